This design comes from an exercise in tuning for small area on the open sky130 flow, not from production work. At most, simulation tests tie the RTL to the original design; equivalence was not proved. Runs are listed by start time; runs that overlapped did not see each other's results, and the first one shown may already differ from the original design. Not every run is shown, and edits may drop behaviour that the tests do not exercise. Function not checked in run 1: the RTL went through the layout flow alone. Power is estimated from default activity; no workload was simulated.

File: run.sh
#!/bin/bash
# synth_recipe.tcl (not shown) runs the flow's synth.tcl, then flattens the netlist and writes it again
# the make line also repeats each setting of config.mk as NAME=value (left out here)
make -C /OpenROAD-flow-scripts/flow DESIGN_CONFIG=/design/flow/config.mk WORK_HOME=/design/flow/orfs CLKGATE_MAP_FILE= SYNTH_SCRIPT=/design/flow/synth_recipe.tcl finish
File: config.mk
export PLATFORM = sky130hd
export DESIGN_NAME = riscV
export DESIGN_NICKNAME = riscV
export VERILOG_FILES = /design/flow/design.v
export SDC_FILE = /design/flow/constraint.sdc
export NUM_CORES = 4
export LEC_CHECK = 0
export CAP_MARGIN = 20
export CORE_MARGIN = 2
export CORE_UTILIZATION = 40
export PLACE_DENSITY = 0.6
export SLEW_MARGIN = 20
File: constraint.sdc
create_clock -name core_clock -period 10.0 [get_ports {clk}]
set_input_delay 2.0000 -clock core_clock [delete_from_list [all_inputs] [get_ports {clk}]]
set_output_delay 2.0000 -clock core_clock [all_outputs]
set_load 0.01 [all_outputs]
File: design.v
module alu(
    input wire signed [31:0] A1,
    input wire signed [31:0] A2,
    input wire[3:0] aluCont,
    output reg[31:0] aluOut
);
wire [31:0] X;
wire [31:0] Y;
assign X = A1;
assign Y = A2;
always@(*) begin
    case(aluCont)
    4'b0000: aluOut = A1 + A2;       
    4'b1000: aluOut = A1 - A2;       
    4'b0100: aluOut = A1 ^ A2;       
    4'b0110: aluOut = A1 | A2;       
    4'b0111: aluOut = A1 & A2;       
    4'b0001: aluOut = A1 << A2[4:0];      
    4'b0101: aluOut = X >> A2[4:0];       
    4'b1101: aluOut = A1 >>> A2[4:0];     
    4'b0010: aluOut = A1 < A2 ? 32'd1 : 32'd0;   
    4'b0011: aluOut = X < Y ? 32'd1 : 32'd0;       
    default: aluOut = 32'd0;
    endcase
end
endmodule
module branch (
    input branch_comm,               
    input prediction,                
    input jump,                      
    input [31:0] PC,                 
    input [31:0] imm,                
    input prev_mispredicted,         
    input ex_pred_taken,             
    input [31:0] ex_PC,
    input [31:0] ex_imm,
    input ex_jalr,                   
    input [31:0] ex_jalr_target,
    output id_takebranch,
    output ex_takebranch,
    output reg [31:0] next_add
);
assign id_takebranch = (branch_comm && prediction) || jump;
assign ex_takebranch = prev_mispredicted || ex_jalr;
always @(*) begin
    if (ex_jalr)
        next_add = {ex_jalr_target[31:1], 1'b0};
    else if (prev_mispredicted)
        next_add = ex_pred_taken ? ex_PC + 4 : ex_PC + ex_imm;
    else
        next_add = PC + imm;
end
endmodule
module branchpredictor (
    input wire clk,
    input wire rst,
    input wire mispredicted,       
    input wire update_en,          
    output wire prediction         
);
    parameter STRONGLY_NOT_TAKEN = 2'b00;
    parameter WEAKLY_NOT_TAKEN   = 2'b01;
    parameter WEAKLY_TAKEN       = 2'b10;
    parameter STRONGLY_TAKEN     = 2'b11;
    reg [1:0] state;
    assign prediction = state[1];
    always @(posedge clk) begin
        if (rst) begin
            state <= WEAKLY_NOT_TAKEN;   
        end
        else if (update_en) begin
            case (state)
                STRONGLY_NOT_TAKEN: 
                    state <= mispredicted ? WEAKLY_NOT_TAKEN : STRONGLY_NOT_TAKEN;
                WEAKLY_NOT_TAKEN:   
                    state <= mispredicted ? WEAKLY_TAKEN : STRONGLY_NOT_TAKEN;
                WEAKLY_TAKEN:       
                    state <= mispredicted ? WEAKLY_NOT_TAKEN : STRONGLY_TAKEN;
                STRONGLY_TAKEN:     
                    state <= mispredicted ? WEAKLY_TAKEN : STRONGLY_TAKEN;
            endcase
        end
    end
endmodule
module branchresolve(
    input wire [2:0] func3,
    input wire signed [31:0] A,
    input wire signed [31:0] B,
    input wire branch_taken,     
    input wire branch_comm,      
    output reg brnchOut,         
    output reg misprediction);
wire [31:0] X;   
wire [31:0] Y;  
assign X = A;
assign Y = B;
always @(*) begin
    case(func3)
        3'b000: brnchOut = A == B ? 1:0;
        3'b001: brnchOut = A != B ? 1:0;
        3'b100: brnchOut = A <  B ? 1:0;
        3'b101: brnchOut = A >= B ? 1:0;
        3'b110: brnchOut = X <  Y ? 1:0;
        3'b111: brnchOut = X >= Y ? 1:0;
        default: brnchOut = 0;
    endcase
end
always @(*) begin
    if (branch_comm && branch_taken && brnchOut) misprediction = 0;
    else if (branch_comm && !branch_taken && !brnchOut) misprediction = 0;
    else if (branch_comm) misprediction = 1;
    else misprediction = 0;
end
endmodule
module controlUnit(
    input wire[6:0]opcode,
    input wire[2:0]func3,
    input wire func7,
    output reg[3:0] aluCont,
    output reg rdEn,
    output reg rs1_read,
    output reg rs2_read,
    output reg DMwriteEn,
    output reg DMread,
    output reg rdmuxSel,
    output reg alumux1sel,
    output reg alumux2sel,
    output reg[2:0]imm,
    output reg branch,
    output reg jump   
    );
always@(*) begin
    case(opcode)
    7'b0110011: begin          
        aluCont = {func7, func3};
        rdEn = 1;
        rs1_read = 1;
        rs2_read = 1;
        DMwriteEn = 0;
        DMread = 0;
        imm = 3'b000; 
        rdmuxSel = 0;  
        alumux1sel  = 0;
        alumux2sel = 0;
        branch = 0;
        jump = 0;
    end
    7'b0010011: begin     
        aluCont = {func7 & (func3 == 3'b101), func3};
        rdEn = 1;
        rs1_read = 1;
        rs2_read = 0;
        DMwriteEn = 0;
        DMread = 0;
        if(func3==3'b101)
            imm = 3'b101; 
        else imm = 3'b000;
        rdmuxSel = 0;  
        alumux1sel  = 0;
        alumux2sel = 1;
        branch = 0;
        jump = 0;
    end
    7'b0000011: begin     
        aluCont = 4'b0000;
        rdEn = 1;
        rs1_read = 1;
        rs2_read = 0;
        DMwriteEn = 0;
        DMread = 1;
        imm = 3'b000;
        rdmuxSel = 1;   
        alumux1sel  = 0;
        alumux2sel = 1;
        branch = 0;
        jump = 0;
    end
    7'b0100011: begin     
        aluCont = 4'b0000;
        rdEn = 0;
        rs1_read = 1;
        rs2_read = 1;
        DMwriteEn = 1;
        DMread = 0;
        imm = 3'b001;
        rdmuxSel = 0;   
        alumux1sel  = 0;
        alumux2sel = 1;
        branch = 0;
        jump = 0;
    end
    7'b1100011: begin     
        aluCont = 4'b0000;
        rdEn = 0;
        rs1_read = 1;
        rs2_read = 1;
        DMwriteEn = 0;
        DMread = 0;
        imm = 3'b010;
        rdmuxSel = 0;   
        alumux1sel  = 1;
        alumux2sel = 1;
        branch = 1;
        jump = 0;
    end
    7'b1101111: begin     
        aluCont = 4'b0000;
        rdEn = 1;
        rs1_read = 0;
        rs2_read = 0;
        DMwriteEn = 0;
        DMread = 0;
        imm = 3'b011; 
        rdmuxSel = 0;   
        alumux1sel  = 1;
        alumux2sel = 1;
        branch = 0;
        jump = 1;
    end
    7'b1100111: begin     
        aluCont = 4'b0000;
        rdEn = 1;
        rs1_read = 1;
        rs2_read = 0;
        DMwriteEn = 0;
        DMread = 0;
        imm = 3'b000; 
        rdmuxSel = 0;   
        alumux1sel  = 0;
        alumux2sel = 1;
        branch = 0;
        jump = 1;
    end
    7'b0110111: begin     
        aluCont = 4'b0000;
        rdEn = 1;
        rs1_read = 0;
        rs2_read = 0;
        DMwriteEn = 0;
        DMread = 0;
        imm = 3'b100; 
        rdmuxSel = 0;   
        alumux1sel  = 0;
        alumux2sel = 0;
        branch = 0;
        jump = 0;
    end
    7'b0010111: begin     
        aluCont = 4'b0000;
        rdEn = 1;
        rs1_read = 0;
        rs2_read = 0;
        DMwriteEn = 0;
        DMread = 0;
        imm = 3'b100; 
        rdmuxSel = 0;   
        alumux1sel  = 1;
        alumux2sel = 1;
        branch = 0;
        jump = 0;
    end
    default: begin     
        aluCont = 4'b0000;
        rdEn = 0;
        rs1_read = 0;
        rs2_read = 0;
        DMwriteEn = 0;
        DMread = 0;
        imm = 3'b0; 
        rdmuxSel = 0;
        alumux1sel  = 0;
        alumux2sel = 0;
        branch = 0;
        jump = 0;
    end
    endcase
end
endmodule
module datamem(
    input wire[2:0]func3,
    input wire[31:0] rdata,
    output reg[31:0] loadVal
);
always @(*) begin
    case(func3)
    3'b000: loadVal = {{24{rdata[7]}}, rdata[7:0]};     
    3'b001: loadVal = {{16{rdata[15]}}, rdata[15:0]};     
    3'b010: loadVal = rdata;    
    3'b100: loadVal = {24'd0, rdata[7:0]};     
    3'b101: loadVal = {16'd0, rdata[15:0]};     
    default: loadVal = 32'd0;
    endcase   
end
endmodule
module forwardingUnit (
    input wire [4:0] dec_ex_rs1_ad,
    input wire [4:0] dec_ex_rs2_ad,
    input wire [4:0] ex_mem_rd_ad,
    input wire [4:0] mem_wb_rd_ad,
    input wire ex_mem_rdEn,
    input wire mem_wb_rdEn,
    output reg [1:0] ForwardA,
    output reg [1:0] ForwardB
);
always @(*) begin
    if (ex_mem_rdEn && (ex_mem_rd_ad != 5'b00000) && (ex_mem_rd_ad == dec_ex_rs1_ad))
        ForwardA = 2'b10;
    else if (mem_wb_rdEn && (mem_wb_rd_ad != 5'b00000) && (mem_wb_rd_ad == dec_ex_rs1_ad))
        ForwardA = 2'b01;
    else
        ForwardA = 2'b00;
end
always @(*) begin
    if (ex_mem_rdEn && (ex_mem_rd_ad != 5'b00000) && (ex_mem_rd_ad == dec_ex_rs2_ad))
        ForwardB = 2'b10;
    else if (mem_wb_rdEn && (mem_wb_rd_ad != 5'b00000) && (mem_wb_rd_ad == dec_ex_rs2_ad))
        ForwardB = 2'b01;
    else
        ForwardB = 2'b00;
end
endmodule
module imm(
    input wire[31:0] ins,
    input wire[2:0] cont,
    output reg [31:0] imm
);
always@(*) begin
    case(cont)
    3'b000: imm = {{20{ins[31]}}, ins[31:20]};  
    3'b001: imm = {{20{ins[31]}}, ins[31:25], ins[11:7]};    
    3'b010: imm = {{20{ins[31]}}, ins[7], ins[30:25], ins[11:8], 1'b0};  
    3'b011: imm = {{11{ins[31]}}, ins[31], ins[19:12], ins[20], ins[30:21], 1'b0};      
    3'b100: imm = {ins[31:12], 12'd0};   
    3'b101: imm = {27'd0, ins[24:20]};  
    default: imm = 32'd0;
    endcase
end
endmodule
module mux2to1 (
    input wire sel,
    input wire[31:0] A,
    input wire[31:0] B,
    output reg[31:0] Out
);
always @(*) begin
    case(sel)
        1'b0: Out = A;
        1'b1: Out = B;
    endcase
end
endmodule
module mux4to1 (
    input [1:0] sel,
    input [31:0] A,
    input [31:0] B,
    input [31:0] C,
    input [31:0] D,
    output reg [31:0] out
);
always @(*)begin
    case (sel)
        0: out = A;
        1: out = B;
        2: out = C;
        3: out = D;
        default: out = A;
    endcase
end
endmodule
module pc(
    input clk,
    input reset,
    input stall,
    input enl,
    input wire[31:0] load,     
    output reg[31:0] count
);
always @(posedge clk ) begin
    if(reset) count <= 0;
    else if(enl) count <= load;
    else if(!stall) count <= count + 4;
end
endmodule
module pipeline_control (
    input wire reset,
    input wire branch_taken,         
    input wire branch_mispredicted,  
    input wire load_use_hazard,
    output reg stall_fetch_dec,
    output reg flush_fetch_dec,
    output reg flush_dec_ex
);
always @(*) begin
    flush_fetch_dec = 1'b0;
    flush_dec_ex = 1'b0;
    stall_fetch_dec = 1'b0;
    if (reset) begin
        flush_fetch_dec = 1'b1;
        flush_dec_ex = 1'b1;
    end else if (branch_mispredicted) begin
        flush_fetch_dec = 1'b1;
        flush_dec_ex = 1'b1;
    end else if (load_use_hazard) begin
        stall_fetch_dec = 1'b1;
        flush_dec_ex = 1'b1;
    end else if (branch_taken) begin
        flush_fetch_dec = 1'b1;
    end
end
endmodule
module pip_dec_ex (
    input clk,
    input discard,
    input [4:0] rs1_ad,
    input [4:0] rs2_ad,
    input [4:0] rd_ad,
    input [31:0] rs1,
    input [31:0] rs2,
    input [31:0] imm,
    input [31:0] pc,
    input [3:0] aluCont,
    input rdmuxSel,
    input alumux1sel,
    input alumux2sel,  
    input DMwriteEn,
    input DMread,
    input [2:0] DM_ctrl,
    input rdEn,
    input branch_comm,
    input branch_taken,
    input jump,
    input jalr,
    output reg [4:0] rs1_ad_p,
    output reg [4:0] rs2_ad_p,
    output reg [4:0] rd_ad_p,
    output reg [31:0] rs1_p,
    output reg [31:0] rs2_p,
    output reg [31:0] imm_p,
    output reg [31:0] pc_p,
    output reg [3:0] aluCont_p,
    output reg rdmuxSel_p,
    output reg alumux1sel_p,
    output reg alumux2sel_p,  
    output reg DMwriteEn_p,
    output reg DMread_p,
    output reg [2:0] DM_ctrl_p,
    output reg rdEn_p,
    output reg branch_comm_p,
    output reg branch_taken_p,
    output reg jump_p,
    output reg jalr_p
);
always @(posedge clk) begin
    if (discard) begin
        rs1_ad_p <= 0;
        rs2_ad_p <= 0;
        rd_ad_p <= 0;
        rs1_p <= 0;
        rs2_p <= 0;
        imm_p <= 0;
        pc_p <= 0;
        aluCont_p <= 0;
        rdmuxSel_p <= 0;
        alumux1sel_p <= 0;
        alumux2sel_p <= 0;
        DMwriteEn_p <= 0;
        DMread_p <= 0;
        DM_ctrl_p <= 0; 
        rdEn_p <= 0;
        branch_taken_p <= 0;
        branch_comm_p <= 0;
        jump_p <= 0;
        jalr_p <= 0;
    end
    else begin
        rs1_ad_p <= rs1_ad;
        rs2_ad_p <= rs2_ad;
        rd_ad_p <= rd_ad;
        rs1_p <= rs1;
        rs2_p <= rs2;
        imm_p <= imm;
        pc_p <= pc;
        aluCont_p <= aluCont;
        rdmuxSel_p <= rdmuxSel;
        alumux1sel_p <= alumux1sel;
        alumux2sel_p <= alumux2sel;
        DMwriteEn_p <= DMwriteEn;
        DMread_p <= DMread;
        DM_ctrl_p <= DM_ctrl; 
        rdEn_p <= rdEn;
        branch_taken_p <= branch_taken;
        branch_comm_p <= branch_comm;
        jump_p <= jump;
        jalr_p <= jalr;
    end
end
endmodule
module pip_ex_mem (
    input clk,
    input discard,
    input [31:0] alu_out,
    input [31:0] rs2,
    input [4:0] rd_ad,
    input DMwriteEn,
    input DMread,
    input [2:0] DM_ctrl,
    input rdEn,
    input rdmuxSel,
    output reg [31:0] alu_out_p,
    output reg [31:0] rs2_p,
    output reg [4:0] rd_ad_p,
    output reg DMwriteEn_p,
    output reg DMread_p,
    output reg [2:0] DM_ctrl_p,
    output reg rdEn_p,
    output reg rdmuxSel_p
);
always @(posedge clk ) begin
    if(discard) begin
        rd_ad_p <= 0;
        DMwriteEn_p <= 0;
        DMread_p <= 0;
        rdEn_p <= 0;
        alu_out_p <= 0;
        rs2_p <= 0;
        DM_ctrl_p <= 0;
        rdmuxSel_p <= 0;
    end
    else begin
        rd_ad_p <= rd_ad;
        DMwriteEn_p <= DMwriteEn;
        DMread_p <= DMread;
        rdEn_p <= rdEn;
        alu_out_p <= alu_out;
        rs2_p <= rs2;
        DM_ctrl_p <= DM_ctrl;
        rdmuxSel_p <= rdmuxSel;
    end
end
endmodule
module pip_fetch_dec (
    input clk,
    input pip_en,
    input discard,
    input [31:0] instr,
    input [31:0] pc,
    output reg [31:0] instr_p,
    output reg [31:0] pc_p
);
always @(posedge clk) begin
    if(discard)
        instr_p <= 0;
    else if(pip_en) begin
        instr_p <= instr;
        pc_p <= pc;
    end
end
endmodule
module pip_mem_wb (
    input clk,
    input discard,
    input [31:0] rd,
    input [4:0] rd_ad,
    input rdEn,
    output reg [31:0] rd_p,
    output reg [4:0] rd_ad_p,
    output reg rdEn_p
);
always @(posedge clk) begin
    if(discard) begin
        rd_p <= 0;
        rd_ad_p <= 0;
        rdEn_p <= 0;
    end
    else begin
        rd_p <= rd;
        rd_ad_p <= rd_ad;
        rdEn_p <= rdEn;
    end
end
endmodule
module regFile(
    input clk,
    input enrd,
    input reset,
    input wire [4:0] rdsel,
    input wire [31:0] rd,
    input wire [4:0] rs1sel,
    input wire [4:0] rs2sel,
    output wire[31:0] rs1,
    output wire[31:0] rs2,
    output wire[31:0] out
);
integer i;
reg [31:0] registers[0:31];
always @(posedge clk) begin
    if(reset) begin
        for (i = 0; i < 32; i = i + 1) begin
            registers[i] <= 0;
        end
    end
    else if(enrd && (rdsel != 5'd0)) begin 
        registers[rdsel] <= rd;
    end
end
assign rs1 = (enrd && (rdsel != 5'd0) && (rdsel == rs1sel)) ? rd : registers[rs1sel];
assign rs2 = (enrd && (rdsel != 5'd0) && (rdsel == rs2sel)) ? rd : registers[rs2sel];
assign out = registers[31];
endmodule
module riscV(
    input wire clk,
    input wire reset,
    output wire [31:0] imem_addr,
    input wire [31:0] imem_rdata,
    output wire [31:0] dmem_addr,
    output wire [31:0] dmem_wdata,
    output wire [2:0] dmem_size,
    output wire dmem_we,
    output wire dmem_re,
    input wire [31:0] dmem_rdata,
    output wire [18:0] out
);
wire[31:0] instr;
wire[31:0] rd, rs1, rs2, imm;
wire[31:0] aluOut, count, dmLoad;
wire[31:0] A1, A2, A1s;
wire [31:0] pcload;
wire[2:0] immsel;
wire[3:0] alucont;
wire aluMux1Sel;
wire aluMux2sel;
wire rdmuxSel;
wire rdEn, DMwriteEn, DMread, branch, rs1_read, rs2_read, jump;
wire[31:0] t6;
wire stall;
wire [31:0] instr_p, pc_p;
wire[31:0] rs1_p, rs2_p, imm_p, rs2_p2, pc_p2;
wire [4:0] rs1_ad, rs2_ad;
wire [4:0] rs1_ad_p, rs2_ad_p, rd_ad_p;
wire [4:0] rd_ad_p2;
wire [4:0] rd_ad_p3;
wire rdEn_p, rdEn_p2, rdEn_p3;
wire DMwriteEn_p, DMwriteEn_p2;
wire DMread_p, DMread_p2;
wire [3:0] aluCont_p;
wire [2:0] DM_ctrl_p, DM_ctrl_p2;
wire aluMux1Sel_p, aluMux2sel_p;
wire jump_p, jalr_p;
wire rdmuxSel_p, rdmuxSel_p2;
wire [31:0] alu_out_p;
wire [31:0] rd_p;
wire [31:0] ex_result;
wire branch_comm_p;
wire branch_taken_p;
wire brnchOut;
wire p1flush, p2flush;
wire id_redirect, ex_redirect, id_take;
wire load_use;
wire [1:0] ForwardA, ForwardB;
wire [31:0] A2F;
wire prediction;
wire mispredicted;
assign imem_addr = count;
assign instr = imem_rdata;
pc counter(
    .clk(clk),
    .reset(reset),
    .stall(stall),
    .enl(ex_redirect | id_redirect),
    .load(pcload),
    .count(count)
);
pip_fetch_dec p1(
    .clk(clk),
    .pip_en(!stall),
    .discard(p1flush),
    .instr(instr),
    .pc(count),
    .instr_p(instr_p),
    .pc_p(pc_p)
);
controlUnit CU1(
    .opcode(instr_p[6:0]),
    .func3(instr_p[14:12]),
    .func7(instr_p[30]),
    .branch(branch),
    .jump(jump),
    .aluCont(alucont),
    .rdEn(rdEn),
    .rs1_read(rs1_read),
    .rs2_read(rs2_read),
    .DMwriteEn(DMwriteEn),
    .DMread(DMread),
    .rdmuxSel(rdmuxSel),
    .alumux1sel(aluMux1Sel),
    .alumux2sel(aluMux2sel),
    .imm(immsel)
);
imm imm1(
    .ins(instr_p),
    .cont(immsel),
    .imm(imm)
);
assign rs1_ad = rs1_read ? instr_p[19:15] : 5'd0;
assign rs2_ad = rs2_read ? instr_p[24:20] : 5'd0;
regFile regfile(
    .clk(clk),
    .enrd(rdEn_p3),
    .reset(reset),
    .rdsel(rd_ad_p3),
    .rs1sel(rs1_ad),
    .rs2sel(rs2_ad),
    .rd(rd_p),
    .rs1(rs1),
    .rs2(rs2),
    .out(t6)
);
branchpredictor bp(      
    .clk(clk),
    .rst(reset),
    .mispredicted(mispredicted),     
    .update_en(branch_comm_p),        
    .prediction(prediction)          
);
assign load_use = DMread_p && (rd_ad_p != 5'd0) &&
                  ((rs1_ad == rd_ad_p) || (rs2_ad == rd_ad_p));
branch b1(
    .branch_comm(branch),
    .prediction(prediction),
    .jump(jump & !rs1_read),         
    .PC(pc_p),
    .imm(imm),
    .prev_mispredicted(mispredicted),
    .ex_pred_taken(branch_taken_p),
    .ex_PC(pc_p2),
    .ex_imm(imm_p),
    .ex_jalr(jalr_p),
    .ex_jalr_target(aluOut),
    .id_takebranch(id_take),
    .ex_takebranch(ex_redirect),
    .next_add(pcload)
);
assign id_redirect = id_take & !stall;
pipeline_control pctrl(
    .reset(reset),
    .branch_taken(id_take),
    .branch_mispredicted(ex_redirect),
    .load_use_hazard(load_use),
    .stall_fetch_dec(stall),
    .flush_fetch_dec(p1flush),
    .flush_dec_ex(p2flush)
);
pip_dec_ex p2 (
    .clk(clk),                 
    .discard(p2flush),
    .rs1_ad(rs1_ad), 
    .rs2_ad(rs2_ad),  
    .rd_ad(instr_p[11:7]), 
    .rs1(rs1), 
    .rs2(rs2), 
    .imm(imm),
    .pc(pc_p),
    .aluCont(alucont),     
    .rdmuxSel(rdmuxSel),
    .alumux1sel(aluMux1Sel),
    .alumux2sel(aluMux2sel),
    .DMwriteEn(DMwriteEn),
    .DMread(DMread),
    .DM_ctrl(instr_p[14:12]),
    .rdEn(rdEn),
    .branch_comm(branch),
    .branch_taken(prediction),
    .jump(jump),
    .jalr(jump & rs1_read),
    .rs1_ad_p(rs1_ad_p),
    .rs2_ad_p(rs2_ad_p),
    .rd_ad_p(rd_ad_p),
    .rs1_p(rs1_p),
    .rs2_p(rs2_p), 
    .imm_p(imm_p),
    .pc_p(pc_p2),
    .aluCont_p(aluCont_p),
    .rdmuxSel_p(rdmuxSel_p),
    .alumux1sel_p(aluMux1Sel_p),
    .alumux2sel_p(aluMux2sel_p),
    .DMwriteEn_p(DMwriteEn_p),
    .DMread_p(DMread_p),
    .DM_ctrl_p(DM_ctrl_p),
    .rdEn_p(rdEn_p),
    .branch_comm_p(branch_comm_p),
    .branch_taken_p(branch_taken_p),
    .jump_p(jump_p),
    .jalr_p(jalr_p)
);
forwardingUnit fu1(
    .dec_ex_rs1_ad(rs1_ad_p),
    .dec_ex_rs2_ad(rs2_ad_p),
    .ex_mem_rd_ad(rd_ad_p2),
    .mem_wb_rd_ad(rd_ad_p3),
    .ex_mem_rdEn(rdEn_p2),
    .mem_wb_rdEn(rdEn_p3),
    .ForwardA(ForwardA),
    .ForwardB(ForwardB)
);
mux4to1 f1(
    .sel(ForwardA),
    .A(rs1_p),
    .B(rd_p),
    .C(alu_out_p),
    .D(rs1_p),
    .out(A1)
);
mux4to1 f2(
    .sel(ForwardB),
    .A(rs2_p),
    .B(rd_p),
    .C(alu_out_p),
    .D(rs2_p),
    .out(A2F)
);
mux2to1 Alumux1(     
    .sel(aluMux1Sel_p),
    .A(A1),
    .B(pc_p2),
    .Out(A1s)
);
mux2to1 Alumux2(
    .sel(aluMux2sel_p),
    .A(A2F),
    .B(imm_p),
    .Out(A2)
);
alu Alu(
    .A1(A1s),
    .A2(A2),
    .aluCont(aluCont_p),
    .aluOut(aluOut)
);
branchresolve brnch1(    
    .func3(DM_ctrl_p), 
    .A(A1),
    .B(A2F),
    .branch_taken(branch_taken_p),
    .branch_comm(branch_comm_p),    
    .brnchOut(brnchOut),
    .misprediction(mispredicted)         
);
assign ex_result = jump_p ? pc_p2 + 32'd4 : aluOut;
pip_ex_mem p3(
    .clk(clk),         
    .discard(reset),
    .alu_out(ex_result),
    .rs2(A2F),
    .DM_ctrl(DM_ctrl_p),
    .rd_ad(rd_ad_p),  
    .DMwriteEn(DMwriteEn_p), 
    .DMread(DMread_p),  
    .rdEn(rdEn_p),
    .rdmuxSel(rdmuxSel_p), 
    .alu_out_p(alu_out_p), 
    .rs2_p(rs2_p2), 
    .DM_ctrl_p(DM_ctrl_p2), 
    .rd_ad_p(rd_ad_p2),        
    .DMwriteEn_p(DMwriteEn_p2), 
    .DMread_p(DMread_p2),   
    .rdEn_p(rdEn_p2),
    .rdmuxSel_p(rdmuxSel_p2)   
);
assign dmem_addr = alu_out_p;
assign dmem_wdata = rs2_p2;
assign dmem_size = DM_ctrl_p2;
assign dmem_we = DMwriteEn_p2;
assign dmem_re = DMread_p2;
datamem DataMem(
    .func3(DM_ctrl_p2),
    .rdata(dmem_rdata),
    .loadVal(dmLoad)
);
mux2to1 rdMux(
    .sel(rdmuxSel_p2),
    .A(alu_out_p),
    .B(dmLoad),
    .Out(rd)
);
pip_mem_wb p4 (
    .clk(clk),
    .discard(reset),
    .rd(rd),
    .rd_ad(rd_ad_p2),
    .rdEn(rdEn_p2),
    .rd_p(rd_p),
    .rd_ad_p(rd_ad_p3),
    .rdEn_p(rdEn_p3)
);
assign out = t6[18:0];
endmodule
==> results.py, run 1 <==
metrics = {
    "critical_path": {
        "cp_slowest_stage_delay_ns": 0.94,
        "critPathArrivalTime_ns": 8.70,
        "critPathBufInv": 4,
        "r2r_cells": 20,
        "cp_top_family": "simple AND/OR/NAND/NOR gates",
        "crit_start": "p4.rd_ad_p[3]$_SDFF_PP0_",
        "criticalPathCategory": "reg2reg",
        "cp_max_fo": 31,
        "path_cells": "or3_1 > o31ai_4 > or4_4 > nor2_2 > buf_4 > a222oi_1 > ha_1 > nand4_1 > nor4_1 > nand3_1 > nand2_1 > xnor2_1 > nor3_1 > a21oi_1 > o221ai_4 > buf_4 > nor3_2 > buf_4 > and3_1 > buf_4",
        "crit_end": "p1.pc_p[0]$_DFFE_PP_",
        "cp.depth": 20,
        "cpMostUsedCell": "buf_4",
        "reg2reg_to": "p1.pc_p[0]$_DFFE_PP_",
        "slowest_stage": "nor4_1",
        "r2r_slack_ns": 1.80,
        "crit_path_end_kind": "flop",
        "reg2reg_from": "p4.rd_ad_p[3]$_SDFF_PP0_",
        "cp-start-kind": "flop",
        "critPathRequiredTime_ns": 10.50,
    },
    "logic_synthesis": {
        "yosysUniqueCellTypes": 98,
        "synth_edf_count": 1056,
        "synth_area_um2": 85600,
        "yosysSeqAreaShare": 0.450,
        "synth_area_per_cell_um2": 9.04,
        "synth.yosys.warnings": 17,
        "synth-seq-cells": 1394,
        "synthTopCellsByArea": "edfxtp_1 37%, dfxtp_1 7.9%, and2_1 7.9%, nand2_1 6.8%, nand3_1 3.2%",
        "ys.flop_type": "edfxtp_1",
        "yosysTopAreaCellShare": 0.371,
        "yosysTopAreaCell": "edfxtp_1",
        "synth_async_sr_flop_share": 0,
        "synthCells": 9468,
    },
    "clock_network": {
        "cts.path.max_buffers": 3,
        "numCtsBuffers": 164,
        "cts_tree": "built",
        "clk_latency_ns": 0.86,
        "clock-sinks": 1394,
        "cts.hold.buffers_added": 0,
        "root_buffer": "clkbuf_16",
        "cts_resized": 0,
        "htreeDepth": 4,
        "cts_setup_buffers": 0,
        "path_clk_slew_ns": 0.06,
    },
    "grt": {
        "grt_overflow": 0,
        "grt_pass1_vias": 74305,
        "gr-usage-all-layers": 0.400,
        "grt_first_pass_wirelength_um": 612000,
        "antenna_found_initial": 63,
        "grt_start_max_net_pins": 142,
    },
    "die": {
        "start_util": 0.403,
        "die_area_um2": 218000,
        "rows": 169,
        "io_pins": 186,
        "die_y_um": 466,
        "coreArea_um2": 212000,
        "dieWidth_um": 466,
    },
    "layout": {
        "areaGrowthSynthToFinish_pct": 12.5,
        "layout_common_cells": "1,535 x nand2_1, 1,079 x and2_1, 1,056 x edfxtp_1",
        "nNetsFinal": 9541,
        "final_common_cell": "nand2_1",
        "final_layout_size_suffix_gt1_frac": 0.0898,
    },
    "timing": {
        "setup_tns_ns": 0,
        "hold_viol": 0,
        "rsz0062_at_grt": "false",
        "slew_viol_final": 0,
        "period_share": 0.820,
        "skew_ns": 0.0618,
        "setup-violations-final": 0,
        "worstMarginPinSlew_ns": 1.39,
        "slew_headroom": 0.0650,
        "period_needed_ns": 8.20,
        "fmax_mhz": 122,
    },
    "routing": {
        "wl_met2_um": 183000,
        "antenna_left": 0,
        "dr.pass1.iters": 9,
        "drtIter0Drc": 13672,
        "post_drt_via_cell_ratio": 6.57,
        "routed_wl_um": 450000,
        "met3_length_um": 63700,
        "drc": 0,
        "wl_per_cell_um": 36.7,
        "top_layer": "met5",
        "wl_met1_um": 175000,
        "vias": 80516,
    },
    "pwr": {
        "netSwitchingFraction": 0.301,
        "clockPowerShare": 0.404,
        "p_comb_frac": 0.147,
        "ir_worst_vdd_mv": 0.187,
        "p_leak_nw": 36.2,
        "internal_power_mw": 10.4,
        "switchingPower_mw": 4.49,
        "seqPwrFrac": 0.448,
        "fin_total_pwr_mw": 14.9,
        "power_density_nw_per_um2": 155,
    },
    "placed_design": {
        "dp_hpwl_um": 310000,
        "portBuffers": 185,
        "routabilityCongestion": 1.08,
    },
    "min_path": {
        "hold_path.class": "reg2reg",
        "min_path_cells": 1,
    },
    "run": {
        "maxCapViolCount": 0,
    },
    "outcome": {
        "status": "no timing/DRC/antenna violations",
    },
}
## worst min-delay path by stage
stage                     slack (ns)                         to                      start
after global routing            0.46       p3.rdEn_p$_SDFF_PP0_       p2.rdEn_p$_SDFF_PP0_
after floorplan                 0.41  p3.DMwriteEn_p$_SDFF_PP0_  p2.DMwriteEn_p$_SDFF_PP0_
after CTS                       0.46       p3.rdEn_p$_SDFF_PP0_       p2.rdEn_p$_SDFF_PP0_
after global placement          0.43       p3.rdEn_p$_SDFF_PP0_       p2.rdEn_p$_SDFF_PP0_
final                           0.46       p3.rdEn_p$_SDFF_PP0_       p2.rdEn_p$_SDFF_PP0_
after detailed placement        0.44       p3.rdEn_p$_SDFF_PP0_       p2.rdEn_p$_SDFF_PP0_
## metrics by stage
step | cells | utilization | hold WS, ns | area [um2] | setup WS [ns]
6_report | 12263 | 0.453 | 0.460 | 96200 | 1.80
2_1_floorplan | 9499 | - | 0.414 | 85700 | 4.07
5_1_grt | 12244 | 0.453 | 0.461 | 96200 | 1.45
3_3_place_gp | 11925 | 0.427 | 0.426 | 90700 | 2.17
3_5_place_dp | 11929 | 0.428 | 0.441 | 90800 | 2.00
4_1_cts | 12234 | 0.453 | 0.455 | 96100 | 1.98
## power groups by stage
stage	Clock (mW)	Combinational, mW	Sequential [mW]
global route	6.27	2.26	6.69
global placement	0	2.10	6.79
detailed placement	0	2.09	6.79
CTS	6.04	2.10	6.67
finish	6.04	2.20	6.69
floorplan	0	1.14	6.65
## layout make-up
class,count,area (um2)
clock inverter,75,747
sequential,1394,38500
multi-input combinational,7103,44000
fill,20279,116000
timing repair buffer,483,4270
antenna,25,62.6
clock buffer,230,4560
inverter,132,502
tap,2821,3530
## sequential cells by signal, summed over array words and instances, names as in the netlist, 4 cells and up, named ones only
name	flops
counter.count	32
p1.instr_p	32
p1.pc_p	32
p2.aluCont_p	4
p2.imm_p	32
p2.pc_p	32
p2.rd_ad_p	5
p2.rs1_ad_p	5
p2.rs1_p	32
p2.rs2_ad_p	5
p2.rs2_p	32
p3.alu_out_p	32
p3.rd_ad_p	5
p3.rs2_p	32
p4.rd_ad_p	5
p4.rd_p	32
regfile.registers	1024
## layer usage
metal  vias up  track usage
met5         -            0
met4        38        0.219
met3      1024        0.144
met2      5968        0.560
met1     39746        0.533
li1      33740            -
## synthesized netlist by cell type, drive strengths merged (122+ instances only)
library cell / number
a31oi: 134
a22oi: 277
inv: 129
buf: 166
nor2: 562
o211ai: 195
a311oi: 122
dfxtp: 338
and3: 142
nand3: 546
and2: 1084
edfxtp: 1056
nor3: 185
mux2i: 272
ha: 193
a21oi: 498
clkbuf: 704
nand2: 1545
o21ai: 303
## kinds of logic (layout without fill, tap and decap cells)
| group | count (synthesis) | after routing | share of synthesized area |
|---|---|---|---|
| AOI/OAI and AO/OA | 2109 | 2109 | 0.174 |
| xor gates and xnor gates | 149 | 149 | 0.0153 |
| adders and majority gates | 197 | 197 | 0.0292 |
| buffers and inverters | 1002 | 920 | 0.0463 |
| DFF | 1394 | 1394 | 0.450 |
| muxes | 375 | 375 | 0.0469 |
| other | 1 | 57 | 0.0000438 |
| and+or+nand+nor | 4241 | 4241 | 0.239 |
==> inputs of run 2 (changes only) <==
==> design.v (replaced) <==
module riscV(
    input wire clk,
    input wire reset,
    output wire [31:0] imem_addr,
    input wire [31:0] imem_rdata,
    output wire [31:0] dmem_addr,
    output wire [31:0] dmem_wdata,
    output wire [2:0] dmem_size,
    output wire dmem_we,
    output wire dmem_re,
    input wire [31:0] dmem_rdata,
    output wire [18:0] out
);
localparam [3:0] C_NOP   = 4'd0,
                 C_LUI   = 4'd1,
                 C_AUIPC = 4'd2,
                 C_JAL   = 4'd3,
                 C_IA    = 4'd4,
                 C_LD    = 4'd5,
                 C_JALR  = 4'd6,
                 C_R     = 4'd12,
                 C_ST    = 4'd13,
                 C_BR    = 4'd14;
reg [31:1] pc;                   
assign imem_addr = {pc, 1'b0};
reg [3:0] f_cls;
always @(*) begin
    case (imem_rdata[6:0])
    7'b0110011: f_cls = C_R;
    7'b0010011: f_cls = C_IA;
    7'b0000011: f_cls = C_LD;
    7'b0100011: f_cls = C_ST;
    7'b1100011: f_cls = C_BR;
    7'b1101111: f_cls = C_JAL;
    7'b1100111: f_cls = C_JALR;
    7'b0110111: f_cls = C_LUI;
    7'b0010111: f_cls = C_AUIPC;
    default:    f_cls = C_NOP;
    endcase
end
reg [3:0]  d_cls;
reg [31:7] d_ins;
reg [31:1] d_pc;
wire d_r    = d_cls == C_R;
wire d_ia   = d_cls == C_IA;
wire d_ld   = d_cls == C_LD;
wire d_st   = d_cls == C_ST;
wire d_br   = d_cls == C_BR;
wire d_jal  = d_cls == C_JAL;
wire d_jalr = d_cls == C_JALR;
wire d_lui  = d_cls == C_LUI;
wire d_aui  = d_cls == C_AUIPC;
wire d_rs1r = d_r | d_ia | d_ld | d_st | d_br | d_jalr;
wire d_rs2r = d_r | d_st | d_br;
wire d_rdEn = d_r | d_ia | d_ld | d_jal | d_jalr | d_lui | d_aui;
reg        e_wen, e_ld, e_st, e_br, e_jalr;
reg        e_rs1r, e_rs2r, e_pxsel, e_immsel, e_arith, e_pred;
reg [31:7] e_ins;
reg [31:1] e_px;
wire       e_redirect;
wire [31:1] e_target;
reg [1:0] bp;                    
wire pred = bp[1];
wire lu = e_ld & e_wen &
          ((d_rs1r & (d_ins[19:15] == e_ins[11:7])) |
           (d_rs2r & (d_ins[24:20] == e_ins[11:7])));
wire d_take = (d_br & pred) | d_jal;
reg [31:1] d_imm;
always @(*) begin
    if (d_jal)
        d_imm = {{12{d_ins[31]}}, d_ins[19:12], d_ins[20], d_ins[30:21]};
    else if (d_aui)
        d_imm = {d_ins[31:12], 11'd0};
    else
        d_imm = {{20{d_ins[31]}}, d_ins[7], d_ins[30:25], d_ins[11:8]};
end
wire [31:1] d_tgt = d_pc + d_imm;
wire [31:1] d_px = (d_aui | (d_br & ~pred)) ? d_tgt : pc;
wire stall   = lu & ~e_redirect;
wire f_flush = reset | e_redirect | (d_take & ~lu);
wire d_flush = reset | e_redirect | lu;
always @(posedge clk) begin
    if (reset)
        pc <= 31'd0;
    else if (e_redirect)
        pc <= e_target;
    else if (!lu) begin
        if (d_take) pc <= d_tgt;
        else        pc <= pc + 31'd2;
    end
end
always @(posedge clk) begin
    if (f_flush)
        d_cls <= C_NOP;
    else if (!stall)
        d_cls <= f_cls;
    if (!stall) begin
        d_ins <= imem_rdata[31:7];
        d_pc  <= pc;
    end
end
always @(posedge clk) begin
    if (d_flush) begin
        e_wen  <= 1'b0;
        e_ld   <= 1'b0;
        e_st   <= 1'b0;
        e_br   <= 1'b0;
        e_jalr <= 1'b0;
    end else begin
        e_wen  <= d_rdEn & (d_ins[11:7] != 5'd0);
        e_ld   <= d_ld;
        e_st   <= d_st;
        e_br   <= d_br;
        e_jalr <= d_jalr;
    end
    e_rs1r   <= d_rs1r;
    e_rs2r   <= d_rs2r;
    e_pxsel  <= d_aui | d_jal | d_jalr;
    e_immsel <= d_ia | d_ld | d_st | d_jalr;
    e_arith  <= d_r | d_ia;
    e_pred   <= pred;
    e_ins    <= d_ins;
    e_px     <= d_px;
end
reg  [31:0] m_res;
reg  [4:0]  m_rd;
reg         m_wen;
wire [4:0] e_rs1 = e_ins[19:15];
wire [4:0] e_rs2 = e_ins[24:20];
wire [2:0] e_f3  = e_ins[14:12];
wire [31:0] m_wd;
wire [31:0] rfq [0:31];
assign rfq[0] = 32'd0;
wire [31:0] m_wd_r = m_wd & {32{~reset}};
genvar gi;
generate
    for (gi = 1; gi < 32; gi = gi + 1) begin : rf
        reg [31:0] q;
        always @(posedge clk)
            if (reset | (m_wen & (m_rd == gi)))
                q <= m_wd_r;
        assign rfq[gi] = q;
    end
endgenerate
wire [4:0] ra1 = e_rs1r ? e_rs1 : 5'd0;
wire [4:0] ra2 = e_rs2r ? e_rs2 : 5'd0;
wire [31:0] rv1 = rfq[ra1];
wire [31:0] rv2 = rfq[ra2];
wire fwd1 = m_wen & e_rs1r & (m_rd == e_rs1);
wire fwd2 = m_wen & e_rs2r & (m_rd == e_rs2);
wire [31:0] opa = fwd1 ? m_res : rv1;
wire [31:0] opb = fwd2 ? m_res : rv2;
wire [31:0] e_imm = {{20{e_ins[31]}}, e_ins[31:25], e_st ? e_ins[11:7] : e_ins[24:20]};
wire [31:0] opb2 = e_immsel ? e_imm : opb;
wire [3:0] fn = e_arith ? {e_ins[30] & (e_rs2r | (e_f3 == 3'b101)), e_f3} : 4'b0000;
wire sub = e_br | (fn == 4'b1000) | (fn == 4'b0010) | (fn == 4'b0011);
wire [32:0] sum = {1'b0, opa} + {1'b0, opb2 ^ {32{sub}}} + {32'd0, sub};
wire ltu = ~sum[32];
wire lt  = (opa[31] ^ opb2[31]) ? opa[31] : sum[31];
wire eq  = sum[31:0] == 32'd0;
function [31:0] rev32(input [31:0] x);
    integer k;
    for (k = 0; k < 32; k = k + 1) rev32[k] = x[31 - k];
endfunction
wire shl = fn[2:0] == 3'b001;
wire [31:0] sh_in = shl ? rev32(opa) : opa;
wire sh_fill = fn[3] & opa[31];
wire [31:0] sh_1 = opb2[0] ? {{1{sh_fill}},  sh_in[31:1]}  : sh_in;
wire [31:0] sh_2 = opb2[1] ? {{2{sh_fill}},  sh_1[31:2]}   : sh_1;
wire [31:0] sh_4 = opb2[2] ? {{4{sh_fill}},  sh_2[31:4]}   : sh_2;
wire [31:0] sh_8 = opb2[3] ? {{8{sh_fill}},  sh_4[31:8]}   : sh_4;
wire [31:0] sh_r = opb2[4] ? {{16{sh_fill}}, sh_8[31:16]}  : sh_8;
reg [31:0] alu;
always @(*) begin
    case (fn)
    4'b0000, 4'b1000: alu = sum[31:0];
    4'b0100: alu = opa ^ opb2;
    4'b0110: alu = opa | opb2;
    4'b0111: alu = opa & opb2;
    4'b0001: alu = rev32(sh_r);
    4'b0101, 4'b1101: alu = sh_r;
    4'b0010: alu = {31'd0, lt};
    4'b0011: alu = {31'd0, ltu};
    default: alu = 32'd0;
    endcase
end
wire [31:0] e_res = e_pxsel ? {e_px, 1'b0} : alu;
reg taken;
always @(*) begin
    case (e_f3)
    3'b000: taken = eq;
    3'b001: taken = ~eq;
    3'b100: taken = lt;
    3'b101: taken = ~lt;
    3'b110: taken = ltu;
    3'b111: taken = ~ltu;
    default: taken = 1'b0;
    endcase
end
wire mispred = e_br & (taken != e_pred);
assign e_redirect = mispred | e_jalr;
assign e_target = e_jalr ? sum[31:1] : e_px;
always @(posedge clk) begin
    if (reset)
        bp <= 2'b01;
    else if (e_br)
        case (bp)
        2'b00: bp <= mispred ? 2'b01 : 2'b00;
        2'b01: bp <= mispred ? 2'b10 : 2'b00;
        2'b10: bp <= mispred ? 2'b01 : 2'b11;
        2'b11: bp <= mispred ? 2'b10 : 2'b11;
        endcase
end
reg [31:0] m_wdata;
reg [2:0]  m_f3;
reg        m_we, m_re;
always @(posedge clk) begin
    if (reset) begin
        m_wen <= 1'b0;
        m_we  <= 1'b0;
        m_re  <= 1'b0;
    end else begin
        m_wen <= e_wen;
        m_we  <= e_st;
        m_re  <= e_ld;
    end
    m_res   <= e_res;
    m_wdata <= opb;
    m_f3    <= e_f3;
    m_rd    <= e_ins[11:7];
end
assign dmem_addr  = m_res;
assign dmem_wdata = m_wdata;
assign dmem_size  = m_f3;
assign dmem_we    = m_we;
assign dmem_re    = m_re;
reg [31:0] ld;
always @(*) begin
    case (m_f3)
    3'b000: ld = {{24{dmem_rdata[7]}}, dmem_rdata[7:0]};
    3'b001: ld = {{16{dmem_rdata[15]}}, dmem_rdata[15:0]};
    3'b010: ld = dmem_rdata;
    3'b100: ld = {24'd0, dmem_rdata[7:0]};
    3'b101: ld = {16'd0, dmem_rdata[15:0]};
    default: ld = 32'd0;
    endcase
end
assign m_wd = m_re ? ld : m_res;
reg [18:0] out_q;
always @(posedge clk) begin
    if (reset) out_q <= 19'd0;
    else       out_q <= rfq[31][18:0];
end
assign out = out_q;
endmodule
==> run 2 against run 1 <==
Hold slack lost 0.083 ns. Via count fell by 32%. Combinational power fell by 77%. Setup slack got worse by 1.3 ns. Critical endpoint is now pc[24]$_SDFFE_PP0P_. Synthesized area decreased by 30%. Non-clock buffer count is 17 lower. Critical path type unchanged. Clock power fell by 12%. Critical path depth is 10 higher. Largest cell class is now flip-flops and latches. Register-to-register slack got worse by 1.3 ns. Clock-buffer cell count is 65 lower.
==> results.py, run 2 <==
metrics = {
    "die": {
        "io_pins": 186,
        "die_area_um2": 153000,
        "rows": 142,
        "die_y_um": 392,
        "dieWidth_um": 392,
        "start_util": 0.402,
        "coreArea_um2": 149000,
    },
    "clock_network": {
        "cts_tree": "built",
        "clk_latency_ns": 0.83,
        "cts.hold.buffers_added": 0,
        "clock-sinks": 1246,
        "htreeDepth": 4,
        "numCtsBuffers": 139,
        "path_clk_slew_ns": 0.06,
        "cts.path.max_buffers": 3,
        "root_buffer": "clkbuf_16",
        "cts_resized": 0,
        "cts_setup_buffers": 0,
    },
    "critical_path": {
        "cpMostUsedCell": "buf_4",
        "cp-start-kind": "flop",
        "critPathArrivalTime_ns": 10.19,
        "critPathBufInv": 3,
        "slowest_stage": "nor4_1",
        "cp_slowest_stage_delay_ns": 1.01,
        "cp_top_family": "simple AND/OR/NAND/NOR gates",
        "crit_path_end_kind": "flop",
        "cp_max_fo": 31,
        "critPathRequiredTime_ns": 10.71,
        "criticalPathCategory": "reg2reg",
    },
    "timing": {
        "period_share": 0.948,
        "fmax_mhz": 105,
        "hold-worst-slack_ns": 0.377,
        "setup-violations-final": 0,
        "rsz0062_at_grt": "false",
        "skew_ns": 0.0365,
        "setup_tns_ns": 0,
        "worstMarginPinSlew_ns": 1.33,
        "hold_viol": 0,
        "slew_headroom": 0.106,
        "slew_viol_final": 0,
        "period_needed_ns": 9.48,
        "fin_ws_ns": 0.517,
    },
    "logic_synthesis": {
        "synth.most_common_cell": "edfxtp_1",
        "synth.yosys.warnings": 1,
        "synth_edf_count": 1048,
        "synth_area_um2": 60100,
        "yosysUniqueCellTypes": 94,
        "yosysTopAreaCell": "edfxtp_1",
        "synth-seq-cells": 1246,
        "yosysTopAreaCellShare": 0.524,
        "ys.flop_type": "edfxtp_1",
        "synthCells": 5233,
        "synth_area_per_cell_um2": 11.5,
        "yosysSeqAreaShare": 0.590,
        "synthTopCellsByArea": "edfxtp_1 52%, a22oi_1 11%, dfxtp_1 6.6%, nand2_1 3.9%, ha_1 2.6%",
        "synth_async_sr_flop_share": 0,
        "synth_common_cells": "1,048 x edfxtp_1, 897 x a22oi_1, 631 x nand2_1",
    },
    "placed_design": {
        "dp_slack_ns": 0.932,
        "dp_hpwl_um": 199000,
        "portBuffers": 184,
        "routabilityCongestion": 1.06,
        "placed_cells": 7337,
    },
    "routing": {
        "dr.pass1.iters": 17,
        "wl_per_cell_um": 41.4,
        "routed_wl_um": 315000,
        "vias": 54868,
        "post_drt_via_cell_ratio": 7.21,
        "antenna_left": 0,
        "drc": 0,
        "drtIter0Drc": 12279,
    },
    "layout": {
        "final_layout_size_suffix_gt1_frac": 0.119,
        "top_regs": "rf.q (992), m_res (32), m_wdata (32)",
        "fillers": 13380,
        "regMostFlops": "rf.q",
        "largest_reg_flops": 992,
        "layout_common_cells": "1,048 x edfxtp_1, 897 x a22oi_1, 616 x nand2_1",
        "final_common_cell": "edfxtp_1",
        "stdcell_count": 7608,
        "areaGrowthSynthToFinish_pct": 17.8,
        "nNetsFinal": 5660,
    },
    "min_path": {
        "hold_path.class": "reg2reg",
    },
    "run": {
        "maxCapViolCount": 0,
    },
    "grt": {
        "antenna_found_initial": 17,
        "grt_first_pass_wirelength_um": 419000,
        "grtUsageMet3": 0.195,
        "gr-usage-all-layers": 0.399,
        "grtUsageMet2": 0.565,
        "grt_pass1_vias": 50920,
        "grt_overflow": 0,
        "grt_start_max_net_pins": 62,
        "use_met1": 0.476,
        "gr-max-usage-layer": "met2",
    },
    "pwr": {
        "power_density_nw_per_um2": 167,
        "ir_worst_vdd_mv": 0.182,
        "p_leak_nw": 27.0,
    },
    "outcome": {
        "status": "no timing/DRC/antenna violations",
    },
}
run 2: kinds of logic (layout without fill, tap and decap cells):
logic type	after synthesis	in the layout	synth area share
xor+xnor	108	108	0.0157
simple gates	1445	1445	0.113
fa+ha+maj	128	128	0.0269
flops	1246	1246	0.590
mux	136	136	0.0231
compound gates	1690	1690	0.201
other cells	1	16	0.0000624
buf+inv	479	823	0.0306
run 2: area by class of cell:
class / instances / area (um2) / area share
clock inverters: 87 / 967 / 0.0137
inverters: 105 / 394 / 0.00557
repair buffers: 466 / 4120 / 0.0583
clock buffers: 165 / 3660 / 0.0517
flip-flops and latches: 1246 / 35400 / 0.501
diodes: 15 / 37.5 / 0.000530
multi-input cells: 3508 / 23600 / 0.334
well taps: 2016 / 2520 / 0.0356
run 2: per-stage QoR:
step                total power, mW   util  cell area (um2)
floorplan                      6.22      -            60100
global placement               6.58  0.442            66000
detailed placement             6.58  0.442            66000
CTS                            11.8  0.473            70700
global route                   12.0  0.473            70700
finish                         11.8  0.474            70800
run 2: worst paths after layout:
check                                         start                   to  slack, ns  depth (start not counted)
worst max-delay path              e_ins[23]$_DFF_P_  pc[24]$_SDFFE_PP0P_       0.52                         30
worst min-delay path            d_ins[12]$_DFFE_PN_    e_ins[12]$_DFF_P_       0.38                          0
worst min register to register  d_ins[12]$_DFFE_PN_    e_ins[12]$_DFF_P_       0.38                          0
worst max register to register    e_ins[23]$_DFF_P_  pc[24]$_SDFFE_PP0P_       0.52                         30
run 2: metal layers:
layer / up-vias / share of wire
met5: - / 0.0017
met4: 26 / 0.085
met3: 1533 / 0.17
met2: 5698 / 0.41
met1: 26597 / 0.34
li1: 21014 / -
run 2: where the power goes:
part           internal, mW  switching, mW  total [mW]  leakage (nW)
combinational         0.121          0.377       0.498          12.2
clock                  3.05           2.26        5.31          2.26
sequential             5.83          0.193        6.02          12.5
==> inputs of run 3 (changes only) <==
--- a/design.v
+++ b/design.v
@@ -1,3 +1,94 @@
+module bk_add #(parameter N = 32) (
+    input  wire [N-1:0] a,
+    input  wire [N-1:0] b,
+    input  wire         ci,
+    output reg  [N-1:0] s,
+    output reg          co,
+    output reg          pa
+);
+localparam integer H = (N - 1) / 2;
+localparam integer DS = (H >= 64) ? 64 : (H >= 32) ? 32 : (H >= 16) ? 16 : (H >= 8) ? 8 : (H >= 4) ? 4 : (H >= 2) ? 2 : 1;
+reg [N-1:0] p, G, P;
+integer i, d;
+always @(*) begin
+    p = a ^ b;
+    G = a & b;
+    P = p;
+    G[0] = G[0] | (p[0] & ci);
+    for (d = 1; d < N; d = d * 2)
+        for (i = 2 * d - 1; i < N; i = i + 2 * d) begin
+            G[i] = G[i] | (P[i] & G[i - d]);
+            P[i] = P[i] & P[i - d];
+        end
+    for (d = DS; d >= 1; d = d / 2)
+        for (i = 3 * d - 1; i < N; i = i + 2 * d) begin
+            G[i] = G[i] | (P[i] & G[i - d]);
+            P[i] = P[i] & P[i - d];
+        end
+    s[0] = p[0] ^ ci;
+    for (i = 1; i < N; i = i + 1)
+        s[i] = p[i] ^ G[i - 1];
+    co = G[N - 1];
+    pa = P[N - 1];
+end
+endmodule
+module rf_aoi222(input a0, input b0, input a1, input b1, input a2, input b2, output y);
+assign y = ~((a0 & b0) | (a1 & b1) | (a2 & b2));
+endmodule
+module rf_nand2(input a, input b, output y);
+assign y = ~(a & b);
+endmodule
+module rf_nand4(input a, input b, input c, input d, output y);
+assign y = ~(a & b & c & d);
+endmodule
+module rf_nand3(input a, input b, input c, output y);
+assign y = ~(a & b & c);
+endmodule
+module rf_ao2111(input a1, input a2, input b, input c, input d, output y);
+assign y = (a1 & a2) | b | c | d;
+endmodule
+module rf_rdbit(input [31:1] d, input [31:1] s, input f, input fs, output y);
+wire [10:0] l;
+genvar k;
+generate
+    for (k = 0; k < 10; k = k + 1) begin : g
+        rf_aoi222 u(.a0(d[3*k+1]), .b0(s[3*k+1]), .a1(d[3*k+2]), .b1(s[3*k+2]),
+                    .a2(d[3*k+3]), .b2(s[3*k+3]), .y(l[k]));
+    end
+endgenerate
+rf_nand2 u10(.a(d[31]), .b(s[31]), .y(l[10]));
+wire n0, n1, n2;
+rf_nand4 v0(.a(l[0]), .b(l[1]), .c(l[2]), .d(l[3]), .y(n0));
+rf_nand4 v1(.a(l[4]), .b(l[5]), .c(l[6]), .d(l[7]), .y(n1));
+rf_nand3 v2(.a(l[8]), .b(l[9]), .c(l[10]), .y(n2));
+rf_ao2111 w(.a1(f), .a2(fs), .b(n0), .c(n1), .d(n2), .y(y));
+endmodule
+module sh_mux2i(input a, input b, input s, output y);
+assign y = ~(s ? b : a);
+endmodule
+module shifter(input [31:0] x, input rev, input fill, input [4:0] n, output [31:0] y);
+wire [31:0] l0, l1, l2, l3, l4, l5;
+wire [63:0] e0 = {{32{~fill}}, l0};
+wire [63:0] e1 = {{32{ fill}}, l1};
+wire [63:0] e2 = {{32{~fill}}, l2};
+wire [63:0] e3 = {{32{ fill}}, l3};
+wire [63:0] e4 = {{32{~fill}}, l4};
+genvar i;
+generate
+    for (i = 0; i < 32; i = i + 1) begin : b
+        sh_mux2i m0(.a(x[i]),  .b(x[31 - i]),  .s(rev),  .y(l0[i]));
+        sh_mux2i m1(.a(e0[i]), .b(e0[i + 1]),  .s(n[0]), .y(l1[i]));
+        sh_mux2i m2(.a(e1[i]), .b(e1[i + 2]),  .s(n[1]), .y(l2[i]));
+        sh_mux2i m3(.a(e2[i]), .b(e2[i + 4]),  .s(n[2]), .y(l3[i]));
+        sh_mux2i m4(.a(e3[i]), .b(e3[i + 8]),  .s(n[3]), .y(l4[i]));
+        sh_mux2i m5(.a(e4[i]), .b(e4[i + 16]), .s(n[4]), .y(l5[i]));
+    end
+endgenerate
+assign y = l5;
+endmodule
+module rf_hold(input en, input d, input nen, input q, output y);
+assign y = (en & d) | (nen & q);
+endmodule
 module riscV(
     input wire clk,
     input wire reset,
@@ -40,7 +131,6 @@
 end
 reg [3:0]  d_cls;
 reg [31:7] d_ins;
-reg [31:1] d_pc;
 wire d_r    = d_cls == C_R;
 wire d_ia   = d_cls == C_IA;
 wire d_ld   = d_cls == C_LD;
@@ -74,9 +164,21 @@
     else
         d_imm = {{20{d_ins[31]}}, d_ins[7], d_ins[30:25], d_ins[11:8]};
 end
-wire [31:1] d_tgt = d_pc + d_imm;
+reg [31:1] d_immm;
+reg        d_bw;
+integer bi;
+always @(*) begin
+    d_bw = 1'b1;
+    d_immm[1] = d_imm[1];
+    for (bi = 2; bi < 32; bi = bi + 1) begin
+        d_immm[bi] = d_imm[bi] ^ d_bw;
+        d_bw = d_bw & ~d_imm[bi];
+    end
+end
+wire [31:1] d_tgt;
+wire        d_tgt_co, d_tgt_pa;
+bk_add #(31) tgt_add(.a(pc), .b(d_immm), .ci(1'b0), .s(d_tgt), .co(d_tgt_co), .pa(d_tgt_pa));
 wire [31:1] d_px = (d_aui | (d_br & ~pred)) ? d_tgt : pc;
-wire stall   = lu & ~e_redirect;
 wire f_flush = reset | e_redirect | (d_take & ~lu);
 wire d_flush = reset | e_redirect | lu;
 always @(posedge clk) begin
@@ -92,12 +194,10 @@
 always @(posedge clk) begin
     if (f_flush)
         d_cls <= C_NOP;
-    else if (!stall)
+    else if (!lu)
         d_cls <= f_cls;
-    if (!stall) begin
+    if (!lu)
         d_ins <= imem_rdata[31:7];
-        d_pc  <= pc;
-    end
 end
 always @(posedge clk) begin
     if (d_flush) begin
@@ -128,48 +228,64 @@
 wire [4:0] e_rs1 = e_ins[19:15];
 wire [4:0] e_rs2 = e_ins[24:20];
 wire [2:0] e_f3  = e_ins[14:12];
-wire [31:0] m_wd;
 wire [31:0] rfq [0:31];
 assign rfq[0] = 32'd0;
-wire [31:0] m_wd_r = m_wd & {32{~reset}};
+wire [31:0] m_wd_r;
 genvar gi;
 generate
     for (gi = 1; gi < 32; gi = gi + 1) begin : rf
         reg [31:0] q;
+        wire en = reset | (m_wen & (m_rd == gi));
+        wire nen = ~en;
+        wire [31:0] nx;
+        genvar gj;
+        for (gj = 0; gj < 32; gj = gj + 1) begin : b
+            rf_hold h(.en(en), .d(m_wd_r[gj]), .nen(nen), .q(q[gj]), .y(nx[gj]));
+        end
         always @(posedge clk)
-            if (reset | (m_wen & (m_rd == gi)))
-                q <= m_wd_r;
+            q <= nx;
         assign rfq[gi] = q;
     end
 endgenerate
-wire [4:0] ra1 = e_rs1r ? e_rs1 : 5'd0;
-wire [4:0] ra2 = e_rs2r ? e_rs2 : 5'd0;
-wire [31:0] rv1 = rfq[ra1];
-wire [31:0] rv2 = rfq[ra2];
 wire fwd1 = m_wen & e_rs1r & (m_rd == e_rs1);
 wire fwd2 = m_wen & e_rs2r & (m_rd == e_rs2);
-wire [31:0] opa = fwd1 ? m_res : rv1;
-wire [31:0] opb = fwd2 ? m_res : rv2;
+wire [31:1] sel1, sel2;
+generate
+    for (gi = 1; gi < 32; gi = gi + 1) begin : rs
+        assign sel1[gi] = e_rs1r & ~fwd1 & (e_rs1 == gi);
+        assign sel2[gi] = e_rs2r & ~fwd2 & (e_rs2 == gi);
+    end
+endgenerate
+wire [31:0] opa, opb;
+generate
+    for (gi = 0; gi < 32; gi = gi + 1) begin : rp
+        wire [31:1] col;
+        genvar gj;
+        for (gj = 1; gj < 32; gj = gj + 1) begin : c
+            assign col[gj] = rfq[gj][gi];
+        end
+        rf_rdbit p1(.d(col), .s(sel1), .f(m_res[gi]), .fs(fwd1), .y(opa[gi]));
+        rf_rdbit p2(.d(col), .s(sel2), .f(m_res[gi]), .fs(fwd2), .y(opb[gi]));
+    end
+endgenerate
 wire [31:0] e_imm = {{20{e_ins[31]}}, e_ins[31:25], e_st ? e_ins[11:7] : e_ins[24:20]};
 wire [31:0] opb2 = e_immsel ? e_imm : opb;
 wire [3:0] fn = e_arith ? {e_ins[30] & (e_rs2r | (e_f3 == 3'b101)), e_f3} : 4'b0000;
 wire sub = e_br | (fn == 4'b1000) | (fn == 4'b0010) | (fn == 4'b0011);
-wire [32:0] sum = {1'b0, opa} + {1'b0, opb2 ^ {32{sub}}} + {32'd0, sub};
+wire [32:0] sum;
+wire        all_p;
+bk_add #(32) alu_add(.a(opa), .b(opb2 ^ {32{sub}}), .ci(sub), .s(sum[31:0]), .co(sum[32]), .pa(all_p));
 wire ltu = ~sum[32];
-wire lt  = (opa[31] ^ opb2[31]) ? opa[31] : sum[31];
-wire eq  = sum[31:0] == 32'd0;
+wire lt  = (opa[31] ^ opb2[31]) ? opa[31] : ltu;
+wire eq  = all_p;
 function [31:0] rev32(input [31:0] x);
     integer k;
     for (k = 0; k < 32; k = k + 1) rev32[k] = x[31 - k];
 endfunction
 wire shl = fn[2:0] == 3'b001;
-wire [31:0] sh_in = shl ? rev32(opa) : opa;
 wire sh_fill = fn[3] & opa[31];
-wire [31:0] sh_1 = opb2[0] ? {{1{sh_fill}},  sh_in[31:1]}  : sh_in;
-wire [31:0] sh_2 = opb2[1] ? {{2{sh_fill}},  sh_1[31:2]}   : sh_1;
-wire [31:0] sh_4 = opb2[2] ? {{4{sh_fill}},  sh_2[31:4]}   : sh_2;
-wire [31:0] sh_8 = opb2[3] ? {{8{sh_fill}},  sh_4[31:8]}   : sh_4;
-wire [31:0] sh_r = opb2[4] ? {{16{sh_fill}}, sh_8[31:16]}  : sh_8;
+wire [31:0] sh_r;
+shifter sh(.x(opa), .rev(shl), .fill(sh_fill), .n(opb2[4:0]), .y(sh_r));
 reg [31:0] alu;
 always @(*) begin
     case (fn)
@@ -245,7 +361,9 @@
     default: ld = 32'd0;
     endcase
 end
-assign m_wd = m_re ? ld : m_res;
+wire m_sel_ld  = m_re & ~reset;
+wire m_sel_res = ~m_re & ~reset;
+assign m_wd_r = ({32{m_sel_ld}} & ld) | ({32{m_sel_res}} & m_res);
 reg [18:0] out_q;
 always @(posedge clk) begin
     if (reset) out_q <= 19'd0;
==> flow/run.sh (new file) <==
#!/bin/bash
# The standard layout (standard.sh, unchanged synthesis), with two changes:
# port buffers are the smallest buffer cell, and the clock tree uses mid-size
# buffers without dummy loads.
set -euo pipefail
export BUFFER_PORTS_ARGS="-buffer_cell sky130_fd_sc_hd__buf_1"
export CTS_ARGS="-sink_clustering_enable -repair_clock_nets -dont_use_dummy_load -buf_list sky130_fd_sc_hd__clkbuf_8"
bash standard.sh > standard.log 2>&1
==> standard.sh (new file) <==
#!/bin/bash
# synth_recipe.tcl (not shown) runs the flow's synth.tcl, then flattens the netlist and writes it again
# the make line also repeats each setting of config.mk as NAME=value (left out here)
make -C /OpenROAD-flow-scripts/flow DESIGN_CONFIG=/design/flow/config.mk WORK_HOME=/design/flow/orfs CLKGATE_MAP_FILE= SYNTH_SCRIPT=/design/flow/synth_recipe.tcl "${@:-finish}"
--- a/config.mk
+++ b/config.mk
@@ -7,6 +7,7 @@
 export LEC_CHECK = 0
 export CAP_MARGIN = 20
 export CORE_MARGIN = 2
-export CORE_UTILIZATION = 40
-export PLACE_DENSITY = 0.6
+export CORE_UTILIZATION = 50
+export PLACE_DENSITY = 0.65
 export SLEW_MARGIN = 20
+export SYNTH_HIERARCHICAL = 1
removed: run.sh
==> run 3 against run 2 <==
Clock power down 32%. Wire length shrank 13%. Total power shrank 23%. Via count up 1.5%. Cell area fell by 13%. Core utilization up 9.3 points. Critical endpoint is now pc[31]$_SDFFE_PP0P_. Largest cell class is now multi-input gates. Largest power group unchanged.
==> results.py, run 3 <==
metrics = {
    "outcome": {
        "status": "no timing/DRC/antenna violations",
    },
    "placed_design": {
        "routabilityCongestion": 1.05,
        "dp_hpwl_um": 175000,
        "portBuffers": 184,
    },
    "critical_path": {
        "cp_top_family": "adder cells",
        "cp_max_fo": 14,
        "critPathRequiredTime_ns": 10.80,
        "crit_path_end_kind": "flop",
        "slowest_stage": "dfxtp_1",
        "cpMostUsedCell": "ha_1",
        "critPathArrivalTime_ns": 9.68,
        "critPathBufInv": 4,
        "criticalPathCategory": "reg2reg",
        "reg2reg_from": "d_cls[1]$_SDFFE_PP0N_",
        "cp_slowest_stage_delay_ns": 0.56,
        "crit_start": "d_cls[1]$_SDFFE_PP0N_",
        "r2r_slack_ns": 1.12,
        "cp-start-kind": "flop",
    },
    "logic_synthesis": {
        "synthCells": 5084,
        "synth.yosys.warnings": 9,
        "synth_area_um2": 55000,
        "synth_area_per_cell_um2": 10.8,
    },
    "min_path": {
        "hp-start": "d_ins[10]$_DFFE_PN_",
        "hold_path.class": "reg2reg",
    },
    "pwr": {
        "clockPowerShare": 0.397,
        "seqPwrFrac": 0.548,
        "netSwitchingFraction": 0.257,
        "internal_power_mw": 6.77,
        "p_comb_frac": 0.055,
        "ir_worst_vdd_mv": 0.113,
        "switchingPower_mw": 2.34,
        "p_leak_nw": 23.5,
        "power_density_nw_per_um2": 148,
    },
    "timing": {
        "rsz0062_at_grt": "false",
        "period_share": 0.888,
        "worstMarginPinSlew_ns": 1.18,
        "hold-worst-slack_ns": 0.419,
        "slew_viol_final": 0,
        "period_needed_ns": 8.88,
        "setup_tns_ns": 0,
        "fmax_mhz": 113,
        "hold_viol": 0,
        "setup-violations-final": 0,
        "skew_ns": 0.105,
        "slew_headroom": 0.215,
    },
    "die": {
        "io_pins": 186,
        "dieWidth_um": 336,
        "rows": 121,
        "coreArea_um2": 109000,
        "start_util": 0.505,
        "die_y_um": 336,
        "die_area_um2": 113000,
    },
    "run": {
        "maxCapViolCount": 0,
    },
    "routing": {
        "post_drt_via_cell_ratio": 7.98,
        "wl_per_cell_um": 39.1,
        "drtIter0Drc": 13669,
        "antenna_left": 0,
        "drc": 0,
        "vias": 55677,
        "routed_wl_um": 273000,
        "dr.pass1.iters": 17,
    },
    "clock_network": {
        "cts_setup_buffers": 0,
        "cts_resized": 0,
        "root_buffer": "clkbuf_8",
        "htreeDepth": 4,
        "path_clk_slew_ns": 0.06,
        "clock-sinks": 1215,
        "cts_tree": "built",
        "cts.hold.buffers_added": 0,
        "cts.path.max_buffers": 3,
        "clk_latency_ns": 0.93,
        "numCtsBuffers": 199,
    },
    "layout": {
        "areaGrowthSynthToFinish_pct": 12.2,
        "nNetsFinal": 5803,
        "final_core_util": 0.566,
        "top_regs": "rf.q (992), m_res (32), m_wdata (32)",
        "regMostFlops": "rf.q",
        "layout_common_cells": "1,188 x dfxtp_1, 1,028 x a22o_1, 642 x a222oi_1",
        "largest_reg_flops": 992,
        "final_common_cell": "dfxtp_1",
        "final_layout_size_suffix_gt1_frac": 0.101,
    },
    "grt": {
        "grt_first_pass_wirelength_um": 379000,
        "antenna_found_initial": 17,
        "grt_pass1_vias": 50684,
        "gr-usage-all-layers": 0.463,
        "grt_overflow": 0,
        "grt_start_max_net_pins": 75,
    },
}
==> run 3: changes by cell type in the layout (fill, tap and decap cells not counted), moves of 106 or more <==
| cell | before | now |
|---|---|---|
| edfxtp_1 | 1048 | 25 |
| dfxtp_1 | 196 | 1188 |
| a22o_1 | 45 | 1028 |
| a22oi_1 | 897 | 3 |
| a222oi_1 | 57 | 642 |
| nand2_1 | 616 | 249 |
| clkbuf_8 | 2 | 199 |
| buf_1 | 0 | 183 |
| clkdlybuf4s50_1 | 183 | 0 |
| clkbuf_16 | 142 | 0 |
| inv_1 | 100 | 207 |
| nor2_1 | 189 | 83 |
==> run 3: metal layers <==
metal,vias up,GRT usage,share of wire
met2,5235,0.632,0.39
met3,1112,0.202,0.17
met1,26879,0.595,0.37
met4,14,0.283,0.075
li1,22437,-,-
met5,-,0,0.00038
==> run 3: area by class of cell <==
cell class,instances,area (um2)
diodes,16,40.0
well taps,1414,1770
multi-input cells,3551,29700
fillers,9625,47300
inverters,209,785
repair buffers,374,2120
clock buffers,199,2740
flip-flops and latches,1215,24600
==> run 3: per-stage QoR <==
stage          setup slack, ns  cell area [um2]  cells  total power [mW]
4_1_cts                   1.14            61700   6962              9.06
5_1_grt                  0.652            61700   6963              9.30
3_5_place_dp              1.17            59000   6763              5.56
6_report                  1.12            61700   6978              9.11
2_1_floorplan             1.85            55000   5085              5.30
3_3_place_gp              1.22            59000   6763              5.56
==> run 3: final timing paths <==
check / endpoint / depth (start not counted)
setup / recovery: pc[31]$_SDFFE_PP0P_ / 44
hold / removal: e_ins[10]$_DFF_P_ / 0
setup reg to reg: pc[31]$_SDFFE_PP0P_ / 44
hold reg to reg: e_ins[10]$_DFF_P_ / 0
==> run 3: power groups by stage <==
| stage | clock (mW) | sequential, mW | combinational (mW) |
|---|---|---|---|
| 2_1_floorplan | 0 | 5.06 | 0.237 |
| 3_3_place_gp | 0 | 5.09 | 0.465 |
| 3_5_place_dp | 0 | 5.09 | 0.467 |
| 4_1_cts | 3.60 | 4.99 | 0.469 |
| 5_1_grt | 3.80 | 5.00 | 0.502 |
| 6_report | 3.62 | 5.00 | 0.502 |
==> inputs of run 4 (changes only) <==
--- a/design.v
+++ b/design.v
@@ -32,6 +32,22 @@
     pa = P[N - 1];
 end
 endmodule
+module alu_bit(
+    input a, input b, input sum, input shr, input shl, input px,
+    input S1, input S2, input ssum, input ssr, input ssl, input spx,
+    output y
+);
+wire t1, t2;
+alu_ha h(.a(a), .b(b), .c(t1), .s(t2));
+wire l0, l1;
+rf_aoi222 u0(.a0(t1), .b0(S1), .a1(t2), .b1(S2), .a2(sum), .b2(ssum), .y(l0));
+rf_aoi222 u1(.a0(shr), .b0(ssr), .a1(shl), .b1(ssl), .a2(px), .b2(spx), .y(l1));
+rf_nand2 n(.a(l0), .b(l1), .y(y));
+endmodule
+module alu_ha(input a, input b, output c, output s);
+assign c = a & b;
+assign s = a ^ b;
+endmodule
 module rf_aoi222(input a0, input b0, input a1, input b1, input a2, input b2, output y);
 assign y = ~((a0 & b0) | (a1 & b1) | (a2 & b2));
 endmodule
@@ -112,6 +128,7 @@
                  C_R     = 4'd12,
                  C_ST    = 4'd13,
                  C_BR    = 4'd14;
+genvar gi;
 reg [31:1] pc;                   
 assign imem_addr = {pc, 1'b0};
 reg [3:0] f_cls;
@@ -191,13 +208,18 @@
         else        pc <= pc + 31'd2;
     end
 end
+wire [31:7] d_ins_nx;
+generate
+    for (gi = 7; gi < 32; gi = gi + 1) begin : dh
+        rf_hold h(.en(~lu), .d(imem_rdata[gi]), .nen(lu), .q(d_ins[gi]), .y(d_ins_nx[gi]));
+    end
+endgenerate
 always @(posedge clk) begin
     if (f_flush)
         d_cls <= C_NOP;
     else if (!lu)
         d_cls <= f_cls;
-    if (!lu)
-        d_ins <= imem_rdata[31:7];
+    d_ins <= d_ins_nx;
 end
 always @(posedge clk) begin
     if (d_flush) begin
@@ -231,7 +253,6 @@
 wire [31:0] rfq [0:31];
 assign rfq[0] = 32'd0;
 wire [31:0] m_wd_r;
-genvar gi;
 generate
     for (gi = 1; gi < 32; gi = gi + 1) begin : rf
         reg [31:0] q;
@@ -278,29 +299,27 @@
 wire ltu = ~sum[32];
 wire lt  = (opa[31] ^ opb2[31]) ? opa[31] : ltu;
 wire eq  = all_p;
-function [31:0] rev32(input [31:0] x);
-    integer k;
-    for (k = 0; k < 32; k = k + 1) rev32[k] = x[31 - k];
-endfunction
 wire shl = fn[2:0] == 3'b001;
 wire sh_fill = fn[3] & opa[31];
 wire [31:0] sh_r;
 shifter sh(.x(opa), .rev(shl), .fill(sh_fill), .n(opb2[4:0]), .y(sh_r));
-reg [31:0] alu;
-always @(*) begin
-    case (fn)
-    4'b0000, 4'b1000: alu = sum[31:0];
-    4'b0100: alu = opa ^ opb2;
-    4'b0110: alu = opa | opb2;
-    4'b0111: alu = opa & opb2;
-    4'b0001: alu = rev32(sh_r);
-    4'b0101, 4'b1101: alu = sh_r;
-    4'b0010: alu = {31'd0, lt};
-    4'b0011: alu = {31'd0, ltu};
-    default: alu = 32'd0;
-    endcase
-end
-wire [31:0] e_res = e_pxsel ? {e_px, 1'b0} : alu;
+wire r_sum  = ~e_pxsel & ((fn == 4'b0000) | (fn == 4'b1000));
+wire r_s1   = ~e_pxsel & ((fn == 4'b0111) | (fn == 4'b0110));
+wire r_s2   = ~e_pxsel & ((fn == 4'b0110) | (fn == 4'b0100));
+wire r_sr   = ~e_pxsel & ((fn == 4'b0101) | (fn == 4'b1101));
+wire r_sl   = ~e_pxsel & (fn == 4'b0001);
+wire r_slt  = ~e_pxsel & (fn == 4'b0010);
+wire r_sltu = ~e_pxsel & (fn == 4'b0011);
+wire [31:0] e_px32 = {e_px, 1'b0};
+wire [31:0] e_res0;
+generate
+    for (gi = 0; gi < 32; gi = gi + 1) begin : rb
+        alu_bit u(.a(opa[gi]), .b(opb2[gi]), .sum(sum[gi]), .shr(sh_r[gi]), .shl(sh_r[31 - gi]),
+                  .px(e_px32[gi]), .S1(r_s1), .S2(r_s2), .ssum(r_sum), .ssr(r_sr), .ssl(r_sl),
+                  .spx(e_pxsel), .y(e_res0[gi]));
+    end
+endgenerate
+wire [31:0] e_res = {e_res0[31:1], e_res0[0] | (r_slt & lt) | (r_sltu & ltu)};
 reg taken;
 always @(*) begin
     case (e_f3)
@@ -350,20 +369,17 @@
 assign dmem_size  = m_f3;
 assign dmem_we    = m_we;
 assign dmem_re    = m_re;
-reg [31:0] ld;
-always @(*) begin
-    case (m_f3)
-    3'b000: ld = {{24{dmem_rdata[7]}}, dmem_rdata[7:0]};
-    3'b001: ld = {{16{dmem_rdata[15]}}, dmem_rdata[15:0]};
-    3'b010: ld = dmem_rdata;
-    3'b100: ld = {24'd0, dmem_rdata[7:0]};
-    3'b101: ld = {16'd0, dmem_rdata[15:0]};
-    default: ld = 32'd0;
-    endcase
-end
-wire m_sel_ld  = m_re & ~reset;
-wire m_sel_res = ~m_re & ~reset;
-assign m_wd_r = ({32{m_sel_ld}} & ld) | ({32{m_sel_res}} & m_res);
+wire m_ld  = m_re & ~reset;
+wire w_res = ~m_re & ~reset;
+wire w_b0  = m_ld & ((m_f3 == 3'b000) | (m_f3 == 3'b001) | (m_f3 == 3'b010) |
+                     (m_f3 == 3'b100) | (m_f3 == 3'b101));      
+wire w_b1  = m_ld & ((m_f3 == 3'b001) | (m_f3 == 3'b010) | (m_f3 == 3'b101));  
+wire w_b2  = m_ld & (m_f3 == 3'b010);                           
+wire w_s7  = m_ld & (m_f3 == 3'b000) & dmem_rdata[7];           
+wire w_s15 = m_ld & (m_f3 == 3'b001) & dmem_rdata[15];          
+assign m_wd_r[7:0]   = ({8{w_b0}} & dmem_rdata[7:0]) | ({8{w_res}} & m_res[7:0]);
+assign m_wd_r[15:8]  = ({8{w_b1}} & dmem_rdata[15:8]) | {8{w_s7}} | ({8{w_res}} & m_res[15:8]);
+assign m_wd_r[31:16] = ({16{w_b2}} & dmem_rdata[31:16]) | {16{w_s7 | w_s15}} | ({16{w_res}} & m_res[31:16]);
 reg [18:0] out_q;
 always @(posedge clk) begin
     if (reset) out_q <= 19'd0;
==> flow/run.sh (replaced) <==
#!/bin/bash
# The standard layout (standard.sh, unchanged synthesis), with two changes:
# port buffers are the smallest buffer cell, and the clock tree uses clkbuf_8
# in clusters of at most 16 sinks within 60 um, without dummy loads.
set -euo pipefail
export BUFFER_PORTS_ARGS="-buffer_cell sky130_fd_sc_hd__buf_1"
export CTS_ARGS="-sink_clustering_enable -repair_clock_nets -dont_use_dummy_load -buf_list sky130_fd_sc_hd__clkbuf_8 -sink_clustering_size 16 -sink_clustering_max_diameter 60"
bash standard.sh > standard.log 2>&1
==> run 4 against run 3 <==
Still clean on timing, DRC and antenna. Cell area decreased by 4.5%. Critical path depth up 1. Global-route usage decreased by 4.4 points. Flip-flop and latch count did not move.
==> results.py, run 4 <==
metrics = {
    "clock_network": {
        "htreeDepth": 3,
        "cts.hold.buffers_added": 0,
        "clock-sinks": 1215,
        "root_buffer": "clkbuf_8",
        "cts_tree": "built",
        "cts.path.max_buffers": 3,
        "path_clk_slew_ns": 0.10,
        "clk_latency_ns": 0.89,
        "numCtsBuffers": 107,
        "cts_resized": 0,
        "cts_setup_buffers": 0,
    },
    "routing": {
        "vias": 52243,
        "post_drt_via_cell_ratio": 7.90,
        "drtIter0Drc": 11993,
        "drc": 0,
        "dr.pass1.iters": 17,
        "antenna_left": 0,
        "routed_wl_um": 244000,
        "wl_per_cell_um": 36.9,
    },
    "layout": {
        "final_common_cell": "dfxtp_1",
        "multiInputGateArea_um2": 28900,
        "top_regs": "rf.q (992), m_res (32), m_wdata (32)",
        "regMostFlops": "rf.q",
        "final_layout_size_suffix_gt1_frac": 0.0858,
        "stdcell_count": 6612,
        "layout_common_cells": "1,213 x dfxtp_1, 1,024 x a22o_1, 704 x a222oi_1",
        "fillers": 9332,
        "largest_reg_flops": 992,
        "seqCellArea_um2": 24300,
        "areaGrowthSynthToFinish_pct": 9.90,
        "stdcell_area_um2": 59000,
        "nNetsFinal": 5430,
    },
    "logic_synthesis": {
        "synth_area_um2": 53700,
        "synthCells": 4832,
        "synth.yosys.warnings": 9,
        "synth_area_per_cell_um2": 11.1,
    },
    "critical_path": {
        "cp_slowest_stage_delay_ns": 0.58,
        "critPathArrivalTime_ns": 9.33,
        "cpMostUsedCell": "ha_1",
        "r2r_slack_ns": 1.37,
        "cp_max_fo": 13,
        "cp-start-kind": "flop",
        "crit_path_end_kind": "flop",
        "critPathRequiredTime_ns": 10.70,
        "slowest_stage": "dfxtp_1",
        "reg2reg_to": "pc[31]$_SDFFE_PP0P_",
        "criticalPathCategory": "reg2reg",
        "r2r_cells": 45,
        "reg2reg_from": "d_cls[1]$_SDFFE_PP0N_",
    },
    "min_path": {
        "hp-start": "d_ins[8]$_DFF_P_",
        "min_path_cells": 0,
        "hold_path.class": "reg2reg",
        "holdPathEnd": "e_ins[8]$_DFF_P_",
    },
    "grt": {
        "grt_start_max_net_pins": 72,
        "grt_first_pass_wirelength_um": 343000,
        "antenna_found_initial": 13,
        "grt_overflow": 0,
        "grt_pass1_vias": 46987,
        "gr-usage-all-layers": 0.418,
    },
    "timing": {
        "skew_ns": 0.156,
        "period_share": 0.863,
        "fmax_mhz": 116,
        "rsz0062_at_grt": "false",
        "slew_viol_final": 0,
        "hold_viol": 0,
        "fin_ws_ns": 1.37,
        "slew_headroom": 0.106,
        "setup_tns_ns": 0,
        "worstMarginPinSlew_ns": 1.34,
        "setup-violations-final": 0,
        "period_needed_ns": 8.63,
    },
    "die": {
        "die_area_um2": 110000,
        "die_y_um": 332,
        "dieWidth_um": 332,
        "io_pins": 186,
        "coreArea_um2": 107000,
        "start_util": 0.503,
        "rows": 120,
    },
    "pwr": {
        "power_density_nw_per_um2": 136,
        "fin_total_pwr_mw": 8.04,
        "ir_worst_vdd_mv": 0.102,
        "p_leak_nw": 22.0,
    },
    "placed_design": {
        "placed_cells": 6501,
        "dp_hpwl_um": 156000,
        "placed_cell_area_um2": 57500,
        "portBuffers": 184,
        "routabilityCongestion": 0.993,
        "dp_slack_ns": 1.41,
    },
    "run": {
        "maxCapViolCount": 0,
    },
    "outcome": {
        "status": "no timing/DRC/antenna violations",
    },
}
[run 4: worst max-delay path, delay by kind of cell (launching register included)]
family                   cells  cell delay, ns
AO/OA/AOI/OAI                7            1.14
adder cells (fa/ha/maj)     30            5.89
buffers and inverters        4            0.45
flip-flops                   1            0.58
AND/OR/NAND/NOR              4            0.49
[run 4: power by group]
group          leakage, nW  total, mW  switching (mW)  internal, mW
registers             9.82       4.98          0.0785          4.90
clock network        0.769       2.60            1.65         0.948
logic                 11.4      0.458           0.346         0.111
[run 4: cell type report]
class | count | share of cell area
Multi-Input combinational cell | 3375 | 0.489
Sequential cell | 1215 | 0.412
Timing Repair Buffer | 350 | 0.0334
Tap cell | 1403 | 0.0298
Clock buffer | 107 | 0.0250
Inverter | 160 | 0.0102
Antenna cell | 2 | 0.0000848
[run 4: metrics by stage]
step | util | hold slack (ns)
6_report | 0.553 | 0.378
3_5_place_dp | 0.538 | 0.390
3_3_place_gp | 0.538 | 0.386
2_1_floorplan | - | 0.326
5_1_grt | 0.553 | 0.388
4_1_cts | 0.552 | 0.386
[run 4: how the worst max path moves through the flow]
stage          slack, ns  cells past startpoint                   to                  start
2_1_floorplan       1.46                     28   pc[1]$_SDFFE_PP0P_        m_rd[0]$_DFF_P_
3_3_place_gp        1.40                     45  pc[31]$_SDFFE_PP0P_  d_cls[1]$_SDFFE_PP0N_
3_5_place_dp        1.41                     45  pc[31]$_SDFFE_PP0P_  d_cls[1]$_SDFFE_PP0N_
4_1_cts             1.37                     45  pc[31]$_SDFFE_PP0P_  d_cls[1]$_SDFFE_PP0N_
5_1_grt             0.81                     45  pc[31]$_SDFFE_PP0P_  d_cls[1]$_SDFFE_PP0N_
6_report            1.37                     45  pc[31]$_SDFFE_PP0P_  d_cls[1]$_SDFFE_PP0N_
[run 4: layer usage]
layer	up-vias	global-route usage	routed length, um
met4	14	0.264	19000
li1	21625	-	-
met1	25541	0.554	91500
met5	-	0.00782	188
met3	718	0.115	33400
met2	4345	0.600	99500
==> inputs of run 5 (changes only) <==
==> flow/run.sh (replaced) <==
#!/bin/bash
# The standard layout (standard.sh, unchanged synthesis), with two changes:
# port buffers are the smallest buffer cell, and the clock tree uses clkbuf_8
# in clusters of at most 18 sinks within 60 um, without dummy loads.
set -euo pipefail
export BUFFER_PORTS_ARGS="-buffer_cell sky130_fd_sc_hd__buf_1"
export CTS_ARGS="-sink_clustering_enable -repair_clock_nets -dont_use_dummy_load -buf_list sky130_fd_sc_hd__clkbuf_8 -sink_clustering_size 18 -sink_clustering_max_diameter 60"
bash standard.sh > standard.log 2>&1
==> config.mk (replaced) <==
export PLATFORM = sky130hd
export DESIGN_NAME = riscV
export DESIGN_NICKNAME = riscV
export VERILOG_FILES = /design/flow/design.v
export SDC_FILE = /design/flow/constraint.sdc
export NUM_CORES = 4
export LEC_CHECK = 0
export CAP_MARGIN = 10
export CORE_MARGIN = 2
export CORE_UTILIZATION = 60
export PLACE_DENSITY = 0.75
export SLEW_MARGIN = 10
export SYNTH_HIERARCHICAL = 1
==> run 5 against run 4 <==
Flip-flop and latch count unchanged. Clock skew shrank 0.032 ns. Wire length shrank 0.61%. Critical endpoint unchanged. Clock-buffer cell count down 16. Non-clock buffer count rose by 3. Die area shrank 16%. Sequential power is essentially flat. Sequential share of layout area rose by 0.42 points. Total power shrank 2.4%. Still clean on timing, DRC and antenna. Register-to-register slack got worse by 0.09 ns.
==> results.py, run 5 <==
metrics = {
    "clock_network": {
        "path_clk_slew_ns": 0.10,
        "numCtsBuffers": 91,
        "cts.path.max_buffers": 3,
        "cts_resized": 0,
        "cts_tree": "built",
        "root_buffer": "clkbuf_8",
        "cts_setup_buffers": 0,
        "clock-sinks": 1215,
        "clk_latency_ns": 0.84,
        "cts.hold.buffers_added": 0,
        "htreeDepth": 3,
    },
    "routing": {
        "post_drt_via_cell_ratio": 8.37,
        "dr.pass1.iters": 17,
        "routed_wl_um": 242000,
        "drtIter0Drc": 13349,
        "antenna_left": 0,
        "wl_per_cell_um": 38.0,
        "drc": 0,
        "vias": 53270,
    },
    "grt": {
        "grt_start_max_net_pins": 78,
        "grt_pass1_vias": 48240,
        "grt_first_pass_wirelength_um": 341000,
        "antenna_found_initial": 16,
        "gr-usage-all-layers": 0.504,
        "grt_overflow": 0,
    },
    "die": {
        "coreArea_um2": 88500,
        "die_y_um": 303,
        "die_area_um2": 91900,
        "start_util": 0.606,
        "io_pins": 186,
        "dieWidth_um": 303,
        "rows": 109,
    },
    "timing": {
        "slew_headroom": 0.105,
        "fmax_mhz": 115,
        "slew_viol_final": 0,
        "hold_viol": 0,
        "fin_ws_ns": 1.29,
        "hold-worst-slack_ns": 0.417,
        "period_needed_ns": 8.71,
        "worstMarginPinSlew_ns": 1.34,
        "setup_tns_ns": 0,
        "period_share": 0.871,
        "skew_ns": 0.124,
        "setup-violations-final": 0,
        "rsz0062_at_grt": "false",
    },
    "placed_design": {
        "dp_hpwl_um": 158000,
        "routabilityCongestion": 1.09,
        "placed_cell_area_um2": 57100,
        "portBuffers": 184,
        "dp_slack_ns": 1.34,
    },
    "pwr": {
        "netSwitchingFraction": 0.257,
        "fin_total_pwr_mw": 7.84,
        "p_leak_nw": 21.9,
        "ir_worst_vdd_mv": 0.105,
        "internal_power_mw": 5.82,
        "p_comb_frac": 0.057,
        "switchingPower_mw": 2.02,
        "clockPowerShare": 0.308,
        "seqPwrFrac": 0.635,
        "power_density_nw_per_um2": 134,
    },
    "layout": {
        "seqCellArea_um2": 24300,
        "top_regs": "rf.q (992), m_res (32), m_wdata (32)",
        "regMostFlops": "rf.q",
        "final_layout_size_suffix_gt1_frac": 0.0853,
        "layout_common_cells": "1,213 x dfxtp_1, 1,023 x a22o_1, 704 x a222oi_1",
        "largest_reg_flops": 992,
        "stdcell_area_um2": 58400,
        "fillers": 7130,
        "multiInputGateArea_um2": 28800,
        "nNetsFinal": 5417,
        "areaGrowthSynthToFinish_pct": 8.79,
        "final_common_cell": "dfxtp_1",
    },
    "min_path": {
        "hold_path.class": "reg2reg",
    },
    "outcome": {
        "status": "no timing/DRC/antenna violations",
    },
    "logic_synthesis": {
        "synthCells": 4832,
        "synth.yosys.warnings": 9,
        "synth_area_per_cell_um2": 11.1,
        "synth_area_um2": 53700,
    },
    "critical_path": {
        "crit_path_end_kind": "flop",
        "cp_max_fo": 13,
        "criticalPathCategory": "reg2reg",
        "critPathRequiredTime_ns": 10.70,
        "cpMostUsedCell": "ha_1",
        "cp_top_family": "adder cells",
        "cp_slowest_stage_delay_ns": 0.58,
        "slowest_stage": "dfxtp_1",
        "critPathBufInv": 4,
        "critPathArrivalTime_ns": 9.42,
        "cp-start-kind": "flop",
    },
    "run": {
        "maxCapViolCount": 0,
    },
}
run 5: through the flow:
stage,utilization,cells
2_1_floorplan,-,4834
3_3_place_gp,0.645,6268
3_5_place_dp,0.645,6268
4_1_cts,0.659,6359
5_1_grt,0.660,6360
6_report,0.660,6367
run 5: worst register-to-register path: cells and delay by family, from the launching register on:
kind	cells	cell delay, ns
AO/OA/AOI/OAI	7	1.16
adder cells (fa/ha/maj)	30	5.96
AND/OR/NAND/NOR	4	0.46
buffers and inverters	4	0.46
flip-flops	1	0.58
run 5: routing by layer:
metal,global-route usage,part of all wire,vias up
met2,0.705,0.40,4985
li1,-,-,21598
met4,0.295,0.075,16
met5,0.00983,0.00090,-
met1,0.633,0.35,25696
met3,0.232,0.18,975
run 5: power groups by stage:
stage                     sequential (mW)  combinational (mW)  clock (mW)
after detailed placement             5.08               0.421           0
after floorplan                      5.05               0.235           0
after global placement               5.08               0.415           0
after CTS                            4.97               0.422        2.37
final                                4.98               0.447        2.42
after global routing                 4.98               0.456        2.54
run 5: layout make-up:
class                   count  share of cell area
multi-input cells        3375               0.493
flip-flops and latches   1215               0.417
repair buffers            353              0.0336
well taps                1165              0.0250
clock buffers              91              0.0214
inverters                 160              0.0103
diodes                      8            0.000343
run 5: worst paths after layout:
kind | startpoint | endpoint | slack [ns] | cells after the start
max | d_cls[1]$_SDFFE_PP0N_ | pc[31]$_SDFFE_PP0P_ | 1.29 | 45
min | d_ins[25]$_DFF_P_ | e_ins[25]$_DFF_P_ | 0.42 | 0
max reg2reg | d_cls[1]$_SDFFE_PP0N_ | pc[31]$_SDFFE_PP0P_ | 1.29 | 45
min reg2reg | d_ins[25]$_DFF_P_ | e_ins[25]$_DFF_P_ | 0.42 | 0
==> inputs of run 6 (changes only) <==
==> flow/run.sh (replaced) <==
#!/bin/bash
# The standard layout (standard.sh, unchanged synthesis), with two changes:
# port buffers are the smallest buffer cell, and the clock tree uses clkbuf_8
# in clusters of at most 16 sinks within 60 um, without dummy loads.
set -euo pipefail
export BUFFER_PORTS_ARGS="-buffer_cell sky130_fd_sc_hd__buf_1"
export CTS_ARGS="-sink_clustering_enable -repair_clock_nets -dont_use_dummy_load -buf_list sky130_fd_sc_hd__clkbuf_8 -sink_clustering_size 16 -sink_clustering_max_diameter 60"
bash standard.sh > standard.log 2>&1
--- a/config.mk
+++ b/config.mk
@@ -7,7 +7,7 @@
 export LEC_CHECK = 0
 export CAP_MARGIN = 10
 export CORE_MARGIN = 2
-export CORE_UTILIZATION = 60
-export PLACE_DENSITY = 0.75
+export CORE_UTILIZATION = 65
+export PLACE_DENSITY = 0.8
 export SLEW_MARGIN = 10
 export SYNTH_HIERARCHICAL = 1
==> run 6 against run 5 <==
Combinational power grew 1%. Setup slack improved by 0.028 ns. Total power rose by 0.13%. Critical path type unchanged. Critical endpoint unchanged.
==> results.py, run 6 <==
metrics = {
    "outcome": {
        "status": "no timing/DRC/antenna violations",
    },
    "clock_network": {
        "htreeDepth": 3,
        "clock-sinks": 1215,
        "cts_setup_buffers": 0,
        "cts.hold.buffers_added": 0,
        "cts_tree": "built",
        "numCtsBuffers": 94,
        "path_clk_slew_ns": 0.10,
        "cts.path.max_buffers": 3,
        "cts_resized": 0,
        "clk_latency_ns": 0.81,
        "root_buffer": "clkbuf_8",
    },
    "layout": {
        "layout_common_cells": "1,213 x dfxtp_1, 1,021 x a22o_1, 704 x a222oi_1",
        "final_common_cell": "dfxtp_1",
        "final_core_util": 0.711,
        "fillers": 6120,
        "nNetsFinal": 5425,
        "top_regs": "rf.q (992), m_res (32), m_wdata (32)",
        "areaGrowthSynthToFinish_pct": 8.65,
        "final_layout_size_suffix_gt1_frac": 0.0865,
        "regMostFlops": "rf.q",
        "largest_reg_flops": 992,
        "stdcell_area_um2": 58300,
    },
    "grt": {
        "gr-usage-all-layers": 0.537,
        "antenna_found_initial": 6,
        "grt_pass1_vias": 49301,
        "grt_start_max_net_pins": 78,
        "grt_overflow": 0,
        "grt_first_pass_wirelength_um": 341000,
    },
    "critical_path": {
        "crit_path_end_kind": "flop",
        "cp_slowest_stage_delay_ns": 0.61,
        "criticalPathCategory": "reg2reg",
        "critPathRequiredTime_ns": 10.64,
        "cp-start-kind": "flop",
        "cp_max_fo": 13,
        "slowest_stage": "dfxtp_1",
        "cpMostUsedCell": "ha_1",
        "critPathArrivalTime_ns": 9.33,
    },
    "timing": {
        "fin_ws_ns": 1.31,
        "period_share": 0.869,
        "worstMarginPinSlew_ns": 1.26,
        "setup_tns_ns": 0,
        "period_needed_ns": 8.69,
        "setup-violations-final": 0,
        "hold_viol": 0,
        "rsz0062_at_grt": "false",
        "slew_viol_final": 0,
        "fmax_mhz": 115,
        "slew_headroom": 0.157,
        "skew_ns": 0.119,
    },
    "pwr": {
        "p_leak_nw": 21.9,
        "fin_total_pwr_mw": 7.85,
        "ir_worst_vdd_mv": 0.119,
        "power_density_nw_per_um2": 135,
    },
    "die": {
        "die_y_um": 291,
        "start_util": 0.655,
        "die_area_um2": 84900,
        "rows": 105,
        "io_pins": 186,
        "coreArea_um2": 82000,
        "dieWidth_um": 291,
    },
    "placed_design": {
        "dp_hpwl_um": 155000,
        "routabilityCongestion": 1.06,
        "dp_slack_ns": 1.41,
        "placed_cell_area_um2": 57000,
        "portBuffers": 184,
    },
    "routing": {
        "dr.pass1.iters": 22,
        "drc": 0,
        "routed_wl_um": 241000,
        "wl_per_cell_um": 38.4,
        "top_layer": "met5",
        "wl_met1_um": 81900,
        "met3_length_um": 43400,
        "drtIter0Drc": 14862,
        "antenna_left": 0,
        "post_drt_via_cell_ratio": 8.63,
        "vias": 54209,
        "wl_met2_um": 93400,
    },
    "logic_synthesis": {
        "synthCells": 4832,
        "synth.yosys.warnings": 9,
        "synth_area_um2": 53700,
        "synth_area_per_cell_um2": 11.1,
    },
    "min_path": {
        "hold_path.class": "reg2reg",
    },
    "run": {
        "maxCapViolCount": 0,
    },
}
run 6: cell count changes in the layout (fill, tap and decap cells not counted):
cell and delta:
diode_2 -2, a221o_1 +3, inv_1 +1, nor2_4 -6, a22o_2 +2, a221o_2 -3, and3_2 +2, buf_4 +5
and3_1 -2, nor2_2 +5, clkbuf_8 +3, inv_2 -1, nor2_1 +1, a22o_1 -2
run 6: final cells by class:
class	count	area (um2)	share of cell area
multi-input cells	3375	28700	0.493
flip-flops and latches	1215	24300	0.417
repair buffers	358	2000	0.0343
well taps	1070	1340	0.0230
clock buffers	94	1290	0.0222
inverters	160	601	0.0103
diodes	6	15.0	0.000257
run 6: worst max-delay path: cells and delay by family (launching register included):
kind                     cells  cell delay, ns
AND/OR/NAND/NOR              4            0.47
buffers and inverters        4            0.46
AO/OA/AOI/OAI                7            1.12
adder cells (fa/ha/maj)     30            5.95
flip-flops                   1            0.61
run 6: final timing paths:
check | from | endpoint | slack (ns) | cells past startpoint
setup / recovery | d_cls[1]$_SDFFE_PP0N_ | pc[31]$_SDFFE_PP0P_ | 1.31 | 45
hold / removal | d_ins[11]$_DFF_P_ | e_ins[11]$_DFF_P_ | 0.42 | 0
setup reg to reg | d_cls[1]$_SDFFE_PP0N_ | pc[31]$_SDFFE_PP0P_ | 1.31 | 45
hold reg to reg | d_ins[11]$_DFF_P_ | e_ins[11]$_DFF_P_ | 0.42 | 0
run 6: layer usage:
| layer | GRT usage | vias up |
|---|---|---|
| li1 | - | 21603 |
| met1 | 0.672 | 25673 |
| met2 | 0.737 | 5655 |
| met3 | 0.233 | 1270 |
| met4 | 0.375 | 8 |
| met5 | 0.00908 | - |
run 6: through the flow:
step | hold WS [ns] | cells
3_3_place_gp | 0.413 | 6178
2_1_floorplan | 0.326 | 4834
4_1_cts | 0.412 | 6272
6_report | 0.420 | 6278
3_5_place_dp | 0.413 | 6178
5_1_grt | 0.431 | 6274
run 6: report_power, final:
part	switching, mW	total [mW]	internal, mW
logic	0.343	0.453	0.110
registers	0.0802	4.98	4.90
clock network	1.58	2.42	0.840
==> inputs of run 7 (changes only) <==
--- a/config.mk
+++ b/config.mk
@@ -7,7 +7,7 @@
 export LEC_CHECK = 0
 export CAP_MARGIN = 10
 export CORE_MARGIN = 2
-export CORE_UTILIZATION = 65
-export PLACE_DENSITY = 0.8
+export CORE_UTILIZATION = 60
+export PLACE_DENSITY = 0.75
 export SLEW_MARGIN = 10
 export SYNTH_HIERARCHICAL = 1
==> run 7 against run 6 <==
Flip-flop and latch count unchanged. Total power increased by 0.41%. Core utilization decreased by 5.1 points. Hold slack got worse by 0.0037 ns. Critical endpoint unchanged. Maximum frequency decreased by 0.37%. Largest cell class unchanged. Synthesized area unchanged. Clock-buffer cell count increased by 2. Cell count increased by 1.5%. Setup slack got worse by 0.032 ns.
==> results.py, run 7 <==
metrics = {
    "grt": {
        "gr-max-usage-layer": "met2",
        "grtUsageMet2": 0.702,
        "grt_start_max_net_pins": 78,
        "grtUsageMet3": 0.221,
        "use_met1": 0.640,
        "antenna_found_initial": 14,
        "gr-usage-all-layers": 0.503,
        "grt_overflow": 0,
        "grt_pass1_vias": 48324,
        "grt_first_pass_wirelength_um": 342000,
    },
    "critical_path": {
        "cp_max_fo": 13,
        "crit_path_end_kind": "flop",
        "cpMostUsedCell": "ha_1",
        "cp_slowest_stage_delay_ns": 0.58,
        "cp_top_family": "adder cells",
        "critPathArrivalTime_ns": 9.43,
        "cp-start-kind": "flop",
        "critPathRequiredTime_ns": 10.71,
        "criticalPathCategory": "reg2reg",
        "reg2reg_to": "pc[31]$_SDFFE_PP0P_",
        "reg2reg_from": "d_cls[1]$_SDFFE_PP0N_",
        "r2r_cells": 45,
        "slowest_stage": "dfxtp_1",
        "critPathBufInv": 4,
        "r2r_slack_ns": 1.28,
    },
    "timing": {
        "setup-violations-final": 0,
        "skew_ns": 0.0907,
        "setup_tns_ns": 0,
        "period_needed_ns": 8.72,
        "worstMarginPinSlew_ns": 1.34,
        "hold-worst-slack_ns": 0.416,
        "hold_viol": 0,
        "slew_headroom": 0.106,
        "slew_viol_final": 0,
        "fmax_mhz": 115,
        "period_share": 0.872,
        "rsz0062_at_grt": "false",
    },
    "layout": {
        "largest_reg_flops": 992,
        "nNetsFinal": 5422,
        "fillers": 7104,
        "layout_common_cells": "1,213 x dfxtp_1, 1,023 x a22o_1, 704 x a222oi_1",
        "regMostFlops": "rf.q",
        "top_regs": "rf.q (992), m_res (32), m_wdata (32)",
        "seqCellArea_um2": 24300,
        "areaGrowthSynthToFinish_pct": 8.91,
        "final_layout_size_suffix_gt1_frac": 0.0862,
        "multiInputGateArea_um2": 28800,
        "final_common_cell": "dfxtp_1",
    },
    "clock_network": {
        "cts_tree": "built",
        "clock-sinks": 1215,
        "htreeDepth": 3,
        "path_clk_slew_ns": 0.11,
        "cts_setup_buffers": 0,
        "cts.path.max_buffers": 3,
        "cts_resized": 0,
        "cts.hold.buffers_added": 0,
        "clk_latency_ns": 0.84,
        "root_buffer": "clkbuf_8",
        "numCtsBuffers": 96,
    },
    "placed_design": {
        "portBuffers": 184,
        "dp_hpwl_um": 158000,
        "routabilityCongestion": 1.09,
    },
    "logic_synthesis": {
        "synth_area_um2": 53700,
        "synthCells": 4832,
        "synth_area_per_cell_um2": 11.1,
        "synth.yosys.warnings": 9,
    },
    "routing": {
        "drtIter0Drc": 13647,
        "post_drt_via_cell_ratio": 8.34,
        "drc": 0,
        "antenna_left": 0,
        "dr.pass1.iters": 22,
        "wl_per_cell_um": 38.0,
        "vias": 53119,
        "routed_wl_um": 242000,
    },
    "pwr": {
        "p_comb_frac": 0.056,
        "clockPowerShare": 0.312,
        "seqPwrFrac": 0.631,
        "power_density_nw_per_um2": 135,
        "netSwitchingFraction": 0.256,
        "ir_worst_vdd_mv": 0.104,
        "p_leak_nw": 21.9,
        "internal_power_mw": 5.86,
        "switchingPower_mw": 2.02,
    },
    "outcome": {
        "status": "no timing/DRC/antenna violations",
    },
    "die": {
        "io_pins": 186,
        "die_area_um2": 91900,
        "die_y_um": 303,
        "rows": 109,
        "coreArea_um2": 88500,
        "dieWidth_um": 303,
        "start_util": 0.606,
    },
    "min_path": {
        "min_path_cells": 0,
        "hp-start": "d_ins[26]$_DFF_P_",
        "holdPathEnd": "e_ins[26]$_DFF_P_",
        "hold_path.class": "reg2reg",
    },
    "run": {
        "maxCapViolCount": 0,
    },
}
[run 7: per-stage QoR]
stage               utilization  area, um2  cells  total power [mW]  setup WS, ns
detailed placement        0.645      57100   6268              5.50          1.34
CTS                       0.660      58400   6364              7.82          1.32
global placement          0.645      57100   6268              5.50          1.44
finish                    0.660      58500   6370              7.88          1.28
global route              0.660      58400   6366              8.02         0.590
floorplan                     -      53700   4834              5.28          1.46
[run 7: power groups by stage]
stage / logic [mW] / clock network [mW] / registers [mW]
2_1_floorplan: 0.235 / 0 / 5.05
3_3_place_gp: 0.415 / 0 / 5.08
3_5_place_dp: 0.421 / 0 / 5.08
4_1_cts: 0.422 / 2.43 / 4.97
5_1_grt: 0.455 / 2.59 / 4.98
6_report: 0.445 / 2.46 / 4.98
[run 7: how the worst max path moves through the flow]
stage,start,endpoint,cells past startpoint
floorplan,m_rd[0]$_DFF_P_,pc[1]$_SDFFE_PP0P_,28
global placement,d_cls[1]$_SDFFE_PP0N_,pc[31]$_SDFFE_PP0P_,45
global route,d_cls[1]$_SDFFE_PP0N_,pc[31]$_SDFFE_PP0P_,45
finish,d_cls[1]$_SDFFE_PP0N_,pc[31]$_SDFFE_PP0P_,45
CTS,d_cls[1]$_SDFFE_PP0N_,pc[31]$_SDFFE_PP0P_,45
detailed placement,d_cls[1]$_SDFFE_PP0N_,pc[31]$_SDFFE_PP0P_,45
[run 7: per-layer routing]
| layer | wire length, um | part of all wire | up-vias |
|---|---|---|---|
| li1 | - | - | 21599 |
| met2 | 95500 | 0.39 | 4851 |
| met1 | 85500 | 0.35 | 25710 |
| met5 | 345 | 0.0014 | - |
| met4 | 18300 | 0.076 | 14 |
| met3 | 42200 | 0.17 | 945 |
[run 7: worst reg2reg max path, delay by kind of cell, from the launching register on]
family	cells	cell delay (ns)
adders and majority gates	30	5.98
AOI/OAI and AO/OA	7	1.16
DFF	1	0.58
and+or+nand+nor	4	0.48
buffers and inverters	4	0.46
[run 7: layout make-up]
cell class	count	share of cell area
diodes	6	0.000257
well taps	1165	0.0249
flip-flops and latches	1215	0.416
repair buffers	353	0.0336
multi-input cells	3375	0.492
inverters	160	0.0103
clock buffers	96	0.0226

[separate check: timing with driven ports]
No port has a modelled driver above. Below, the same layouts with a new extraction and two added sets of constraints.
Step 1 assumes that a clkbuf_16 drives the clock port and a buf_2 every other input.
Step 2 also shifts input and output timing later by t, the mid clock arrival at the registers, as if the neighbouring blocks saw the same clock.
Three values: no drivers, after step 1, after step 2; two values: the first two.
run	shift t [ns]	setup WS [ns]	clock arrival spread, ns	worst data-port slew with drivers (ns)
run 1	0.918	1.802 / 1.802 / 1.802	0.063 / 0.063	0.13
run 2	0.887	0.517 / 0.517 / 0.517	0.036 / 0.037	0.05
run 3	0.966	1.117 / 1.117 / 1.117	0.105 / 0.105	0.11
run 4	0.890	1.374 / 1.374 / 1.374	0.156 / 0.156	0.06
run 5	0.854	1.286 / 1.286 / 1.286	0.126 / 0.125	0.04
run 6	0.824	1.314 / 1.314 / 1.314	0.120 / 0.120	0.08
run 7	0.867	1.281 / 1.281 / 1.281	0.091 / 0.090	0.04
After both steps every run listed still meets setup and hold.
